Background: an optimization exercise with open tools, aiming at small area. Do not read the settings as production practice.
RTL that was checked went through simulation tests only; none was proved equivalent to the original.
The runs stand in the order in which they began. Some may have run side by side, so a run need not build on the results above it, and the first need not be the original design.
Some runs may be left out. An edit can pass the tests and still lose a function that they never use.
For runs 1, 3 and 4, only the layout was checked, not whether the RTL still works.
In runs 5 to 15 the design's own scripts or RTL, not TritonCTS, make the clock network.
No driver is modelled on the clock port, so clock power and skew are understated where the tree is cut down; a real chip needs a root buffer or a tree.
Power and IR drop assume default switching activity.

**design/flow/config.mk**
```make
export PLATFORM = sky130hd
export DESIGN_NAME = top
export DESIGN_NICKNAME = top
export VERILOG_FILES = /design/flow/design.v
export SDC_FILE = /design/flow/constraint.sdc
export NUM_CORES = 4
export LEC_CHECK = 0
export CAP_MARGIN = 20
export CORE_MARGIN = 2
export CORE_UTILIZATION = 40
export SLEW_MARGIN = 20
```
**design/flow/run.sh**
```bash
#!/bin/bash
# synth_recipe.tcl (not shown) runs the flow's synth.tcl, then flattens the netlist and writes it again
# the make line also repeats each setting of config.mk as NAME=value (left out here)
make -C /OpenROAD-flow-scripts/flow DESIGN_CONFIG=/design/flow/config.mk WORK_HOME=/design/flow/orfs CLKGATE_MAP_FILE= SYNTH_SCRIPT=/design/flow/synth_recipe.tcl finish
```
**design/flow/design.v**
```verilog
`timescale 1ns / 1ps
module top(
    input wire clk,
    input wire rstn,
    input wire uart_rx,
    output wire uart_tx,
    input wire [3:0] switches,
    output wire spi_cs,
    output wire spi_dq0,  
    input wire spi_dq1,  
    output wire spi_dq2,  
    output wire spi_dq3,  
    output wire spi_sck,
    output wire speaker_mute,
    output wire mclk,
    (* X_INTERFACE_INFO = "xilinx.com:interface:iic:1.0 IIC SCL_I" *)
    input wire i2c_scl_i,
    (* X_INTERFACE_INFO = "xilinx.com:interface:iic:1.0 IIC SCL_O" *)
    output wire i2c_scl_o,
    (* X_INTERFACE_INFO = "xilinx.com:interface:iic:1.0 IIC SCL_T" *)
    output wire i2c_scl_t,
    (* X_INTERFACE_INFO = "xilinx.com:interface:iic:1.0 IIC SDA_I" *)
    input wire i2c_sda_i,
    (* X_INTERFACE_INFO = "xilinx.com:interface:iic:1.0 IIC SDA_O" *)
    output wire i2c_sda_o,
    (* X_INTERFACE_INFO = "xilinx.com:interface:iic:1.0 IIC SDA_T" *)
    output wire i2c_sda_t,
    output wire i2s_lrclk,
    output wire i2s_dacdat,
    input wire i2s_adcdat,
    output wire i2s_bclk,
    (* X_INTERFACE_INFO = "xilinx.com:interface:bram:1.0 BRAM ADDR" *)
    output wire [31:0] bram_addra,
    (* X_INTERFACE_INFO = "xilinx.com:interface:bram:1.0 BRAM DOUT" *)
    input wire [31:0] bram_douta,
    (* X_INTERFACE_INFO = "xilinx.com:interface:bram:1.0 BRAM EN" *)
    output wire bram_ena,
    (* X_INTERFACE_INFO = "xilinx.com:interface:bram:1.0 BRAM RST" *)
    output wire bram_rsta
    );
    wire rst;
    assign rst = ~rstn;
    assign speaker_mute = 1'b0;
    reg [7:0] mclk_counter;
    reg mclk_reg;
    always @(posedge clk) begin
        if (rst) begin
            mclk_counter <= 8'b0;
            mclk_reg <= 1'b0;
        end else begin
            if (mclk_counter == 8'd2) begin
                mclk_reg <= ~mclk_reg;
                mclk_counter <= 8'b0;
            end else begin
                mclk_counter <= mclk_counter + 8'b1;
            end
        end
    end
    assign mclk = mclk_reg;
    assign uart_tx = uart_rx;
    localparam NUM_I2C_ASSIGNMENTS = 9;
    localparam I2C_ADDRESS = 8'b00110100;
    reg [7:0] i2c_assignment_index;
    reg [8+16-1:0] i2c_assignment;
    always @(*) begin
        case (i2c_assignment_index)
            8'd0: i2c_assignment = {I2C_ADDRESS, 7'b0001111, 9'b0_0000_0000};
            8'd1: i2c_assignment = {I2C_ADDRESS, 7'b0000110, 9'b0_0111_0000};
            8'd2: i2c_assignment = {I2C_ADDRESS, 7'b0000100, 9'b0_0001_0101};
            8'd3: i2c_assignment = {I2C_ADDRESS, 7'b0000001, 9'b1_0001_0111};
            8'd4: i2c_assignment = {I2C_ADDRESS, 7'b0000101, 9'b0_0000_0000};
            8'd5: i2c_assignment = {I2C_ADDRESS, 7'b0000111, 9'b0_0000_1001};
            8'd6: i2c_assignment = {I2C_ADDRESS, 7'b0000010, 9'b1_1110_0101};
            8'd7: i2c_assignment = {I2C_ADDRESS, 7'b0001001, 9'b0_0000_0001};
            8'd8: i2c_assignment = {I2C_ADDRESS, 7'b0000110, 9'b0_0110_0000};
            default: i2c_assignment = 24'b0;
        endcase
    end
    reg [7:0] i2c_bit_index;
    reg [7:0] i2c_scl_counter;
    reg i2c_scl_reg;
    reg i2c_sda_reg;
    reg i2c_sda_reg_delay;
    reg i2c_sda_t_reg;
    localparam I2C_STATE_RESET = 4'd0;
    localparam I2C_STATE_START1 = 4'd1;
    localparam I2C_STATE_WRITE = 4'd2;
    localparam I2C_STATE_READ_ACK = 4'd3;
    localparam I2C_STATE_STOP1 = 4'd4;
    localparam I2C_STATE_STOP2 = 4'd5;
    reg [3:0] i2c_state;
    reg [3:0] i2c_prev_state;
    reg [3:0] i2c_stop_counter;
    always @(posedge clk) begin
        i2c_sda_reg_delay <= i2c_sda_reg;
        if (rst) begin
            i2c_scl_counter <= 8'b0;
            i2c_scl_reg <= 1'b1;
            i2c_sda_reg <= 1'b1;
            i2c_sda_t_reg <= 1'b0;
            i2c_state <= I2C_STATE_RESET;
            i2c_prev_state <= I2C_STATE_RESET;
            i2c_assignment_index <= 8'b0;
        end else begin
            if (i2c_scl_counter == 8'd95) begin
                i2c_scl_counter <= 8'b0;
                case (i2c_state)
                    I2C_STATE_RESET: begin
                        i2c_sda_reg <= 1'b0;
                        i2c_state <= I2C_STATE_START1;
                        i2c_bit_index <= 8'd23;
                    end
                    I2C_STATE_START1: begin
                        i2c_scl_reg <= 1'b0;
                        i2c_state <= I2C_STATE_WRITE;
                        i2c_sda_reg <= i2c_assignment[i2c_bit_index];
                        i2c_bit_index <= i2c_bit_index - 8'b1;
                    end
                    I2C_STATE_WRITE: begin
                        if (i2c_scl_reg == 1'b1) begin
                            if (i2c_prev_state == I2C_STATE_WRITE && (i2c_bit_index == 8'd15 || i2c_bit_index == 8'd7 || i2c_bit_index == 8'hff)) begin
                                i2c_state <= I2C_STATE_READ_ACK;
                                i2c_sda_t_reg <= 1'b1;
                                i2c_sda_reg <= 1'b0;
                            end else begin
                                i2c_sda_t_reg <= 1'b0;
                                i2c_sda_reg <= i2c_assignment[i2c_bit_index];
                                i2c_bit_index <= i2c_bit_index - 8'b1;
                            end
                        end
                        i2c_scl_reg <= ~i2c_scl_reg;
                    end
                    I2C_STATE_READ_ACK: begin
                        if (i2c_scl_reg == 1'b1) begin
                            if (i2c_bit_index == 8'hff) begin
                                i2c_state <= I2C_STATE_STOP1;
                                i2c_sda_t_reg <= 1'b0;
                            end else begin
                                i2c_state <= I2C_STATE_WRITE;
                                i2c_sda_t_reg <= 1'b0;
                                i2c_sda_reg <= i2c_assignment[i2c_bit_index];
                                i2c_bit_index <= i2c_bit_index - 8'b1;
                            end
                        end
                        i2c_scl_reg <= ~i2c_scl_reg;
                    end
                    I2C_STATE_STOP1: begin
                        i2c_scl_reg <= 1'b1;
                        i2c_state <= I2C_STATE_STOP2;
                        i2c_stop_counter <= 4'b0;
                    end
                    I2C_STATE_STOP2: begin
                        i2c_sda_reg <= 1'b1;
                        if (i2c_stop_counter == 4'hf) begin
                            if (i2c_assignment_index != NUM_I2C_ASSIGNMENTS - 1) begin
                                i2c_assignment_index <= i2c_assignment_index + 8'b1;
                                i2c_state <= I2C_STATE_RESET;
                            end
                        end else begin
                            i2c_stop_counter <= i2c_stop_counter + 4'b1;
                        end
                    end
                    default: begin
                    end
                endcase
                if (i2c_scl_reg == 1'b0) begin
                    i2c_prev_state <= i2c_state;
                end
            end else begin
                i2c_scl_counter <= i2c_scl_counter + 8'b1;
            end
        end
    end
    assign i2c_scl_o = i2c_scl_reg;
    assign i2c_scl_t = 1'b0;
    assign i2c_sda_o = i2c_sda_reg_delay;
    assign i2c_sda_t = i2c_sda_t_reg;
    reg [15:0] i2s_lrclk_counter;
    reg i2s_lrclk_reg;
    always @(posedge clk) begin
        if (rst) begin
            i2s_lrclk_counter <= 16'b0;
            i2s_lrclk_reg <= 1'b0;
        end else begin
            if (i2s_lrclk_counter == 16'd767) begin
                i2s_lrclk_reg <= ~i2s_lrclk_reg;
                i2s_lrclk_counter <= 16'b0;
            end else begin
                i2s_lrclk_counter <= i2s_lrclk_counter + 16'b1;
            end
        end
    end
    assign i2s_lrclk = i2s_lrclk_reg;
    assign bram_rsta = 1'b0;
    assign bram_ena = 1'b1;
    reg [7:0] i2s_bclk_counter;
    reg i2s_bclk_reg;
    reg [31:0] bram_addr;
    wire [31:0] bram_addr_shift;
    reg [31:0] bram_data;
    assign spi_cs = 1'b1;
    assign spi_dq0 = 1'b0;
    assign spi_dq2 = 1'b0;
    assign spi_dq3 = 1'b0;
    assign spi_sck = 1'b0;
    assign i2s_dacdat = switches[0] ? i2s_adcdat : bram_data[31];
    assign bram_addr_shift = {bram_addr[31:2], 2'b0};
    assign bram_addra = bram_addr_shift;
    always @(posedge clk) begin
        if (rst) begin
            i2s_bclk_counter <= 16'b0;
            i2s_bclk_reg <= 1'b0;
            bram_addr <= 32'b0;
            bram_data <= 32'b0;
        end else begin
            if (i2s_bclk_counter == 8'd15) begin
                if (i2s_bclk_reg == 1'b1) begin
                    bram_data <= {bram_data[30:0], 1'b0};
                end
                if (i2s_lrclk_counter == 16'd767 && i2s_lrclk_reg == 1'b0) begin
                    bram_data <= bram_douta;
                    if (bram_addr[31:2] < 32'd1000 - 32'd1) begin
                        bram_addr <= bram_addr + 32'b1;
                    end else begin
                        bram_addr <= 32'b0;
                    end
                end else if (i2s_lrclk_counter == 16'd767 && i2s_lrclk_reg == 1'b1) begin
                    bram_data <= bram_douta;
                end
                i2s_bclk_reg <= ~i2s_bclk_reg;
                i2s_bclk_counter <= 8'b0;
            end else begin
                i2s_bclk_counter <= i2s_bclk_counter + 8'b1;
            end
        end
    end
    assign i2s_bclk = i2s_bclk_reg;
endmodule
```
**design/flow/constraint.sdc**
```tcl
create_clock -name core_clock -period 13.5 [get_ports {clk}]
set_input_delay 2.7000 -clock core_clock [delete_from_list [all_inputs] [get_ports {clk}]]
set_output_delay 2.7000 -clock core_clock [all_outputs]
set_load 0.01 [all_outputs]
```
==> results.txt, run 1 <==
Post-CTS Setup Bufs 0; Hold Crit Depth 0; Starting Density 41.2%; top cell type's share of synthesized area 38.7%; Post-Synthesis Cell Area 7140 sq um; final core utilization 47.7%; Hold Worst Slack 381 ps; Fin. Hold Viols 0; hold_sp i2c_sda_reg; worst-margin pin slew 895 ps; commonest non-fill, non-tap cells in the layout 138 x dfxtp_1, 132 x nor2_1, 72 x clkdlybuf4s50_1; most common cell after layout, fill and taps aside dfxtp_1; Avg Vias per Cell 5.15; core footprint 17,400 sq um; largest cells by area after synthesis dfxtp_1 39%, nor2_1 6.9%, mux2i_1 6.0%, edfxtp_1 5.0%, buf_4 4.8%; share of flip-flops with an asynchronous set or reset 0%; residual DRC count 0; wire per inst 13.7 microns; share of cells above drive strength 1 6.23%; Layout area overhead 16.0%; CTS buffer count 17; Buffers on Ports 72; Most used DFF post-synth dfxtp_1; Yosys reg bits 150; EDFF count, synth 12; outcome no timing/DRC/antenna violations; combinational power share 3.4%; post-route cell area 8290 sq um; register area 3120 sq um; RR Startpoint i2c_state[0]; Post-CTS Resized 0; DP HPWL 10.0 mm; Root Driver clkbuf_16; Multi-input gate area 3500 sq um; Pins Over Slew Limit 0; Mapped Avg Cell Area 9.18 sq um; r2r setup slk 10,220 ps; Clk Latency, worst-skew pair 420 ps; Hold Path Class flop to flop; vias post-DR 5,374; area of placed instances 7740 sq um; largest net degree at the start of global routing 64; Seq pwr share 49.4%; final wirelength 14.3 mm; drt pass-1 iters 5; Clock Skew 8.90 ps; Slew HR 39.7%; P_sw 0.193 mW; I/O Pins 92; fmax 150 MHz; Yosys top cell by area dfxtp_1; pwr/cell area 111 nW/um^2; global-route wire length before repair 24.0 mm; 1st-iter DRT viols 369; CTS Hold Bufs 0; WP data arrival 3970 ps; yosys warns 1; Clk network pwr share 47.1%; initial antenna violation count 0; number of library cell types mapped by synthesis 59; Sw Share 20.9%; TNS Setup 0 ps; Antenna Cells 0; Die Height 138 microns; Worst setup EP type output pin; num rows 48; CP Launch Type input port; clock buffer depth 2; Final period util 49.4%; number of global-route vias before repair 5,309; critical-path maximum fanout 1; GP Congestion 0.813; CTS tree yes; CP startpoint switches[0]; Critical Setup Path Class input port to output pin; Leak 3.17 nW; Post-Synthesis Cells 778; Die Wd 138 microns; Antenna Nets Post-Route 0; RSZ-0062 raised after global routing false; internal power 0.730 mW; Reg2Reg Depth 8; Total GRT Usage 15.8%; Die ar. 18,900 sq um; Max-cap violations 0; Final Critical Period 6670 ps; final setup fails 0; clock slew seen by the registers of the worst setup and hold paths 60 ps; Top Registers bram_addr: 32 flops, bram_data: 32 flops, i2s_lrclk_counter: 16 flops; # nets final 867; register area share after synthesis 43.7%; worst endpoint required time 10,800 ps; WHS Endpoint i2c_sda_reg_delay; CTS sink cnt 150; final-layout fill cell count 1,631; peak supply drop 94.2 uV; GR Overflow Total 0; H-Tree Level Count 4
## worst max-delay path, cell delays in order
cell,delay (ps)
clkdlybuf4s50_1,460
mux2_2,320
clkdlybuf4s50_1,480
## worst max-delay path by stage
| stage | depth (start not counted) | endpoint | slack [ps] |
|---|---|---|---|
| CTS | 3 | i2s_dacdat | 6830 |
| global route | 3 | i2s_dacdat | 6820 |
| global placement | 3 | i2s_dacdat | 6830 |
| floorplan | 1 | i2s_dacdat | 7760 |
| detailed placement | 3 | i2s_dacdat | 6840 |
| finish | 3 | i2s_dacdat | 6830 |
## layer usage
layer	track usage (%)	part of all wire [%]
met3	3.94	4.9
met5	0	0
met4	6.76	1.3
met2	25.8	47
met1	19.7	47
## power groups by stage
stage / clock network (mW) / logic [mW] / registers, mW
after floorplan: 0 / 0.0182 / 0.466
after global placement: 0 / 0.0311 / 0.466
after detailed placement: 0 / 0.0316 / 0.466
after CTS: 0.448 / 0.0319 / 0.457
after global routing: 0.467 / 0.0349 / 0.457
final: 0.435 / 0.0315 / 0.457
## stage by stage
step | std cells | worst slack (ps) | power, mW
after floorplan | 787 | 7760 | 0.484
after global placement | 1012 | 6830 | 0.497
after detailed placement | 1012 | 6840 | 0.498
after CTS | 1044 | 6830 | 0.936
after global routing | 1044 | 6820 | 0.959
final | 1044 | 6830 | 0.924
## cell usage after synthesis, types with 2 or more instances
cell type / number
ha_1: 18
clkbuf_1: 17
nor3b_1: 4
and4_1: 5
or3_1: 3
nand2_1: 38
dfxtp_1: 138
buf_1: 3
nand3b_1: 5
mux2i_1: 43
and4b_1: 2
o211ai_1: 5
a21oi_1: 24
mux2_2: 2
xnor2_1: 32
nand2b_1: 6
a211oi_1: 33
buf_2: 9
conb_1: 2
o21ai_0: 7
a31oi_1: 6
nor3_2: 2
o21ba_2: 2
nand4_1: 9
o31ai_1: 4
xor2_1: 26
and2_1: 3
and3_1: 20
nor3_1: 20
edfxtp_1: 12
nand4bb_1: 2
nand3_1: 30
or2_2: 3
o41a_1: 2
nor2_1: 132
inv_1: 21
buf_4: 46
nor4_1: 14
nand4b_1: 2
or4_1: 4
nor4_2: 4
## cell type report
class | count | area share (%)
multi-input combinational | 539 | 42.3
tap | 225 | 3.40
timing repair buffer | 76 | 9.06
inverter | 22 | 0.997
sequential | 150 | 37.7
clock buffer | 23 | 5.65
clock inverter | 9 | 0.936
## cells by family (layout without fill, tap and decap cells)
group / count (synthesis) / count (layout) / synth area share, %
AND/OR/NAND/NOR: 313 / 313 / 22.1
flip-flops: 150 / 150 / 43.7
buffers and inverters: 98 / 130 / 7.83
AO/OA/AOI/OAI: 93 / 93 / 9.33
XOR/XNOR: 58 / 58 / 7.11
multiplexers: 46 / 46 / 6.65
adder cells (fa/ha/maj): 18 / 18 / 3.15
other: 2 / 11 / 0.105
==> inputs of run 2 (changes only) <==
==> design/flow/design.v (replaced) <==
`timescale 1ns / 1ps
module top(
    input wire clk,
    input wire rstn,
    input wire uart_rx,
    output wire uart_tx,
    input wire [3:0] switches,
    output wire spi_cs,
    output wire spi_dq0,
    input wire spi_dq1,
    output wire spi_dq2,
    output wire spi_dq3,
    output wire spi_sck,
    output wire speaker_mute,
    output wire mclk,
    input wire i2c_scl_i,
    output wire i2c_scl_o,
    output wire i2c_scl_t,
    input wire i2c_sda_i,
    output wire i2c_sda_o,
    output wire i2c_sda_t,
    output wire i2s_lrclk,
    output wire i2s_dacdat,
    input wire i2s_adcdat,
    output wire i2s_bclk,
    output wire [31:0] bram_addra,
    input wire [31:0] bram_douta,
    output wire bram_ena,
    output wire bram_rsta
    );
    wire rst = ~rstn;
    assign speaker_mute = 1'b0;
    assign spi_cs = 1'b1;
    assign spi_dq0 = 1'b0;
    assign spi_dq2 = 1'b0;
    assign spi_dq3 = 1'b0;
    assign spi_sck = 1'b0;
    assign bram_rsta = 1'b0;
    assign bram_ena = 1'b1;
    assign i2c_scl_t = 1'b0;
    assign uart_tx = uart_rx;
    reg [2:0] mj;
    always @(posedge clk) begin
        if (rst) mj <= 3'b000;
        else mj <= {mj[1:0], ~mj[2]};
    end
    assign mclk = mj[2];
    reg [4:0] b;
    reg [1:0] v;
    reg [3:0] u;
    wire b_end = &b;
    wire step = b_end & v[1];            
    wire load = step & (&u[2:0]);        
    wire rise = load & ~u[3];
    always @(posedge clk) begin
        if (rst) begin
            b <= 5'd0;
            v <= 2'd0;
            u <= 4'd0;
        end else begin
            b <= b ^ {&b[3:0], &b[2:0], &b[1:0], b[0], 1'b1};
            if (b_end) v <= {v[0], ~v[1] & ~v[0]};
            if (step) u <= u ^ {&u[2:0], &u[1:0], u[0], 1'b1};
        end
    end
    assign i2s_bclk = b[4];
    assign i2s_lrclk = u[3];
    reg [11:0] k;
    wire [11:0] kinc;
    genvar gi;
    assign kinc[0] = 1'b1;
    generate for (gi = 1; gi < 12; gi = gi + 1) begin : kc
        assign kinc[gi] = &k[gi-1:0];
    end endgenerate
    always @(posedge clk) begin
        if (rst) k <= 12'd0;
        else if (rise) k <= (&k[11:7] & (&k[4:2])) ? 12'd0 : k ^ kinc;
    end
    assign bram_addra = {20'b0, k[11:2], 2'b0};
    reg [23:0] d;
    always @(posedge clk) begin
        if (load) d <= bram_douta[31:8];
    end
    reg [2:0] grp;
    always @(*) begin
        case (u[2:0])
            3'd0: grp = d[23:21];
            3'd1: grp = d[20:18];
            3'd2: grp = d[17:15];
            3'd3: grp = d[14:12];
            3'd4: grp = d[11:9];
            3'd5: grp = d[8:6];
            3'd6: grp = d[5:3];
            default: grp = d[2:0];
        endcase
    end
    wire dbit = v[1] ? grp[0] : (v[0] ? grp[1] : grp[2]);
    reg [3:0] t;
    reg [1:0] s;
    reg [3:0] n;
    reg h;
    wire i2c_done = t[3] & t[0];
    wire tail = &s;
    wire hold = i2c_done & n[3] & h;
    always @(posedge clk) begin
        if (rst) begin
            t <= 4'd0;
            s <= 2'd3;
            n <= 4'd8;
            h <= 1'b1;
        end else if (step & ~hold) begin
            if (tail & n[3] & n[0]) begin
                h <= 1'b0;
                n <= 4'd0;
                s <= 2'd0;
            end else if (h) begin
                h <= 1'b0;
                if (n[3] & ~tail) begin
                    n <= 4'd0;
                    s <= {s[1] ^ s[0], ~s[0]};
                    if (s[1]) t <= t ^ {&t[2:0], &t[1:0], t[0], 1'b1};
                end else begin
                    n <= n ^ {&n[2:0], &n[1:0], n[0], 1'b1};
                end
            end else begin
                h <= 1'b1;
            end
        end
    end
    reg [7:0] byte1, byte2;
    always @(*) begin
        case (t)
            4'd0: begin byte1 = 8'b0001111_0; byte2 = 8'b0000_0000; end
            4'd1: begin byte1 = 8'b0000110_0; byte2 = 8'b0111_0000; end
            4'd2: begin byte1 = 8'b0000100_0; byte2 = 8'b0001_0101; end
            4'd3: begin byte1 = 8'b0000001_1; byte2 = 8'b0001_0111; end
            4'd4: begin byte1 = 8'b0000101_0; byte2 = 8'b0000_0000; end
            4'd5: begin byte1 = 8'b0000111_0; byte2 = 8'b0000_1001; end
            4'd6: begin byte1 = 8'b0000010_1; byte2 = 8'b1110_0101; end
            4'd7: begin byte1 = 8'b0001001_0; byte2 = 8'b0000_0001; end
            default: begin byte1 = 8'b0000110_0; byte2 = 8'b0110_0000; end
        endcase
    end
    reg [7:0] cur;
    always @(*) begin
        case (s)
            2'd0: cur = 8'b00110100;
            2'd1: cur = byte1;
            default: cur = byte2;
        endcase
    end
    wire tbit = cur[~n[2:0]];
    wire n_zero = ~|n;
    wire scl_w = h | (tail & ~n_zero);
    wire sdat_w = ~tail & n[3];
    wire sda_w = tail ? (~n_zero & ~(n[3] & n[0])) : (~n[3] & tbit);
    reg sda_dly;
    always @(posedge clk) sda_dly <= sda_w;
    assign i2c_scl_o = scl_w;
    assign i2c_sda_t = sdat_w;
    assign i2c_sda_o = sda_dly;
    wire valid = (|k) | i2c_done;
    assign i2s_dacdat = switches[0] ? i2s_adcdat : (valid & dbit);
endmodule
==> design/flow/flow/run.sh (new file) <==
#!/bin/bash
set -euo pipefail
export SKIP_REPAIR_TIE_FANOUT=1
export BUFFER_PORTS_ARGS="-buffer_cell sky130_fd_sc_hd__buf_1"
export CTS_ARGS="-sink_clustering_enable -repair_clock_nets -dont_use_dummy_load -buf_list {sky130_fd_sc_hd__clkbuf_4 sky130_fd_sc_hd__clkbuf_8}"
bash standard.sh > standard.log 2>&1
==> design/flow/standard.sh (new file) <==
#!/bin/bash
# synth_recipe.tcl (not shown) runs the flow's synth.tcl, then flattens the netlist and writes it again
# the make line also repeats each setting of config.mk as NAME=value (left out here)
make -C /OpenROAD-flow-scripts/flow DESIGN_CONFIG=/design/flow/config.mk WORK_HOME=/design/flow/orfs CLKGATE_MAP_FILE= SYNTH_SCRIPT=/design/flow/synth_recipe.tcl "${@:-finish}"
removed: design/flow/run.sh
==> results.txt, run 2 <==
outcome no timing/DRC/antenna violations (unchanged); CTS sink cnt 74 (was 150); CTS buffer count 9 (was 17); top cell type's share of synthesized area 27.3% (was 38.7%); r2r setup slk 10,660 ps (was 10,220 ps); Antenna Nets Post-Route 0 (unchanged); Starting Density 41.6% (was 41.2%); worst-margin pin slew 911 ps (was 895 ps); CTS Hold Bufs 0 (unchanged); core footprint 8810 sq um (was 17,400 sq um); Post-CTS Setup Bufs 0 (unchanged); Die ar. 9940 sq um (was 18,900 sq um); Leak 1.44 nW (was 3.17 nW); peak supply drop 61.9 uV (was 94.2 uV); worst endpoint required time 10,800 ps (about the same); Seq pwr share 62.4% (was 49.4%); critical-path maximum fanout 2 (was 1); Root Driver clkbuf_8 (was clkbuf_16); global-route wire length before repair 10.9 mm (was 24.0 mm); synth cell count leaders 50 x dfxtp_1, 42 x buf_4, 35 x nor2_1 (was 138 x dfxtp_1, 132 x nor2_1, 46 x buf_4); DP HPWL 4.45 mm (was 10.0 mm); fmax 167 MHz (was 150 MHz); GP Congestion 0.798 (was 0.813); Slew HR 39.1% (was 39.7%); pwr/cell area 99.4 nW/um^2 (was 111 nW/um^2); Critical Setup Path Class input port to output pin (unchanged); most numerous cell in the Yosys netlist dfxtp_1 (unchanged); clock slew seen by the registers of the worst setup and hold paths 50 ps (was 60 ps); CTS tree yes (unchanged); wire per inst 13.4 microns (was 13.7 microns); Final period util 44.4% (was 49.4%); Worst setup EP type output pin (unchanged); Layout area overhead 1.78% (was 16.0%); yosys warns 1 (unchanged); WP data arrival 3290 ps (was 3970 ps); Total GRT Usage 13.6% (was 15.8%); share of cells above drive strength 1 6.15% (was 6.23%); commonest non-fill, non-tap cells in the layout 50 x dfxtp_1, 44 x buf_1, 35 x nor2_1 (was 138 x dfxtp_1, 132 x nor2_1, 72 x clkdlybuf4s50_1); EDFF count, synth 24 (was 12); Yosys reg bits 74 (was 150); residual DRC count 0 (unchanged); Die Height 99.7 microns (was 138 microns); largest net degree at the start of global routing 30 (was 64); drt pass-1 iters 4 (was 5); vias post-DR 2,348 (was 5,374); final wirelength 6.23 mm (was 14.3 mm); Hold Path Class flop to flop (unchanged); Antenna Cells 0 (unchanged); Die Wd 99.7 microns (was 138 microns); Reg2Reg Depth 9 (was 8); Pins Over Slew Limit 0 (unchanged); internal power 0.293 mW (was 0.730 mW); Avg Vias per Cell 5.04 (was 5.15); Most used DFF post-synth dfxtp_1 (unchanged); final setup fails 0 (unchanged); H-Tree Level Count 3 (was 4); Post-Synthesis Cell Area 3660 sq um (was 7140 sq um); most common cell after layout, fill and taps aside dfxtp_1 (unchanged); RSZ-0062 raised after global routing false (unchanged); initial antenna violation count 0 (unchanged); RR Startpoint b[0] (was i2c_state[0]); Post-Synthesis Cells 356 (was 778); Final Critical Period 5990 ps (was 6670 ps); WHS Endpoint b[0] (was i2c_sda_reg_delay); Max-cap violations 0 (unchanged); Buffers on Ports 44 (was 72); Clk network pwr share 34.7% (was 47.1%); num rows 34 (was 48); Sw Share 20.8% (was 20.9%); Mapped Avg Cell Area 10.3 sq um (was 9.18 sq um); hold_sp b[0] (was i2c_sda_reg); number of global-route vias before repair 2,325 (was 5,309); final core utilization 42.3% (was 47.7%); share of flip-flops with an asynchronous set or reset 0% (unchanged); TNS Setup 0 ps (unchanged); Clock Skew 39.0 ps (was 8.90 ps); Clk Latency, worst-skew pair 350 ps (was 420 ps); CP Launch Type input port (unchanged); largest cells by area after synthesis dfxtp_1 27%, edfxtp_1 20%, ha_1 9.6%, buf_4 8.6%, nor2_1 3.6% (was dfxtp_1 39%, nor2_1 6.9%, mux2i_1 6.0%, edfxtp_1 5.0%, buf_4 4.8%); combinational power share 2.9% (was 3.4%); total power 0.370 mW (was 0.924 mW); 1st-iter DRT viols 60 (was 369); P_sw 0.0772 mW (was 0.193 mW); Fin. Hold Viols 0 (unchanged); final-layout fill cell count 840 (was 1,631); Post-CTS Resized 0 (unchanged); clock buffer depth 2 (unchanged); number of library cell types mapped by synthesis 57 (was 59); GR Overflow Total 0 (unchanged); Crit Reg-Reg Endpoint k[3]; register area share after synthesis 47.0% (was 43.7%); # nets final 431 (was 867); Hold Crit Depth 1 (was 0); I/O Pins 92 (unchanged); Yosys top cell by area dfxtp_1 (unchanged)
## run 2: how the worst max path moves through the flow
stage,start,endpoint,depth (start not counted)
final,switches[0],i2s_dacdat,4
after global routing,switches[0],i2s_dacdat,4
after floorplan,switches[0],i2s_dacdat,2
after CTS,switches[0],i2s_dacdat,4
after global placement,switches[0],i2s_dacdat,4
after detailed placement,switches[0],i2s_dacdat,4
## run 2: cell type report
class | count | area [sq um] | share of cell area [%]
sequential | 74 | 1720 | 46.2
multi-input combinational | 212 | 1500 | 40.3
timing repair buffer | 46 | 180 | 4.83
tap | 108 | 135 | 3.63
clock buffer | 9 | 124 | 3.32
inverter | 17 | 63.8 | 1.71
## run 2: cells by family (layout without fill, tap and decap cells)
family                   Yosys count  after routing  synth area share [%]
AND/OR/NAND/NOR                  103            103                  14.1
flip-flops                        74             74                  47.0
buffers and inverters             70             72                  12.0
AO/OA/AOI/OAI                     52             52                  9.70
adder cells (fa/ha/maj)           28             28                  9.57
multiplexers                      14             14                  4.30
XOR/XNOR                          13             13                  3.11
other                              2              2                 0.205
## run 2: through the flow
stage	instances	setup slack (ps)	hold slack, ps	cell area [sq um]
after floorplan	356	7730	390	3660
after global placement	457	7510	393	3600
after detailed placement	457	7500	409	3600
after CTS	466	7500	417	3730
after global routing	466	7440	440	3730
final	466	7510	414	3730
## run 2: metal layers
metal,GRT usage (%),part of all wire (%),up-vias
met4,6.74,1.9,0
met3,2.46,4.0,11
met2,21.5,45,45
met1,18.1,49,1098
met5,0,0,-
li1,-,-,1194
## run 2: power by group through the flow
stage | clock, mW | sequential, mW | combinational (mW)
CTS | 0.134 | 0.231 | 0.0109
global route | 0.142 | 0.231 | 0.0126
finish | 0.129 | 0.231 | 0.0108
detailed placement | 0 | 0.236 | 0.0109
floorplan | 0 | 0.236 | 0.0134
global placement | 0 | 0.236 | 0.0107
## run 2: critical path, cell delays in order
cell and delay [ps]:
buf_1 90, a41oi_1 170, a32o_1 190, buf_1 150
==> inputs of run 3 (changes only) <==
--- a/design/flow/design.v
+++ b/design/flow/design.v
@@ -127,28 +127,17 @@
             end
         end
     end
-    reg [7:0] byte1, byte2;
-    always @(*) begin
-        case (t)
-            4'd0: begin byte1 = 8'b0001111_0; byte2 = 8'b0000_0000; end
-            4'd1: begin byte1 = 8'b0000110_0; byte2 = 8'b0111_0000; end
-            4'd2: begin byte1 = 8'b0000100_0; byte2 = 8'b0001_0101; end
-            4'd3: begin byte1 = 8'b0000001_1; byte2 = 8'b0001_0111; end
-            4'd4: begin byte1 = 8'b0000101_0; byte2 = 8'b0000_0000; end
-            4'd5: begin byte1 = 8'b0000111_0; byte2 = 8'b0000_1001; end
-            4'd6: begin byte1 = 8'b0000010_1; byte2 = 8'b1110_0101; end
-            4'd7: begin byte1 = 8'b0001001_0; byte2 = 8'b0000_0001; end
-            default: begin byte1 = 8'b0000110_0; byte2 = 8'b0110_0000; end
-        endcase
-    end
-    reg [7:0] cur;
-    always @(*) begin
-        case (s)
-            2'd0: cur = 8'b00110100;
-            2'd1: cur = byte1;
-            default: cur = byte2;
-        endcase
-    end
+    wire [15:0] w =
+        (t == 4'd0) ? {7'b0001111, 9'b0_0000_0000} :
+        (t == 4'd1) ? {7'b0000110, 9'b0_0111_0000} :
+        (t == 4'd2) ? {7'b0000100, 9'b0_0001_0101} :
+        (t == 4'd3) ? {7'b0000001, 9'b1_0001_0111} :
+        (t == 4'd4) ? {7'b0000101, 9'b0_0000_0000} :
+        (t == 4'd5) ? {7'b0000111, 9'b0_0000_1001} :
+        (t == 4'd6) ? {7'b0000010, 9'b1_1110_0101} :
+        (t == 4'd7) ? {7'b0001001, 9'b0_0000_0001} :
+                      {7'b0000110, 9'b0_0110_0000};
+    wire [7:0] cur = s[1] ? w[7:0] : (s[0] ? w[15:8] : 8'b00110100);
     wire tbit = cur[~n[2:0]];
     wire n_zero = ~|n;
     wire scl_w = h | (tail & ~n_zero);
==> results.txt, run 3 <==
Post-Synthesis Cell Area 3420 sq um (was 3660 sq um); post-synthesis simple-gate area fraction 16.3% (was 14.1%); fmax 168 MHz (was 167 MHz); critical-path maximum fanout 2 (unchanged); Avg Vias per Cell 5.09 (was 5.04); GR Overflow Total 0 (unchanged); Pins Over Slew Limit 0 (unchanged); number of global-route vias before repair 2,109 (was 2,325); Post-Synth Adder-Cell Area 8.77% (was 9.57%); Leak 1.27 nW (was 1.44 nW); Clk Latency, worst-skew pair 340 ps (was 350 ps); yosys warns 1 (unchanged); Max-cap violations 0 (unchanged); core footprint 8260 sq um (was 8810 sq um); CP peak stage delay 160 ps (was 190 ps); Mapped Avg Cell Area 10.0 sq um (was 10.3 sq um); register area share after synthesis 43.3% (was 47.0%); final-layout fill cell count 815 (was 840); post-place setup slack 7560 ps (was 7500 ps); CP cell instances buf_1, a41oi_1, a22o_1, buf_1 (was buf_1, a41oi_1, a32o_1, buf_1); Fin. Hold Viols 0 (unchanged); WP data arrival 3250 ps (was 3290 ps); H-Tree Level Count 3 (unchanged); top cell type's share of synthesized area 22.2% (was 27.3%); Hold Path Class flop to flop (unchanged); share of flip-flops with an asynchronous set or reset 0% (unchanged); wire per inst 13.4 microns (about the same); DP HPWL 4.15 mm (was 4.45 mm); most common cell after layout, fill and taps aside buf_1 (was dfxtp_1); # nets final 409 (was 431); drt pass-1 iters 4 (unchanged); outcome no timing/DRC/antenna violations (unchanged); main combinational cell family by area after synthesis simple AND/OR/NAND/NOR gates (unchanged); I/O Pins 92 (unchanged); delay-heaviest family, CP compound AO/OA/AOI/OAI gates (unchanged); initial antenna violation count 0 (unchanged); Root Driver clkbuf_8 (unchanged); Post-CTS Setup Bufs 0 (unchanged); post-synthesis compound-gate area fraction 11.7% (was 9.70%); Starting Density 41.5% (was 41.6%); Final period util 44.1% (was 44.4%); share of cells above drive strength 1 5.29% (was 6.15%); Die ar. 9310 sq um (was 9940 sq um); worst endpoint required time 10,800 ps (about the same); Post-CTS Resized 0 (unchanged); crit-path most repeated cell buf_1 (unchanged); GP Congestion 0.766 (was 0.798); global-route wire length before repair 9.66 mm (was 10.9 mm); max FFs per register 24; number of library cell types mapped by synthesis 58 (was 57); CTS Hold Bufs 0 (unchanged); pwr/cell area 94.5 nW/um^2 (was 99.4 nW/um^2); met2 Use GR 21.6% (was 21.5%); CP bufs+invs 2 (unchanged); Total GRT Usage 13.7% (was 13.6%); Layout area overhead 1.10% (was 1.78%); final setup fails 0 (unchanged); vias post-DR 2,264 (was 2,348); Post-Layout Cell Count 445 (was 466); clock slew seen by the registers of the worst setup and hold paths 60 ps (was 50 ps); met3 usage 4.42% (was 2.46%); fin worst setup slack 7550 ps (was 7510 ps); Die Wd 96.5 microns (was 99.7 microns); commonest non-fill, non-tap cells in the layout 44 x buf_1, 38 x dfxtp_1, 24 x nor2_1, 24 x ha_1, 24 x edfxtp_1 (was 50 x dfxtp_1, 44 x buf_1, 35 x nor2_1); XOR/XNOR share of the synthesized area 2.81% (was 3.11%); Die Height 96.5 microns (was 99.7 microns); synth cell count leaders 45 x buf_4, 38 x dfxtp_1, 24 x edfxtp_1, 24 x ha_1, 24 x nor2_1 (was 50 x dfxtp_1, 42 x buf_4, 35 x nor2_1); CTS tree yes (unchanged); GRT Max-Usage Layer met2 (unchanged); Yosys top cell by area dfxtp_1 (unchanged); Antenna Nets Post-Route 0 (unchanged); EDFF count, synth 24 (unchanged); Final Critical Period 5950 ps (was 5990 ps); proportion of synthesized area in mux cells 3.95% (was 4.30%); clock buffer depth 2 (unchanged); Post-Synthesis Cells 342 (was 356); 1st-iter DRT viols 86 (was 60); Yosys reg bits 62 (was 74); worst-margin pin slew 927 ps (was 911 ps); most numerous cell in the Yosys netlist buf_4 (was dfxtp_1); TNS Setup 0 ps (unchanged); residual DRC count 0 (unchanged); Slew HR 38.2% (was 39.1%); Buffers on Ports 44 (unchanged); num rows 33 (was 34); CTS buffer count 9 (unchanged); Worst setup EP type output pin (unchanged); Clock Skew 14.6 ps (was 39.0 ps); CTS sink cnt 62 (was 74); Top Registers d: 24 flops, k: 12 flops, b: 5 flops; RSZ-0062 raised after global routing false (unchanged); Antenna Cells 0 (unchanged); met1 Use GR 17.2% (was 18.1%); final wirelength 5.98 mm (was 6.23 mm); CP max-delay cell a41oi_1 (was a32o_1); peak supply drop 68.3 uV (was 61.9 uV); Most used DFF post-synth dfxtp_1 (unchanged); Critical Setup Path Class input port to output pin (unchanged); Biggest register d; largest cells by area after synthesis dfxtp_1 22%, edfxtp_1 21%, buf_4 9.9%, ha_1 8.8%, mux2i_1 2.6% (was dfxtp_1 27%, edfxtp_1 20%, ha_1 9.6%, buf_4 8.6%, nor2_1 3.6%); largest net degree at the start of global routing 30 (unchanged); Inst Count DP 436 (was 457); CP Launch Type input port (unchanged)
-- run 3: cell families after synthesis --
logic type,Yosys count
multiplexers,13
flip-flops,62
adder cells (fa/ha/maj),24
other,2
XOR/XNOR,11
AND/OR/NAND/NOR,105
AO/OA/AOI/OAI,56
buffers and inverters,69
-- run 3: layout make-up --
cell class / count / area (sq um) / area share (%)
clock buffers: 9 / 124 / 3.58
flip-flops and latches: 62 / 1480 / 42.8
repair buffers: 46 / 180 / 5.21
inverters: 12 / 45.0 / 1.30
multi-input cells: 211 / 1500 / 43.3
well taps: 105 / 131 / 3.80
-- run 3: per-layer routing --
| metal | share of wire, % | routed length [microns] |
|---|---|---|
| met4 | 1.5 | 88 |
| met1 | 47 | 2790 |
| met3 | 6.3 | 374 |
| met2 | 46 | 2730 |
| met5 | 0 | 0 |
-- run 3: per-stage QoR --
step / hold WS [ps] / power [mW] / utilization, % / cell area, sq um
2_1_floorplan: 398 / 0.213 / - / 3420
3_3_place_gp: 409 / 0.210 / 40.4 / 3340
3_5_place_dp: 414 / 0.210 / 40.4 / 3340
4_1_cts: 425 / 0.332 / 41.9 / 3460
5_1_grt: 433 / 0.340 / 41.9 / 3460
6_report: 419 / 0.327 / 41.9 / 3460
-- run 3: path summary, 6_finish.rpt --
check | from | cells after the start | slack [ps] | endpoint
setup / recovery | switches[0] | 4 | 7550 | i2s_dacdat
hold / removal | mj[2] | 1 | 420 | mj[0]
hold reg to reg | mj[2] | 1 | 420 | mj[0]
setup reg to reg | b[0] | 9 | 10580 | k[8]
-- run 3: power by group --
part | leakage, nW | switching [mW] | internal (mW)
clock | 0.0647 | 0.0620 | 0.0593
combinational | 0.685 | 0.00700 | 0.00310
sequential | 0.523 | 0.000430 | 0.195
total | 1.27 | 0.0694 | 0.258
==> inputs of run 4 (changes only) <==
==> design/flow/flow/run.sh (replaced) <==
#!/bin/bash
set -euo pipefail
export SKIP_REPAIR_TIE_FANOUT=1
export BUFFER_PORTS_ARGS="-buffer_cell sky130_fd_sc_hd__buf_1"
export CTS_ARGS="-sink_clustering_enable -repair_clock_nets -dont_use_dummy_load -buf_list {sky130_fd_sc_hd__clkbuf_16} -sink_clustering_size 100 -sink_clustering_max_diameter 500"
bash standard.sh > standard.log 2>&1
==> results.txt, run 4 <==
outcome no timing/DRC/antenna violations (unchanged); Yosys top cell by area dfxtp_1 (unchanged); largest net degree at the start of global routing 30 (unchanged); synth cell count leaders 45 x buf_4, 38 x dfxtp_1, 24 x edfxtp_1, 24 x ha_1, 24 x nor2_1 (unchanged); Root Driver clkbuf_16 (was clkbuf_8); Post-CTS Resized 0 (unchanged); Most used DFF post-synth dfxtp_1 (unchanged); yosys warns 1 (unchanged); CP Depth 4 (unchanged); CTS sink cnt 62 (unchanged); Critical Setup Path Class input port to output pin (unchanged); num rows 33 (unchanged); vias post-DR 2,265 (was 2,264); most numerous cell in the Yosys netlist buf_4 (unchanged); peak supply drop 56.3 uV (was 68.3 uV); post-route cell area 3560 sq um (was 3460 sq um); number of global-route vias before repair 2,115 (was 2,109); max FFs per register 24 (unchanged); share of cells above drive strength 1 5.29% (unchanged); Antenna Cells 0 (unchanged); delay-heaviest family, CP compound AO/OA/AOI/OAI gates (unchanged); Post-Synthesis Cell Area 3420 sq um (unchanged); clock slew seen by the registers of the worst setup and hold paths 50 ps (was 60 ps); CP Launch Type input port (unchanged); global-route wire length before repair 9.66 mm (unchanged); H-Tree Level Count 3 (unchanged); crit-path most repeated cell buf_1 (unchanged); wire per inst 13.3 microns (was 13.4 microns); Fin. Hold Viols 0 (unchanged); critical path endpoint i2s_dacdat (unchanged); largest cells by area after synthesis dfxtp_1 22%, edfxtp_1 21%, buf_4 9.9%, ha_1 8.8%, mux2i_1 2.6% (unchanged); Biggest register d (unchanged); GP Congestion 0.766 (unchanged); final core utilization 43.1% (was 41.9%); Clk Latency, worst-skew pair 320 ps (was 340 ps); final-layout fill cell count 803 (was 815); Final period util 44.1% (about the same); CP max-delay cell a41oi_1 (unchanged); core footprint 8260 sq um (unchanged); Total GRT Usage 13.6% (was 13.7%); worst-margin pin slew 931 ps (was 927 ps); area of placed instances 3340 sq um (unchanged); CP peak stage delay 160 ps (about the same); commonest non-fill, non-tap cells in the layout 44 x buf_1, 38 x dfxtp_1, 24 x nor2_1, 24 x ha_1, 24 x edfxtp_1 (unchanged); clock buffer depth 2 (unchanged); critical-path maximum fanout 2 (unchanged); Starting Density 41.5% (unchanged); Post-CTS Setup Bufs 0 (unchanged); Die ar. 9310 sq um (unchanged); Buffers on Ports 44 (unchanged); Worst setup EP type output pin (unchanged); Avg Vias per Cell 5.09 (about the same); EDFF count, synth 24 (unchanged); CP cell instances buf_1, a41oi_1, a22o_1, buf_1 (unchanged); Mapped Avg Cell Area 10.0 sq um (unchanged); GR Overflow Total 0 (unchanged); Clock Skew 16.1 ps (was 14.6 ps); Top Registers d: 24 flops, k: 12 flops, b: 5 flops (unchanged); number of library cell types mapped by synthesis 58 (unchanged); Leak 1.32 nW (was 1.27 nW); share of flip-flops with an asynchronous set or reset 0% (unchanged); RR Startpoint b[0] (unchanged); Final Critical Period 5950 ps (about the same); Yosys reg bits 62 (unchanged); Reg2Reg Depth 9 (unchanged); # nets final 409 (unchanged); CTS tree yes (unchanged); register area 1480 sq um (unchanged); CP startpoint switches[0] (unchanged); Crit Reg-Reg Endpoint k[8] (unchanged); final setup fails 0 (unchanged); WP data arrival 3250 ps (about the same); Pins Over Slew Limit 0 (unchanged); DP HPWL 4.15 mm (unchanged); CTS buffer count 9 (unchanged); 1st-iter DRT viols 67 (was 86); register area share after synthesis 43.3% (unchanged); drt pass-1 iters 9 (was 4); Die Wd 96.5 microns (unchanged); top cell type's share of synthesized area 22.2% (unchanged); Inst Count DP 436 (unchanged); Post-Layout Cell Count 445 (unchanged); CP bufs+invs 2 (unchanged); initial antenna violation count 0 (unchanged); residual DRC count 0 (unchanged); I/O Pins 92 (unchanged); Slew HR 37.9% (was 38.2%); Die Height 96.5 microns (unchanged); Post-Synthesis Cells 342 (unchanged); r2r setup slk 10,580 ps (about the same); Hold Path Class flop to flop (unchanged); final wirelength 5.94 mm (was 5.98 mm); Multi-input gate area 1500 sq um (unchanged); Max-cap violations 0 (unchanged); Antenna Nets Post-Route 0 (unchanged); RSZ-0062 raised after global routing false (unchanged); worst endpoint required time 10,800 ps (about the same); CTS Hold Bufs 0 (unchanged); most common cell after layout, fill and taps aside buf_1 (unchanged); TNS Setup 0 ps (unchanged); fmax 168 MHz (about the same); Layout area overhead 4.06% (was 1.10%); pwr/cell area 109 nW/um^2 (was 94.5 nW/um^2)
-- run 4: cell counts after synthesis --
No cell type changed its count.
-- run 4: how the worst min path moves through the flow --
stage | cells past startpoint | start | slack [ps] | to
final | 1 | mj[2] | 420 | mj[0]
after global routing | 1 | mj[2] | 430 | mj[0]
after CTS | 1 | mj[2] | 420 | mj[0]
after detailed placement | 1 | mj[2] | 410 | mj[0]
after global placement | 1 | b[0] | 410 | b[0]
after floorplan | 1 | b[0] | 400 | b[0]
-- run 4: final cells by class --
cell class | count | share of cell area, %
clock buffers | 9 | 6.32
well taps | 105 | 3.69
repair buffers | 46 | 5.06
flip-flops and latches | 62 | 41.6
inverters | 12 | 1.26
multi-input cells | 211 | 42.1
-- run 4: cell families (layout without fill, tap and decap cells) --
family,Yosys count,in the layout,share of synthesized area [%]
multiplexers,13,13,3.95
AO/OA/AOI/OAI,56,56,11.7
buffers and inverters,69,67,12.9
other,2,2,0.219
XOR/XNOR,11,11,2.81
AND/OR/NAND/NOR,105,105,16.3
flip-flops,62,62,43.3
adder cells (fa/ha/maj),24,24,8.77
-- run 4: routing by layer --
| metal | vias to the layer above | track usage, % | wire (microns) |
|---|---|---|---|
| met4 | 0 | 6.34 | 45 |
| li1 | 1164 | - | - |
| met1 | 1056 | 17.1 | 2860 |
| met3 | 2 | 3.96 | 238 |
| met2 | 43 | 21.8 | 2800 |
| met5 | - | 0 | 0 |
-- run 4: through the flow --
step / hold WS, ps / power [mW] / setup WS [ps]
floorplan: 398 / 0.213 / 7770
global placement: 409 / 0.210 / 7540
detailed placement: 414 / 0.210 / 7560
CTS: 422 / 0.397 / 7540
global route: 430 / 0.405 / 7490
finish: 417 / 0.390 / 7550
-- run 4: power by group --
part / internal [mW] / switching [mW]
clock network: 0.116 / 0.0672
registers: 0.196 / 0.000428
logic: 0.00310 / 0.00701
total: 0.315 / 0.0746
==> inputs of run 5 (changes only) <==
--- a/design/flow/design.v
+++ b/design/flow/design.v
@@ -98,23 +98,20 @@
     reg [3:0] t;
     reg [1:0] s;
     reg [3:0] n;
-    reg h;
+    wire tail = &s;
+    wire h = u[0] ^ t[0] ^ tail;
     wire i2c_done = t[3] & t[0];
-    wire tail = &s;
-    wire hold = i2c_done & n[3] & h;
+    wire hold = i2c_done & n[3];
     always @(posedge clk) begin
         if (rst) begin
             t <= 4'd0;
             s <= 2'd3;
             n <= 4'd8;
-            h <= 1'b1;
         end else if (step & ~hold) begin
             if (tail & n[3] & n[0]) begin
-                h <= 1'b0;
                 n <= 4'd0;
                 s <= 2'd0;
             end else if (h) begin
-                h <= 1'b0;
                 if (n[3] & ~tail) begin
                     n <= 4'd0;
                     s <= {s[1] ^ s[0], ~s[0]};
@@ -122,21 +119,26 @@
                 end else begin
                     n <= n ^ {&n[2:0], &n[1:0], n[0], 1'b1};
                 end
-            end else begin
-                h <= 1'b1;
             end
         end
     end
-    wire [15:0] w =
-        (t == 4'd0) ? {7'b0001111, 9'b0_0000_0000} :
-        (t == 4'd1) ? {7'b0000110, 9'b0_0111_0000} :
-        (t == 4'd2) ? {7'b0000100, 9'b0_0001_0101} :
-        (t == 4'd3) ? {7'b0000001, 9'b1_0001_0111} :
-        (t == 4'd4) ? {7'b0000101, 9'b0_0000_0000} :
-        (t == 4'd5) ? {7'b0000111, 9'b0_0000_1001} :
-        (t == 4'd6) ? {7'b0000010, 9'b1_1110_0101} :
-        (t == 4'd7) ? {7'b0001001, 9'b0_0000_0001} :
-                      {7'b0000110, 9'b0_0110_0000};
+    wire [15:0] w;
+    assign w[0] = (t[0] & t[2]) | (t[1]);
+    assign w[1] = (t[0] & t[1] & ~t[2]);
+    assign w[2] = (~t[0] & t[1]) | (t[1] & ~t[2]);
+    assign w[3] = (t[0] & ~t[1] & t[2]);
+    assign w[4] = (t[0] & ~t[2]) | (t[1] & ~t[2]);
+    assign w[5] = (~t[0] & t[1] & t[2]) | (t[0] & ~t[1] & ~t[2]) | (t[3]);
+    assign w[6] = (~t[0] & t[1] & t[2]) | (t[0] & ~t[1] & ~t[2]) | (t[3]);
+    assign w[7] = (~t[0] & t[1] & t[2]);
+    assign w[8] = (~t[0] & t[1] & t[2]) | (t[0] & t[1] & ~t[2]);
+    assign w[9] = (~t[0] & ~t[1] & ~t[3]) | (t[0] & t[1]) | (t[0] & t[2]);
+    assign w[10] = (~t[0] & t[1] & t[2]) | (t[0] & ~t[1]) | (~t[1] & ~t[2]);
+    assign w[11] = (~t[0] & ~t[2]) | (~t[1]);
+    assign w[12] = (~t[0] & ~t[1] & ~t[2] & ~t[3]) | (t[0] & t[1] & t[2]);
+    assign w[13] = 1'b0;
+    assign w[14] = 1'b0;
+    assign w[15] = 1'b0;
     wire [7:0] cur = s[1] ? w[7:0] : (s[0] ? w[15:8] : 8'b00110100);
     wire tbit = cur[~n[2:0]];
     wire n_zero = ~|n;
==> design/flow/flow/run.sh (replaced) <==
#!/bin/bash
set -euo pipefail
export SKIP_REPAIR_TIE_FANOUT=1
export BUFFER_PORTS_ARGS="-buffer_cell sky130_fd_sc_hd__buf_1"
export CLOCK_LEAF_CELL=sky130_fd_sc_hd__clkbuf_8
export CLOCK_LEAVES=3
export PRE_CTS_TCL=$PWD/flow/cts_pre.tcl
bash standard.sh > standard.log 2>&1
==> design/flow/flow/cts_pre.tcl (new file) <==
set block [ord::get_db_block]
set db [ord::get_db]
set master [$db findMaster $::env(CLOCK_LEAF_CELL)]
set k $::env(CLOCK_LEAVES)
set clknet [$block findNet clk]
set sinks {}
set xs {}
set ys {}
foreach it [$clknet getITerms] {
  set loc [[$it getInst] getLocation]
  lappend sinks $it
  lappend xs [lindex $loc 0]
  lappend ys [lindex $loc 1]
}
set n [llength $sinks]
# start from sinks spread along the sorted x+y order
set order [lsort -integer -indices [lmap x $xs y $ys {expr {$x + $y}}]]
set cx {}
set cy {}
for {set c 0} {$c < $k} {incr c} {
  set i [lindex $order [expr {int(($c + 0.5) * $n / $k)}]]
  lappend cx [lindex $xs $i]
  lappend cy [lindex $ys $i]
}
set cap [expr {int(ceil(double($n) / $k)) + 1}]
for {set iter 0} {$iter < 30} {incr iter} {
  # balanced assignment: nearest centre with room left, sinks farthest from
  # their best centre first
  set cnt [lrepeat $k 0]
  set asg [lrepeat $n -1]
  set pref {}
  for {set i 0} {$i < $n} {incr i} {
    set best 1e18
    for {set c 0} {$c < $k} {incr c} {
      set d [expr {abs([lindex $xs $i] - [lindex $cx $c]) + abs([lindex $ys $i] - [lindex $cy $c])}]
      if {$d < $best} { set best $d }
    }
    lappend pref [list $i $best]
  }
  foreach p [lsort -real -decreasing -index 1 $pref] {
    set i [lindex $p 0]
    set best 1e18
    set bc -1
    for {set c 0} {$c < $k} {incr c} {
      if {[lindex $cnt $c] >= $cap} continue
      set d [expr {abs([lindex $xs $i] - [lindex $cx $c]) + abs([lindex $ys $i] - [lindex $cy $c])}]
      if {$d < $best} { set best $d; set bc $c }
    }
    lset asg $i $bc
    lset cnt $bc [expr {[lindex $cnt $bc] + 1}]
  }
  set sx [lrepeat $k 0]
  set sy [lrepeat $k 0]
  for {set i 0} {$i < $n} {incr i} {
    set c [lindex $asg $i]
    lset sx $c [expr {[lindex $sx $c] + [lindex $xs $i]}]
    lset sy $c [expr {[lindex $sy $c] + [lindex $ys $i]}]
  }
  for {set c 0} {$c < $k} {incr c} {
    if {[lindex $cnt $c] > 0} {
      lset cx $c [expr {[lindex $sx $c] / [lindex $cnt $c]}]
      lset cy $c [expr {[lindex $sy $c] / [lindex $cnt $c]}]
    }
  }
}
for {set c 0} {$c < $k} {incr c} {
  set buf [odb::dbInst_create $block $master clkbuf_leaf_$c]
  set net [odb::dbNet_create $block clknet_leaf_$c]
  $net setSigType CLOCK
  [$buf findITerm A] connect $clknet
  [$buf findITerm X] connect $net
  $buf setLocation [expr {int([lindex $cx $c])}] [expr {int([lindex $cy $c])}]
  $buf setPlacementStatus PLACED
  set nets($c) $net
}
for {set i 0} {$i < $n} {incr i} {
  set it [lindex $sinks $i]
  $it disconnect
  $it connect $nets([lindex $asg $i])
}
puts "clock: $k x [$master getName] drive $n clock pins, groups of [lsort -integer $cnt]"
proc clock_tree_synthesis {args} {
  puts "clock_tree_synthesis skipped: clock buffered by cts_pre.tcl"
}
==> results.txt, run 5 <==
global-route wire length before repair 9.31 mm (was 9.66 mm); GR Overflow Total 0 (unchanged); critical-path maximum fanout 2 (unchanged); share of flip-flops with an asynchronous set or reset 0% (unchanged); GP Congestion 0.800 (was 0.766); Post-Synth Adder-Cell Area 9.11% (was 8.77%); CP max-delay cell o41ai_1 (was a41oi_1); TNS Setup 0 ps (unchanged); CTS Hold Bufs 0 (unchanged); number of library cell types mapped by synthesis 53 (was 58); post-synthesis compound-gate area fraction 12.5% (was 11.7%); Clk Latency, worst-skew pair 170 ps (was 320 ps); largest cells by area after synthesis dfxtp_1 22%, edfxtp_1 22%, buf_4 9.6%, ha_1 9.1%, nand2_1 4.2% (was dfxtp_1 22%, edfxtp_1 21%, buf_4 9.9%, ha_1 8.8%, mux2i_1 2.6%); Antenna Nets Post-Route 0 (unchanged); main combinational cell family by area after synthesis simple AND/OR/NAND/NOR gates (unchanged); Starting Density 40.7% (was 41.5%); Final period util 44.6% (was 44.1%); outcome no timing/DRC/antenna violations (unchanged); Final Critical Period 6020 ps (was 5950 ps); yosys warns 1 (unchanged); Die Wd 94.8 microns (was 96.5 microns); clock slew seen by the registers of the worst setup and hold paths 110 ps (was 50 ps); final wirelength 5.57 mm (was 5.94 mm); CP Launch Type input port (unchanged); Pins Over Slew Limit 0 (unchanged); Slew HR 41.0% (was 37.9%); number of global-route vias before repair 2,055 (was 2,115); CP cell instances buf_1, o41ai_1, buf_1 (was buf_1, a41oi_1, a22o_1, buf_1); Die Height 94.8 microns (was 96.5 microns); Biggest register d (unchanged); Total GRT Usage 12.3% (was 13.6%); largest net degree at the start of global routing 30 (unchanged); core footprint 8090 sq um (was 8260 sq um); synth cell count leaders 42 x buf_4, 37 x dfxtp_1, 37 x nand2_1 (was 45 x buf_4, 38 x dfxtp_1, 24 x edfxtp_1, 24 x ha_1, 24 x nor2_1); Fin. Hold Viols 0 (unchanged); Clock Skew 10.8 ps (was 16.1 ps); WP data arrival 3320 ps (was 3250 ps); Critical Setup Path Class input port to output pin (unchanged); most numerous cell in the Yosys netlist buf_4 (unchanged); CP bufs+invs 2 (unchanged); post-synthesis simple-gate area fraction 15.7% (was 16.3%); XOR/XNOR share of the synthesized area 3.42% (was 2.81%); Top Registers d: 24 flops, k: 12 flops, b: 5 flops (unchanged); fmax 166 MHz (was 168 MHz); pwr/cell area 82.2 nW/um^2 (was 109 nW/um^2); Inst Count DP 432 (was 436); wire per inst 12.8 microns (was 13.3 microns); CP Depth 3 (was 4); proportion of synthesized area in mux cells 1.56% (was 3.95%); RSZ-0062 raised after global routing false (unchanged); Reg2Reg Depth 8 (was 9); CP peak stage delay 350 ps (was 160 ps); Hold Crit Depth 1 (unchanged); initial antenna violation count 0 (unchanged); commonest non-fill, non-tap cells in the layout 44 x buf_1, 37 x nand2_1, 37 x dfxtp_1 (was 44 x buf_1, 38 x dfxtp_1, 24 x nor2_1, 24 x ha_1, 24 x edfxtp_1); Post-Synthesis Cells 336 (was 342); Antenna Cells 0 (unchanged); Buffers on Ports 44 (unchanged); register area share after synthesis 44.3% (was 43.3%); Yosys top cell by area dfxtp_1 (unchanged); most common cell after layout, fill and taps aside buf_1 (unchanged); Post-CTS Resized 0 (unchanged); EDFF count, synth 24 (unchanged); I/O Pins 92 (unchanged); Worst setup EP type output pin (unchanged); # nets final 399 (was 409); drt pass-1 iters 4 (was 9); share of cells above drive strength 1 3.03% (was 5.29%); worst endpoint required time 10,800 ps (about the same); Die ar. 8980 sq um (was 9310 sq um); worst-margin pin slew 884 ps (was 931 ps); Layout area overhead -0.987% (was 4.06%); peak supply drop 82.1 uV (was 56.3 uV); Max-cap violations 0 (unchanged); num rows 33 (unchanged); Post-Layout Cell Count 435 (was 445); crit-path most repeated cell buf_1 (unchanged); Mapped Avg Cell Area 9.81 sq um (was 10.0 sq um); max FFs per register 24 (unchanged); Hold Path Class flop to flop (unchanged); Leak 1.23 nW (was 1.32 nW); Post-CTS Setup Bufs 0 (unchanged); Avg Vias per Cell 4.93 (was 5.09); Most used DFF post-synth dfxtp_1 (unchanged); Yosys reg bits 61 (was 62); Post-Synthesis Cell Area 3300 sq um (was 3420 sq um); residual DRC count 0 (unchanged); 1st-iter DRT viols 109 (was 67); vias post-DR 2,146 (was 2,265); top cell type's share of synthesized area 22.5% (was 22.2%); DP HPWL 4.07 mm (was 4.15 mm); delay-heaviest family, CP compound AO/OA/AOI/OAI gates (unchanged); final setup fails 0 (unchanged)
[run 5: worst paths after layout]
check	endpoint	slack, ps	startpoint
setup / recovery	i2s_dacdat	7480	switches[0]
hold / removal	mj[0]	420	mj[2]
setup reg to reg	k[9]	10770	b[0]
hold reg to reg	mj[0]	420	mj[2]
[run 5: logic make-up (layout without fill, tap and decap cells)]
kind of cell	after synthesis	count (layout)
XOR/XNOR	12	12
buffers and inverters	70	64
AO/OA/AOI/OAI	59	59
other	2	2
AND/OR/NAND/NOR	103	103
flip-flops	61	61
multiplexers	5	5
adder cells (fa/ha/maj)	24	24
[run 5: layout make-up]
class	count	area [sq um]
inverter	17	63.8
fill	875	4830
sequential	61	1460
tap	105	131
buffer	3	41.3
timing repair buffer	44	165
multi-input combinational	205	1400
[run 5: metal layers]
layer / part of all wire (%) / track usage, % / vias to the layer above
li1: - / - / 1112
met4: 0.84 / 0.966 / 0
met5: 0 / 0 / -
met3: 4.2 / 1.44 / 4
met2: 47 / 21.7 / 30
met1: 48 / 16.8 / 1000
[run 5: worst reg2reg max path, cell delays in order (launching register included)]
cell and delay (ps):
dfxtp_1 350, ha_1 170, and3_1 160, ha_1 370, nand3_1 180, nor2_1 440
nand3_1 130, o21ai_1 680, nor2_1 120
[run 5: per-stage QoR]
stage                     utilization [%]  instance area [sq um]  power, mW  setup slack (ps)  hold slack [ps]
after floorplan                         -                   3300      0.210              7560              398
after global routing                 40.3                   3260      0.279              7460              454
after global placement               39.8                   3220      0.207              7500              408
after CTS                            40.3                   3260      0.255              7480              412
final                                40.3                   3260      0.268              7480              422
after detailed placement             39.8                   3220      0.207              7490              411
[run 5: report_power, final]
group / switching (mW) / total (mW) / internal (mW)
Sequential: 0.000403 / 0.193 / 0.192
Combinational: 0.00702 / 0.0101 / 0.00309
Clock: 0.0446 / 0.0655 / 0.0209
==> inputs of run 6 (changes only) <==
==> design/flow/flow/run.sh (replaced) <==
#!/bin/bash
set -euo pipefail
export SKIP_REPAIR_TIE_FANOUT=1
export BUFFER_PORTS_ARGS="-buffer_cell sky130_fd_sc_hd__buf_1"
export CLOCK_LEAF_CELL=sky130_fd_sc_hd__clkbuf_8
export CLOCK_LEAVES=4
export PRE_CTS_TCL=$PWD/flow/cts_pre.tcl
bash standard.sh > standard.log 2>&1
==> results.txt, run 6 <==
outcome no timing/DRC/antenna violations (unchanged); Buffers on Ports 44 (unchanged); Antenna Cells 0 (unchanged); drt pass-1 iters 4 (unchanged); Die ar. 8980 sq um (unchanged); initial antenna violation count 0 (unchanged); Sw Share 19.1% (was 19.4%); Total GRT Usage 12.5% (was 12.3%); number of library cell types mapped by synthesis 53 (unchanged); Post-CTS Setup Bufs 0 (unchanged); share of flip-flops with an asynchronous set or reset 0% (unchanged); fin worst setup slack 7480 ps (about the same); Post-Layout Cell Count 436 (was 435); top cell type's share of synthesized area 22.5% (unchanged); final wirelength 5.59 mm (was 5.57 mm); Yosys top cell by area dfxtp_1 (unchanged); Leak 1.24 nW (was 1.23 nW); Final period util 44.6% (about the same); Slew HR 40.7% (was 41.0%); main combinational cell family by area after synthesis simple AND/OR/NAND/NOR gates (unchanged); clock slew seen by the registers of the worst setup and hold paths 70 ps (was 110 ps); Inst Count DP 432 (unchanged); total power 0.275 mW (was 0.268 mW); combinational power share 3.7% (was 3.8%); P_sw 0.0524 mW (was 0.0521 mW); final setup fails 0 (unchanged); WP data arrival 3320 ps (about the same); Clk network pwr share 26.3% (was 24.4%); Post-Synth Adder-Cell Area 9.11% (unchanged); largest net degree at the start of global routing 30 (unchanged); largest cells by area after synthesis dfxtp_1 22%, edfxtp_1 22%, buf_4 9.6%, ha_1 9.1%, nand2_1 4.2% (unchanged); critical-path maximum fanout 2 (unchanged); register area share after synthesis 44.3% (unchanged); max FFs per register 24 (unchanged); Most used DFF post-synth dfxtp_1 (unchanged); Clock Skew 29.2 ps (was 10.8 ps); r2r setup slk 10,770 ps (about the same); share of cells above drive strength 1 3.32% (was 3.03%); most numerous cell in the Yosys netlist buf_4 (unchanged); Hold Worst Slack 416 ps (was 422 ps); # nets final 400 (was 399); global-route wire length before repair 9.42 mm (was 9.31 mm); Worst setup EP type output pin (unchanged); most common cell after layout, fill and taps aside buf_1 (unchanged); Post-Synthesis Cells 336 (unchanged); post-synthesis compound-gate area fraction 12.5% (unchanged); XOR/XNOR share of the synthesized area 3.42% (unchanged); Antenna Nets Post-Route 0 (unchanged); worst endpoint required time 10,800 ps (about the same); Die Height 94.8 microns (unchanged); peak supply drop 78.2 uV (was 82.1 uV); worst-margin pin slew 889 ps (was 884 ps); final-layout fill cell count 876 (was 875); Critical Setup Path Class input port to output pin (unchanged); Top Registers d: 24 flops, k: 12 flops, b: 5 flops (unchanged); EDFF count, synth 24 (unchanged); num rows 33 (unchanged); core footprint 8090 sq um (unchanged); synth cell count leaders 42 x buf_4, 37 x dfxtp_1, 37 x nand2_1 (unchanged); Biggest register d (unchanged); Layout area overhead -0.570% (was -0.987%); CP Launch Type input port (unchanged); Starting Density 40.7% (unchanged); number of global-route vias before repair 2,051 (was 2,055); Pins Over Slew Limit 0 (unchanged); Avg Vias per Cell 4.93 (about the same); TNS Setup 0 ps (unchanged); final core utilization 40.5% (was 40.3%); fmax 166 MHz (about the same); Max-cap violations 0 (unchanged); area of placed instances 3220 sq um (unchanged); Yosys reg bits 61 (unchanged); Clk Latency, worst-skew pair 160 ps (was 170 ps); residual DRC count 0 (unchanged); post-place setup slack 7490 ps (unchanged); GP Congestion 0.800 (unchanged); pwr/cell area 83.9 nW/um^2 (was 82.2 nW/um^2); Seq pwr share 70.0% (was 71.8%); Die Wd 94.8 microns (unchanged); Mapped Avg Cell Area 9.81 sq um (unchanged); post-synthesis simple-gate area fraction 15.7% (unchanged); yosys warns 1 (unchanged); vias post-DR 2,151 (was 2,146); Post-CTS Resized 0 (unchanged); RSZ-0062 raised after global routing false (unchanged); Hold Path Class flop to flop (unchanged); post-route cell area 3280 sq um (was 3260 sq um); DP HPWL 4.07 mm (unchanged); CTS Hold Bufs 0 (unchanged); proportion of synthesized area in mux cells 1.56% (unchanged); Final Critical Period 6020 ps (about the same); GR Overflow Total 0 (unchanged); wire per inst 12.8 microns (about the same); internal power 0.223 mW (was 0.216 mW); Post-Synthesis Cell Area 3300 sq um (unchanged); 1st-iter DRT viols 100 (was 109); Fin. Hold Viols 0 (unchanged); commonest non-fill, non-tap cells in the layout 44 x buf_1, 37 x nand2_1, 37 x dfxtp_1 (unchanged); I/O Pins 92 (unchanged)
run 6: cell counts after synthesis:
Identical to the previous run, type by type.
run 6: layout make-up:
type	instances	area [sq um]	area share, %
buffer	4	55.1	1.68
inverter	17	63.8	1.95
sequential	61	1460	44.6
multi-input combinational	205	1400	42.7
timing repair buffer	44	165	5.04
tap	105	131	4.01
run 6: kinds of logic (layout without fill, tap and decap cells):
kind of cell	Yosys count	count (layout)
simple gates	103	103
flops	61	61
other cells	2	2
xor+xnor	12	12
buf+inv	70	65
fa+ha+maj	24	24
mux	5	5
compound gates	59	59
run 6: critical path, cell delays in order:
cell and delay, ps:
buf_1 90, o41ai_1 340, buf_1 190
run 6: worst paths after layout:
kind         cells after the start        start    endpoint
max                              3  switches[0]  i2s_dacdat
max reg2reg                      8         b[0]        k[9]
min                              1        mj[2]       mj[0]
min reg2reg                      1        mj[2]       mj[0]
run 6: routing by layer:
layer	share of wire, %	GRT usage, %	vias up	routed length, microns
met5	0	0	-	0
met4	1.2	1.21	0	67
met3	4.7	1.60	4	263
met2	48	22.2	32	2700
met1	46	16.8	1000	2560
li1	-	-	1115	-
run 6: power by group through the flow:
stage / clock, mW / combinational, mW / sequential, mW
final: 0.0724 / 0.0101 / 0.193
after floorplan: 0 / 0.0134 / 0.197
after global placement: 0 / 0.00994 / 0.197
after CTS: 0.0541 / 0.0102 / 0.197
after detailed placement: 0 / 0.0102 / 0.197
after global routing: 0.0841 / 0.0116 / 0.193
==> inputs of run 7 (changes only) <==
--- a/design/flow/design.v
+++ b/design/flow/design.v
@@ -59,8 +59,8 @@
             u <= 4'd0;
         end else begin
             b <= b ^ {&b[3:0], &b[2:0], &b[1:0], b[0], 1'b1};
-            if (b_end) v <= {v[0], ~v[1] & ~v[0]};
-            if (step) u <= u ^ {&u[2:0], &u[1:0], u[0], 1'b1};
+            v <= v ^ {b_end & (v[1] | v[0]), b_end & ~v[1]};
+            u <= u ^ {load, step & u[1] & u[0], step & u[0], step};
         end
     end
     assign i2s_bclk = b[4];
@@ -68,33 +68,24 @@
     reg [11:0] k;
     wire [11:0] kinc;
     genvar gi;
-    assign kinc[0] = 1'b1;
+    assign kinc[0] = rise;
     generate for (gi = 1; gi < 12; gi = gi + 1) begin : kc
-        assign kinc[gi] = &k[gi-1:0];
+        assign kinc[gi] = kinc[gi-1] & k[gi-1];
     end endgenerate
     always @(posedge clk) begin
-        if (rst) k <= 12'd0;
-        else if (rise) k <= (&k[11:7] & (&k[4:2])) ? 12'd0 : k ^ kinc;
+        if (rst | (rise & (&k[11:7]) & (&k[4:2]))) k <= 12'd0;
+        else k <= k ^ kinc;
     end
     assign bram_addra = {20'b0, k[11:2], 2'b0};
     reg [23:0] d;
     always @(posedge clk) begin
         if (load) d <= bram_douta[31:8];
     end
-    reg [2:0] grp;
-    always @(*) begin
-        case (u[2:0])
-            3'd0: grp = d[23:21];
-            3'd1: grp = d[20:18];
-            3'd2: grp = d[17:15];
-            3'd3: grp = d[14:12];
-            3'd4: grp = d[11:9];
-            3'd5: grp = d[8:6];
-            3'd6: grp = d[5:3];
-            default: grp = d[2:0];
-        endcase
-    end
-    wire dbit = v[1] ? grp[0] : (v[0] ? grp[1] : grp[2]);
+    wire [7:0] col0 = {d[2], d[5], d[8], d[11], d[14], d[17], d[20], d[23]};
+    wire [7:0] col1 = {d[1], d[4], d[7], d[10], d[13], d[16], d[19], d[22]};
+    wire [7:0] col2 = {d[0], d[3], d[6], d[9], d[12], d[15], d[18], d[21]};
+    wire [7:0] col = v[1] ? col2 : (v[0] ? col1 : col0);
+    wire dbit = col[u[2:0]];
     reg [3:0] t;
     reg [1:0] s;
     reg [3:0] n;
@@ -102,24 +93,21 @@
     wire h = u[0] ^ t[0] ^ tail;
     wire i2c_done = t[3] & t[0];
     wire hold = i2c_done & n[3];
+    wire adv = step & ~hold;
+    wire wrap_t = adv & tail & n[3] & n[0];          
+    wire end_byte = adv & h & n[3] & ~tail;          
+    wire inc_n = adv & h & ~(n[3] & ~tail);
+    wire inc_t = end_byte & s[1];
     always @(posedge clk) begin
         if (rst) begin
             t <= 4'd0;
             s <= 2'd3;
             n <= 4'd8;
-        end else if (step & ~hold) begin
-            if (tail & n[3] & n[0]) begin
-                n <= 4'd0;
-                s <= 2'd0;
-            end else if (h) begin
-                if (n[3] & ~tail) begin
-                    n <= 4'd0;
-                    s <= {s[1] ^ s[0], ~s[0]};
-                    if (s[1]) t <= t ^ {&t[2:0], &t[1:0], t[0], 1'b1};
-                end else begin
-                    n <= n ^ {&n[2:0], &n[1:0], n[0], 1'b1};
-                end
-            end
+        end else begin
+            n <= n ^ {(inc_n & n[2] & n[1] & n[0]) | end_byte | wrap_t,
+                      inc_n & n[1] & n[0], inc_n & n[0], inc_n | wrap_t};
+            s <= s ^ {(end_byte & s[0]) | wrap_t, end_byte | wrap_t};
+            t <= t ^ {inc_t & t[2] & t[1] & t[0], inc_t & t[1] & t[0], inc_t & t[0], inc_t};
         end
     end
     wire [15:0] w;
==> results.txt, run 7 <==
largest cells by area after synthesis dfxtp_1 23%, edfxtp_1 22%, buf_4 10%, ha_1 6.6%, and2_1 5.8% (was dfxtp_1 22%, edfxtp_1 22%, buf_4 9.6%, ha_1 9.1%, nand2_1 4.2%); Most used DFF post-synth dfxtp_1 (unchanged); commonest non-fill, non-tap cells in the layout 44 x buf_1, 37 x dfxtp_1, 30 x and2_1 (was 44 x buf_1, 37 x nand2_1, 37 x dfxtp_1); num rows 32 (was 33); Layout area overhead -1.71% (was -0.570%); # nets final 359 (was 400); share of flip-flops with an asynchronous set or reset 0% (unchanged); Sw Share 18.9% (was 19.1%); Avg Vias per Cell 4.91 (was 4.93); Post-Synthesis Cell Area 3220 sq um (was 3300 sq um); Die Height 93.7 microns (was 94.8 microns); Reg2Reg Depth 20 (was 8); WP data arrival 3320 ps (about the same); pwr/cell area 86.8 nW/um^2 (was 83.9 nW/um^2); most common cell after layout, fill and taps aside buf_1 (unchanged); P_sw 0.0517 mW (was 0.0524 mW); yosys warns 1 (unchanged); largest net degree at the start of global routing 30 (unchanged); Clk Latency, worst-skew pair 160 ps (about the same); Hold Path Class flop to flop (unchanged); Post-Synthesis Cells 309 (was 336); Antenna Cells 0 (unchanged); final wirelength 4.92 mm (was 5.59 mm); max FFs per register 24 (unchanged); Post-Layout Cell Count 399 (was 436); CP cell instances buf_1, a41oi_1, a32o_1, buf_1 (was buf_1, o41ai_1, buf_1); RSZ-0062 raised after global routing false (unchanged); Total GRT Usage 11.2% (was 12.5%); Starting Density 41.4% (was 40.7%); Seq pwr share 70.2% (was 70.0%); peak supply drop 64.8 uV (was 78.2 uV); combinational power share 3.6% (was 3.7%); Critical Setup Path Class input port to output pin (unchanged); Max-cap violations 0 (unchanged); Inst Count DP 395 (was 432); 1st-iter DRT viols 79 (was 100); core footprint 7770 sq um (was 8090 sq um); fin worst setup slack 7480 ps (about the same); top cell type's share of synthesized area 23.0% (was 22.5%); Crit Reg-Reg Endpoint k[11] (was k[9]); Buffers on Ports 44 (unchanged); residual DRC count 0 (unchanged); Yosys reg bits 61 (unchanged); number of global-route vias before repair 1,813 (was 2,051); r2r setup slk 9370 ps (was 10,770 ps); Leak 1.17 nW (was 1.24 nW); synth cell count leaders 44 x buf_4, 37 x dfxtp_1, 30 x and2_1 (was 42 x buf_4, 37 x dfxtp_1, 37 x nand2_1); Post-CTS Resized 0 (unchanged); Slew HR 40.5% (was 40.7%); Hold Worst Slack 427 ps (was 416 ps); worst-margin pin slew 892 ps (was 889 ps); final core utilization 40.7% (was 40.5%); Worst setup EP type output pin (unchanged); Biggest register d (unchanged); register area share after synthesis 45.4% (was 44.3%); clock slew seen by the registers of the worst setup and hold paths 90 ps (was 70 ps); global-route wire length before repair 8.34 mm (was 9.42 mm); GP Congestion 0.775 (was 0.800); Fin. Hold Viols 0 (unchanged); outcome no timing/DRC/antenna violations (unchanged); post-place setup slack 7470 ps (was 7490 ps); RR Startpoint b[0] (unchanged); I/O Pins 92 (unchanged); Clock Skew 10.4 ps (was 29.2 ps); crit-path most repeated cell buf_1 (unchanged); internal power 0.222 mW (was 0.223 mW); TNS Setup 0 ps (unchanged); number of library cell types mapped by synthesis 50 (was 53); critical-path maximum fanout 2 (unchanged); final setup fails 0 (unchanged); Die ar. 8770 sq um (was 8980 sq um); vias post-DR 1,959 (was 2,151); CP peak stage delay 210 ps (was 340 ps); CP Launch Type input port (unchanged); DP HPWL 3.53 mm (was 4.07 mm); Die Wd 93.7 microns (was 94.8 microns); fmax 166 MHz (about the same); Final Critical Period 6020 ps (about the same); CP startpoint switches[0] (unchanged); CTS Hold Bufs 0 (unchanged); Final period util 44.6% (about the same); Yosys top cell by area dfxtp_1 (unchanged); Clk network pwr share 26.2% (was 26.3%); EDFF count, synth 24 (unchanged); Pins Over Slew Limit 0 (unchanged); drt pass-1 iters 4 (unchanged); most numerous cell in the Yosys netlist buf_4 (unchanged); Post-CTS Setup Bufs 0 (unchanged); worst endpoint required time 10,800 ps (about the same); initial antenna violation count 0 (unchanged); Antenna Nets Post-Route 0 (unchanged); Mapped Avg Cell Area 10.4 sq um (was 9.81 sq um); wire per inst 12.3 microns (was 12.8 microns); GR Overflow Total 0 (unchanged); CP max-delay cell a32o_1 (was o41ai_1); critical path endpoint i2s_dacdat (unchanged); share of cells above drive strength 1 4.38% (was 3.32%); Top Registers d: 24 flops, k: 12 flops, b: 5 flops (unchanged)
-- run 7: cell type report --
class / count / area (sq um)
fill: 788 / 4610
sequential: 61 / 1460
multi-input combinational: 182 / 1330
timing repair buffer: 44 / 165
tap: 102 / 128
buffer: 4 / 55.1
inverter: 6 / 22.5
-- run 7: cell families (layout without fill, tap and decap cells) --
| kind of cell | Yosys count | count (layout) | share of synthesized area [%] |
|---|---|---|---|
| buffers and inverters | 66 | 54 | 13.5 |
| multiplexers | 14 | 14 | 4.98 |
| AND/OR/NAND/NOR | 97 | 97 | 16.9 |
| XOR/XNOR | 12 | 12 | 3.50 |
| flip-flops | 61 | 61 | 45.4 |
| AO/OA/AOI/OAI | 40 | 40 | 8.83 |
| other | 2 | 2 | 0.234 |
| adder cells (fa/ha/maj) | 17 | 17 | 6.61 |
-- run 7: metal layers --
layer / track usage (%) / part of all wire, % / vias up
met5: 0 / 0 / -
li1: - / - / 1015
met4: 2.05 / 2.2 / 0
met1: 16.0 / 48 / 898
met2: 18.8 / 45 / 40
met3: 0.883 / 4.5 / 6
-- run 7: how the worst min path moves through the flow --
stage               start    end  slack (ps)  cells past startpoint
floorplan            b[0]   b[0]         400                      1
global placement     b[0]   b[0]         410                      1
detailed placement  mj[2]  mj[0]         400                      1
CTS                 mj[2]  mj[0]         420                      1
global route         b[0]   b[0]         440                      1
finish              mj[2]  mj[0]         430                      1
-- run 7: power by group through the flow --
stage	Sequential, mW	Clock, mW	Combinational, mW
global placement	0.197	0	0.00975
CTS	0.197	0.0542	0.00989
global route	0.193	0.0813	0.0117
finish	0.193	0.0718	0.00985
detailed placement	0.197	0	0.00990
floorplan	0.197	0	0.0131
-- run 7: critical path, delay by kind of cell --
family,cells,cell delay [ps]
buffers and inverters,2,250
AOI/OAI and AO/OA,2,370
-- run 7: per-stage QoR --
step	total power, mW	cell area [sq um]
after floorplan	0.210	3220
after global placement	0.207	3100
after detailed placement	0.207	3110
after CTS	0.261	3160
after global routing	0.286	3160
final	0.274	3160
==> inputs of run 8 (changes only) <==
--- a/design/flow/config.mk
+++ b/design/flow/config.mk
@@ -5,6 +5,7 @@
 export SDC_FILE = /design/flow/constraint.sdc
 export NUM_CORES = 4
 export LEC_CHECK = 0
+export ABC_AREA = 1
 export CAP_MARGIN = 20
 export CORE_MARGIN = 2
 export CORE_UTILIZATION = 40
==> results.txt, run 8 <==
wire per inst 12.0 microns (was 12.3 microns); CTS Hold Bufs 0 (unchanged); WP data arrival 3210 ps (was 3320 ps); Slew HR 51.1% (was 40.5%); main combinational cell family by area after synthesis simple AND/OR/NAND/NOR gates (unchanged); peak supply drop 40.0 uV (was 64.8 uV); Clock Skew 20.5 ps (was 10.4 ps); XOR/XNOR share of the synthesized area 1.12% (was 3.50%); Antenna Cells 0 (unchanged); number of library cell types mapped by synthesis 34 (was 50); fin worst setup slack 7590 ps (was 7480 ps); fmax 169 MHz (was 166 MHz); core footprint 7650 sq um (was 7770 sq um); commonest non-fill, non-tap cells in the layout 65 x nand2_1, 44 x buf_1, 37 x dfxtp_1 (was 44 x buf_1, 37 x dfxtp_1, 30 x and2_1); Leak 1.32 nW (was 1.17 nW); Avg Vias per Cell 4.69 (was 4.91); Mapped Avg Cell Area 8.84 sq um (was 10.4 sq um); Post-Synth Adder-Cell Area 6.80% (was 6.61%); Pins Over Slew Limit 0 (unchanged); pwr/cell area 88.3 nW/um^2 (was 86.8 nW/um^2); Hold Worst Slack 421 ps (was 427 ps); yosys warns 1 (unchanged); critical-path maximum fanout 2 (unchanged); max FFs per register 24 (unchanged); synth cell count leaders 65 x nand2_1, 44 x buf_4, 37 x dfxtp_1 (was 44 x buf_4, 37 x dfxtp_1, 30 x and2_1); vias post-DR 2,134 (was 1,959); Post-CTS Setup Bufs 0 (unchanged); proportion of synthesized area in mux cells 0% (was 4.98%); worst endpoint required time 10,800 ps (about the same); GP Congestion 0.846 (was 0.775); Buffers on Ports 44 (unchanged); post-place setup slack 7580 ps (was 7470 ps); Die ar. 8550 sq um (was 8770 sq um); Fin. Hold Viols 0 (unchanged); Layout area overhead -0.200% (was -1.71%); Final Critical Period 5910 ps (was 6020 ps); outcome no timing/DRC/antenna violations (unchanged); EDFF count, synth 24 (unchanged); share of cells above drive strength 1 6.52% (was 4.38%); residual DRC count 0 (unchanged); final core utilization 40.8% (was 40.7%); num rows 32 (unchanged); post-synthesis compound-gate area fraction 6.28% (was 8.83%); Top Registers d: 24 flops, k: 12 flops, b: 5 flops (unchanged); worst-margin pin slew 734 ps (was 892 ps); TNS Setup 0 ps (unchanged); drt pass-1 iters 4 (unchanged); Post-CTS Resized 0 (unchanged); Critical Setup Path Class input port to output pin (unchanged); I/O Pins 92 (unchanged); top cell type's share of synthesized area 23.7% (was 23.0%); share of flip-flops with an asynchronous set or reset 0% (unchanged); # nets final 415 (was 359); Post-Synthesis Cell Area 3130 sq um (was 3220 sq um); Hold Path Class flop to flop (unchanged); Die Height 92.5 microns (was 93.7 microns); DP HPWL 4.06 mm (was 3.53 mm); Yosys top cell by area dfxtp_1 (unchanged); Clk Latency, worst-skew pair 160 ps (about the same); global-route wire length before repair 9.29 mm (was 8.34 mm); register area share after synthesis 46.7% (was 45.4%); final setup fails 0 (unchanged); Die Wd 92.5 microns (was 93.7 microns); largest cells by area after synthesis dfxtp_1 24%, edfxtp_1 23%, buf_4 11%, nand2_1 7.8%, ha_1 6.8% (was dfxtp_1 23%, edfxtp_1 22%, buf_4 10%, ha_1 6.6%, and2_1 5.8%); 1st-iter DRT viols 73 (was 79); most numerous cell in the Yosys netlist nand2_1 (was buf_4); RSZ-0062 raised after global routing false (unchanged); Max-cap violations 0 (unchanged); Biggest register d (unchanged); Final period util 43.8% (was 44.6%); largest net degree at the start of global routing 30 (unchanged); most common cell after layout, fill and taps aside nand2_1 (was buf_1); Post-Synthesis Cells 354 (was 309); GR Overflow Total 0 (unchanged); Reg2Reg Depth 19 (was 20); CP Launch Type input port (unchanged); number of global-route vias before repair 2,065 (was 1,813); initial antenna violation count 0 (unchanged); Yosys reg bits 61 (unchanged); Most used DFF post-synth dfxtp_1 (unchanged); Hold Crit Depth 2 (was 1); Antenna Nets Post-Route 0 (unchanged); Starting Density 40.9% (was 41.4%); clock slew seen by the registers of the worst setup and hold paths 100 ps (was 90 ps); post-synthesis simple-gate area fraction 21.6% (was 16.9%); Total GRT Usage 12.7% (was 11.2%); Worst setup EP type output pin (unchanged); final wirelength 5.44 mm (was 4.92 mm)
[run 8: changes by cell type after synthesis, sizes merged, moves of 4 or more]
cell,change
and2,-31
nand3,+28
nor4,-4
nor2,+21
mux2i,-10
xor2,-6
o211ai,+8
inv,+34
nand2,+56
buf,-6
nor2b,-8
[run 8: path summary, 6_finish.rpt]
| kind | from | to | slack (ps) |
|---|---|---|---|
| setup / recovery | switches[0] | i2s_dacdat | 7590 |
| hold / removal | mj[0] | mj[1] | 420 |
| setup reg to reg | b[0] | k[11] | 9820 |
| hold reg to reg | mj[0] | mj[1] | 420 |
[run 8: cell type report]
| type | instances | area (sq um) |
|---|---|---|
| Fill cell | 780 | 4520 |
| Sequential cell | 61 | 1460 |
| Tap cell | 102 | 128 |
| Multi-Input combinational cell | 200 | 1130 |
| Inverter | 42 | 165 |
| Buffer | 4 | 55.1 |
| Timing Repair Buffer | 46 | 180 |
[run 8: layer usage]
layer  part of all wire (%)  vias to the layer above  global-route usage [%]
li1                       -                     1118                       -
met1                     47                      964                    17.4
met2                     46                       43                    22.3
met3                    4.4                        9                    1.22
met4                    1.9                        0                    1.99
met5                      0                        -                       0
[run 8: stage by stage]
stage	cells	area, sq um	power (mW)
floorplan	354	3130	0.210
global placement	451	3070	0.207
detailed placement	451	3070	0.208
CTS	455	3120	0.262
global route	455	3120	0.288
finish	455	3120	0.276
[run 8: logic make-up (layout without fill, tap and decap cells)]
logic type                 Yosys count  in the layout
xor gates and xnor gates             4              4
and+or+nand+nor                    146            146
AOI/OAI and AO/OA                   31             31
adders and majority gates           17             17
buffers and inverters               93             92
other                                2              2
DFF                                 61             61
[run 8: worst max-delay path, cell delays in order]
cell     delay, ps
buf_1           80
a41oi_1        160
nand2_1         70
nand2_1         60
buf_1          150
[run 8: where the power goes]
| group | internal (mW) | total, mW | switching (mW) |
|---|---|---|---|
| clock | 0.0274 | 0.0722 | 0.0448 |
| combinational | 0.00298 | 0.0109 | 0.00790 |
| sequential | 0.192 | 0.193 | 0.000475 |
| total | 0.223 | 0.276 | 0.0532 |
==> inputs of run 9 (changes only) <==
--- a/design/flow/design.v
+++ b/design/flow/design.v
@@ -92,20 +92,20 @@
     wire tail = &s;
     wire h = u[0] ^ t[0] ^ tail;
     wire i2c_done = t[3] & t[0];
-    wire hold = i2c_done & n[3];
+    wire hold = i2c_done & n[2];
     wire adv = step & ~hold;
-    wire wrap_t = adv & tail & n[3] & n[0];          
-    wire end_byte = adv & h & n[3] & ~tail;          
-    wire inc_n = adv & h & ~(n[3] & ~tail);
+    wire wrap_t = adv & tail & n[3];                         
+    wire end_byte = adv & h & ~tail & n[3] & (~s[1] | n[0]);  
+    wire inc_n = adv & h & ~(~tail & n[3] & (~s[1] | n[0]));
     wire inc_t = end_byte & s[1];
     always @(posedge clk) begin
         if (rst) begin
             t <= 4'd0;
             s <= 2'd3;
-            n <= 4'd8;
+            n <= 4'd7;
         end else begin
             n <= n ^ {(inc_n & n[2] & n[1] & n[0]) | end_byte | wrap_t,
-                      inc_n & n[1] & n[0], inc_n & n[0], inc_n | wrap_t};
+                      inc_n & n[1] & n[0], inc_n & n[0], inc_n | (end_byte & n[0])};
             s <= s ^ {(end_byte & s[0]) | wrap_t, end_byte | wrap_t};
             t <= t ^ {inc_t & t[2] & t[1] & t[0], inc_t & t[1] & t[0], inc_t & t[0], inc_t};
         end
@@ -129,10 +129,9 @@
     assign w[15] = 1'b0;
     wire [7:0] cur = s[1] ? w[7:0] : (s[0] ? w[15:8] : 8'b00110100);
     wire tbit = cur[~n[2:0]];
-    wire n_zero = ~|n;
-    wire scl_w = h | (tail & ~n_zero);
-    wire sdat_w = ~tail & n[3];
-    wire sda_w = tail ? (~n_zero & ~(n[3] & n[0])) : (~n[3] & tbit);
+    wire scl_w = h | tail;
+    wire sdat_w = ~tail & n[3] & ~n[0];
+    wire sda_w = ~n[3] & (tail | tbit);
     reg sda_dly;
     always @(posedge clk) sda_dly <= sda_w;
     assign i2c_scl_o = scl_w;
--- a/design/flow/config.mk
+++ b/design/flow/config.mk
@@ -5,7 +5,6 @@
 export SDC_FILE = /design/flow/constraint.sdc
 export NUM_CORES = 4
 export LEC_CHECK = 0
-export ABC_AREA = 1
 export CAP_MARGIN = 20
 export CORE_MARGIN = 2
 export CORE_UTILIZATION = 40
==> results.txt, run 9 <==
outcome no timing/DRC/antenna violations (unchanged); pwr/cell area 90.0 nW/um^2 (was 88.3 nW/um^2); drt pass-1 iters 4 (unchanged); Max-cap violations 0 (unchanged); combinational power share 3.6% (was 3.9%); number of library cell types mapped by synthesis 48 (was 34); Seq pwr share 69.7% (was 69.9%); Inst Count DP 369 (was 451); GP Congestion 0.791 (was 0.846); Post-Synthesis Cells 281 (was 354); clock slew seen by the registers of the worst setup and hold paths 100 ps (about the same); Post-CTS Setup Bufs 0 (unchanged); Most used DFF post-synth dfxtp_1 (unchanged); Worst setup EP type output pin (unchanged); EDFF count, synth 24 (unchanged); most numerous cell in the Yosys netlist buf_4 (was nand2_1); Yosys top cell by area dfxtp_1 (unchanged); Layout area overhead -1.41% (was -0.200%); worst endpoint required time 10,800 ps (about the same); share of cells above drive strength 1 5.54% (was 6.52%); Slew HR 39.9% (was 51.1%); Final period util 44.4% (was 43.8%); Avg Vias per Cell 4.88 (was 4.69); post-place setup slack 7490 ps (was 7580 ps); critical-path maximum fanout 2 (unchanged); TNS Setup 0 ps (unchanged); internal power 0.223 mW (about the same); Yosys reg bits 61 (unchanged); top cell type's share of synthesized area 23.8% (was 23.7%); CP startpoint switches[0] (unchanged); Clk network pwr share 26.7% (was 26.2%); CP Launch Type input port (unchanged); synth cell count leaders 43 x buf_4, 37 x dfxtp_1, 29 x and2_1 (was 65 x nand2_1, 44 x buf_4, 37 x dfxtp_1); global-route wire length before repair 8.26 mm (was 9.29 mm); share of flip-flops with an asynchronous set or reset 0% (unchanged); RR Startpoint b[0] (unchanged); 1st-iter DRT viols 45 (was 73); num rows 32 (unchanged); GR Overflow Total 0 (unchanged); max FFs per register 24 (unchanged); Critical Setup Path Class input port to output pin (unchanged); Sw Share 19.5% (was 19.3%); Post-Layout Cell Count 373 (was 455); RSZ-0062 raised after global routing false (unchanged); peak supply drop 87.8 uV (was 40.0 uV); Die Wd 92.2 microns (was 92.5 microns); wire per inst 13.0 microns (was 12.0 microns); most common cell after layout, fill and taps aside buf_1 (was nand2_1); yosys warns 1 (unchanged); fmax 167 MHz (was 169 MHz); Total GRT Usage 11.4% (was 12.7%); initial antenna violation count 0 (unchanged); Clk Latency, worst-skew pair 160 ps (about the same); largest net degree at the start of global routing 30 (unchanged); Fin. Hold Viols 0 (unchanged); Final Critical Period 6000 ps (was 5910 ps); core footprint 7650 sq um (unchanged); final wirelength 4.86 mm (was 5.44 mm); WP data arrival 3300 ps (was 3210 ps); Pins Over Slew Limit 0 (unchanged); Starting Density 40.7% (was 40.9%); vias post-DR 1,819 (was 2,134); Antenna Nets Post-Route 0 (unchanged); residual DRC count 0 (unchanged); commonest non-fill, non-tap cells in the layout 44 x buf_1, 37 x dfxtp_1, 29 x and2_1 (was 65 x nand2_1, 44 x buf_1, 37 x dfxtp_1); Post-Synthesis Cell Area 3110 sq um (was 3130 sq um); P_sw 0.0538 mW (was 0.0532 mW); register area share after synthesis 46.9% (was 46.7%); Clock Skew 6.12 ps (was 20.5 ps); Top Registers d: 24 flops, k: 12 flops, b: 5 flops (unchanged); fin worst setup slack 7500 ps (was 7590 ps); Die Height 92.2 microns (was 92.5 microns); Hold Worst Slack 429 ps (was 421 ps); worst-margin pin slew 902 ps (was 734 ps); Antenna Cells 0 (unchanged); final setup fails 0 (unchanged); number of global-route vias before repair 1,706 (was 2,065); Biggest register d (unchanged); Mapped Avg Cell Area 11.1 sq um (was 8.84 sq um); Post-CTS Resized 0 (unchanged); Buffers on Ports 44 (unchanged); hold_sp mj[2] (was mj[0]); largest cells by area after synthesis dfxtp_1 24%, edfxtp_1 23%, buf_4 10%, ha_1 7.2%, and2_1 5.8% (was dfxtp_1 24%, edfxtp_1 23%, buf_4 11%, nand2_1 7.8%, ha_1 6.8%); Leak 1.15 nW (was 1.32 nW); CTS Hold Bufs 0 (unchanged); Die ar. 8500 sq um (was 8550 sq um); # nets final 334 (was 415); Hold Path Class flop to flop (unchanged); I/O Pins 92 (unchanged); DP HPWL 3.48 mm (was 4.06 mm)
-- run 9: changes by cell type after synthesis, sizes merged, moves of 4 or more --
cell,change
inv,-34
nor2,-27
a2111oi,+4
o211ai,-9
xor2,+5
nand2,-53
nand3,-30
nand2b,+5
and2,+29
mux4,+6
clkbuf,+6
-- run 9: final cells by class --
type	instances	area (sq um)
multi-input combinational	156	1240
inverter	6	22.5
tap	102	128
buffer	4	55.1
timing repair buffer	44	165
fill	770	4580
sequential	61	1460
-- run 9: path summary, 6_finish.rpt --
kind | slack (ps) | cells after the start | endpoint
setup reg to reg | 9350 | 20 | k[11]
hold reg to reg | 430 | 1 | mj[0]
setup / recovery | 7500 | 4 | i2s_dacdat
hold / removal | 430 | 1 | mj[0]
-- run 9: critical path: stages --
cell	delay (ps)
buf_1	90
a41oi_1	180
a32o_1	180
buf_1	150
-- run 9: metal layers --
| metal | global-route usage, % | vias up | share of wire, % |
|---|---|---|---|
| met5 | 0 | - | 0 |
| met4 | 1.24 | 0 | 1.6 |
| met3 | 1.48 | 7 | 4.1 |
| met2 | 18.3 | 45 | 44 |
| met1 | 17.1 | 846 | 50 |
| li1 | - | 921 | - |
-- run 9: cell families (layout without fill, tap and decap cells) --
kind of cell,Yosys count,in the layout,synth area share (%)
other cells,2,2,0.241
compound gates,35,35,8.48
fa+ha+maj,18,18,7.23
mux,10,10,5.67
buf+inv,64,54,13.5
simple gates,80,80,14.8
xor+xnor,11,11,3.09
flops,61,61,46.9
-- run 9: through the flow --
stage / power (mW) / utilization [%] / area (sq um)
4_1_cts: 0.261 / 40.1 / 3070
3_3_place_gp: 0.207 / 39.3 / 3010
6_report: 0.276 / 40.1 / 3070
3_5_place_dp: 0.207 / 39.4 / 3010
5_1_grt: 0.285 / 40.1 / 3070
2_1_floorplan: 0.210 / - / 3110
-- run 9: power groups by stage --
stage	Combinational (mW)	Clock, mW	Sequential [mW]
finish	0.00988	0.0739	0.193
global route	0.0115	0.0810	0.193
detailed placement	0.00993	0	0.197
CTS	0.00991	0.0542	0.197
floorplan	0.0131	0	0.197
global placement	0.00987	0	0.197
==> inputs of run 10 (changes only) <==
==> design/flow/flow/run.sh (replaced) <==
#!/bin/bash
set -euo pipefail
export SKIP_REPAIR_TIE_FANOUT=1
export BUFFER_PORTS_ARGS="-buffer_cell sky130_fd_sc_hd__buf_1"
export CLOCK_LEAF_CELL=sky130_fd_sc_hd__clkbuf_8
export CLOCK_LEAVES=3
export PRE_CTS_TCL=$PWD/flow/cts_pre.tcl
bash standard.sh > standard.log 2>&1
--- a/design/flow/config.mk
+++ b/design/flow/config.mk
@@ -7,5 +7,6 @@
 export LEC_CHECK = 0
 export CAP_MARGIN = 20
 export CORE_MARGIN = 2
-export CORE_UTILIZATION = 40
+export CORE_UTILIZATION = 65
+export PLACE_DENSITY = 0.75
 export SLEW_MARGIN = 20
==> results.txt, run 10 <==
GR Overflow Total 0 (unchanged); number of global-route vias before repair 1,683 (was 1,706); outcome no timing/DRC/antenna violations (unchanged); # nets final 334 (unchanged); Post-CTS Setup Bufs 0 (unchanged); Seq pwr share 72.8% (was 69.7%); TNS Setup 0 ps (unchanged); internal power 0.216 mW (was 0.223 mW); Leak 1.15 nW (about the same); WP data arrival 3330 ps (was 3300 ps); Clk Latency, worst-skew pair 170 ps (was 160 ps); share of cells above drive strength 1 5.54% (unchanged); core footprint 4660 sq um (was 7650 sq um); met2 wire len 2.08 mm (was 2.13 mm); most numerous cell in the Yosys netlist buf_4 (unchanged); Yosys reg bits 61 (unchanged); Biggest register d (unchanged); Most used DFF post-synth dfxtp_1 (unchanged); Hold Path Class flop to flop (unchanged); Max-cap violations 0 (unchanged); commonest non-fill, non-tap cells in the layout 44 x buf_1, 37 x dfxtp_1, 29 x and2_1 (unchanged); Post-Synthesis Cell Area 3110 sq um (unchanged); fin worst setup slack 7470 ps (was 7500 ps); worst endpoint required time 10,800 ps (about the same); num rows 25 (was 32); GP Congestion 0.900 (was 0.791); Top Registers d: 24 flops, k: 12 flops, b: 5 flops (unchanged); Slew HR 41.8% (was 39.9%); Yosys top cell by area dfxtp_1 (unchanged); top cell type's share of synthesized area 23.8% (unchanged); global-route wire length before repair 7.56 mm (was 8.26 mm); yosys warns 1 (unchanged); Worst setup EP type output pin (unchanged); met1 WL 2.14 mm (was 2.45 mm); DP HPWL 3.28 mm (was 3.48 mm); Post-Synthesis Cells 281 (unchanged); CP Launch Type input port (unchanged); vias post-DR 1,833 (was 1,819); metal3 WL 211 microns (was 201 microns); pwr/cell area 88.3 nW/um^2 (was 90.0 nW/um^2); Sw Share 18.4% (was 19.5%); wire per inst 13.8 microns (was 13.0 microns); Fin. Hold Viols 0 (unchanged); Critical Setup Path Class input port to output pin (unchanged); Antenna Cells 0 (unchanged); critical-path maximum fanout 2 (unchanged); register area share after synthesis 46.9% (unchanged); largest net degree at the start of global routing 30 (unchanged); Clock Skew 12.5 ps (was 6.12 ps); number of library cell types mapped by synthesis 48 (unchanged); peak supply drop 94.0 uV (was 87.8 uV); final wirelength 4.47 mm (was 4.86 mm); P_sw 0.0487 mW (was 0.0538 mW); Mapped Avg Cell Area 11.1 sq um (unchanged); residual DRC count 0 (unchanged); Starting Density 66.8% (was 40.7%); Die Wd 73.2 microns (was 92.2 microns); Final Critical Period 6030 ps (was 6000 ps); largest cells by area after synthesis dfxtp_1 24%, edfxtp_1 23%, buf_4 10%, ha_1 7.2%, and2_1 5.8% (unchanged); max FFs per register 24 (unchanged); total power 0.265 mW (was 0.276 mW); Pins Over Slew Limit 0 (unchanged); fmax 166 MHz (was 167 MHz); Layout area overhead -3.70% (was -1.41%); post-place setup slack 7470 ps (was 7490 ps); combinational power share 3.7% (was 3.6%); Buffers on Ports 44 (unchanged); final setup fails 0 (unchanged); clock slew seen by the registers of the worst setup and hold paths 110 ps (was 100 ps); Clk network pwr share 23.5% (was 26.7%); CTS Hold Bufs 0 (unchanged); I/O Pins 92 (unchanged); EDFF count, synth 24 (unchanged); Final period util 44.7% (was 44.4%); initial antenna violation count 0 (unchanged); most common cell after layout, fill and taps aside buf_1 (unchanged); drt pass-1 iters 4 (unchanged); Avg Vias per Cell 5.64 (was 4.88); share of flip-flops with an asynchronous set or reset 0% (unchanged); Antenna Nets Post-Route 0 (unchanged); 1st-iter DRT viols 142 (was 45); Die ar. 5360 sq um (was 8500 sq um); max layer used met4 (unchanged); RSZ-0062 raised after global routing false (unchanged); Post-CTS Resized 0 (unchanged); worst-margin pin slew 873 ps (was 902 ps); synth cell count leaders 43 x buf_4, 37 x dfxtp_1, 29 x and2_1 (unchanged); Total GRT Usage 17.3% (was 11.4%); Die Height 73.2 microns (was 92.2 microns)
run 10: cell counts after synthesis:
No cell type changed its count.
run 10: layout make-up:
| type | instances | area [sq um] |
|---|---|---|
| well taps | 54 | 67.6 |
| fillers | 380 | 1660 |
| repair buffers | 45 | 173 |
| plain buffers | 3 | 41.3 |
| flip-flops and latches | 61 | 1460 |
| inverters | 6 | 22.5 |
| multi-input cells | 156 | 1230 |
run 10: logic make-up after synthesis:
| logic type | Yosys count | share of synthesized area (%) |
|---|---|---|
| adders and majority gates | 18 | 7.23 |
| and+or+nand+nor | 80 | 14.8 |
| AOI/OAI and AO/OA | 35 | 8.48 |
| xor gates and xnor gates | 11 | 3.09 |
| muxes | 10 | 5.67 |
| DFF | 61 | 46.9 |
| buffers and inverters | 64 | 13.5 |
| other | 2 | 0.241 |
run 10: critical path, cell delays in order:
cell	delay, ps
buf_1	100
a41oi_1	200
a32o_1	180
buf_1	150
run 10: metal layers:
layer	GRT usage, %	vias up
met5	0	-
met4	2.06	0
met3	0.829	4
met2	27.6	43
met1	27.0	859
li1	-	927
run 10: per-stage QoR:
stage	cell area (sq um)	hold slack, ps	instances	util (%)
global route	3000	462	325	64.3
CTS	3000	416	325	64.3
detailed placement	2960	403	322	63.4
finish	3000	430	325	64.3
floorplan	3110	398	281	-
global placement	2960	412	322	63.4
run 10: worst paths after layout:
path	from	endpoint	slack, ps	cells past startpoint
hold / removal	mj[2]	mj[0]	430	1
hold reg to reg	mj[2]	mj[0]	430	1
setup / recovery	switches[0]	i2s_dacdat	7470	4
setup reg to reg	b[0]	k[11]	9550	20
run 10: power by group through the flow:
stage | clock [mW] | sequential [mW] | combinational, mW
2_1_floorplan | 0 | 0.197 | 0.0131
3_3_place_gp | 0 | 0.197 | 0.00960
3_5_place_dp | 0 | 0.197 | 0.00993
4_1_cts | 0.0477 | 0.197 | 0.00995
5_1_grt | 0.0703 | 0.193 | 0.0115
6_report | 0.0622 | 0.193 | 0.00992
==> inputs of run 11 (changes only) <==
==> design/flow/flow/run.sh (replaced) <==
#!/bin/bash
set -euo pipefail
export SKIP_REPAIR_TIE_FANOUT=1
export BUFFER_PORTS_ARGS="-buffer_cell sky130_fd_sc_hd__buf_1"
export CLOCK_LEAF_CELL=sky130_fd_sc_hd__clkbuf_16
export CLOCK_LEAVES=2
export PRE_CTS_TCL=$PWD/flow/cts_pre.tcl
bash standard.sh > standard.log 2>&1
==> results.txt, run 11 <==
worst-margin pin slew 882 ps (was 873 ps); # nets final 333 (was 334); number of global-route vias before repair 1,679 (was 1,683); Pins Over Slew Limit 0 (unchanged); 1st-iter DRT viols 141 (was 142); Post-Synthesis Cell Area 3110 sq um (unchanged); Clk Latency, worst-skew pair 170 ps (about the same); peak supply drop 65.4 uV (was 94.0 uV); Die Height 73.2 microns (unchanged); initial antenna violation count 0 (unchanged); outcome no timing/DRC/antenna violations (unchanged); most common cell after layout, fill and taps aside buf_1 (unchanged); Hold Worst Slack 430 ps (about the same); largest net degree at the start of global routing 33 (was 30); Total GRT Usage 17.4% (was 17.3%); synth cell count leaders 43 x buf_4, 37 x dfxtp_1, 29 x and2_1 (unchanged); EDFF count, synth 24 (unchanged); TNS Setup 0 ps (unchanged); worst endpoint required time 10,800 ps (about the same); WP data arrival 3330 ps (about the same); drt pass-1 iters 4 (unchanged); core footprint 4660 sq um (unchanged); fmax 166 MHz (about the same); Biggest register d (unchanged); DP HPWL 3.28 mm (unchanged); register area share after synthesis 46.9% (unchanged); critical-path maximum fanout 2 (unchanged); most numerous cell in the Yosys netlist buf_4 (unchanged); wire per inst 13.9 microns (was 13.8 microns); CTS Hold Bufs 0 (unchanged); Reg2Reg Depth 20 (unchanged); residual DRC count 0 (unchanged); CP Launch Type input port (unchanged); Die Wd 73.2 microns (unchanged); Leak 1.16 nW (was 1.15 nW); I/O Pins 92 (unchanged); top cell type's share of synthesized area 23.8% (unchanged); Max-cap violations 0 (unchanged); total power 0.274 mW (was 0.265 mW); Yosys top cell by area dfxtp_1 (unchanged); pwr/cell area 91.1 nW/um^2 (was 88.3 nW/um^2); Antenna Cells 0 (unchanged); Post-CTS Resized 0 (unchanged); Die ar. 5360 sq um (unchanged); Hold Crit Depth 1 (unchanged); yosys warns 1 (unchanged); Worst setup EP type output pin (unchanged); Layout area overhead -3.42% (was -3.70%); clock slew seen by the registers of the worst setup and hold paths 110 ps (about the same); Buffers on Ports 44 (unchanged); num rows 25 (unchanged); RSZ-0062 raised after global routing false (unchanged); Most used DFF post-synth dfxtp_1 (unchanged); share of flip-flops with an asynchronous set or reset 0% (unchanged); Critical Setup Path Class input port to output pin (unchanged); Yosys reg bits 61 (unchanged); Final Critical Period 6030 ps (about the same); Avg Vias per Cell 5.71 (was 5.64); Post-CTS Setup Bufs 0 (unchanged); number of library cell types mapped by synthesis 48 (unchanged); global-route wire length before repair 7.60 mm (was 7.56 mm); commonest non-fill, non-tap cells in the layout 44 x buf_1, 37 x dfxtp_1, 29 x and2_1 (unchanged); Top Registers d: 24 flops, k: 12 flops, b: 5 flops (unchanged); Starting Density 66.8% (unchanged); Hold Path Class flop to flop (unchanged); Mapped Avg Cell Area 11.1 sq um (unchanged); register area 1460 sq um (unchanged); Multi-input gate area 1230 sq um (unchanged); Clock Skew 2.81 ps (was 12.5 ps); Fin. Hold Viols 0 (unchanged); Post-Synthesis Cells 281 (unchanged); Final period util 44.6% (was 44.7%); GP Congestion 0.900 (unchanged); final wirelength 4.50 mm (was 4.47 mm); vias post-DR 1,850 (was 1,833); Antenna Nets Post-Route 0 (unchanged); share of cells above drive strength 1 5.19% (was 5.54%); largest cells by area after synthesis dfxtp_1 24%, edfxtp_1 23%, buf_4 10%, ha_1 7.2%, and2_1 5.8% (unchanged); final-layout fill cell count 382 (was 380); max FFs per register 24 (unchanged); GR Overflow Total 0 (unchanged); Slew HR 41.2% (was 41.8%); final setup fails 0 (unchanged)
## run 11: cell counts after synthesis
No cell type changed its count.
## run 11: cell families after synthesis
kind of cell	share of synthesized area (%)
AOI/OAI and AO/OA	8.48
xor gates and xnor gates	3.09
adders and majority gates	7.23
buffers and inverters	13.5
DFF	46.9
muxes	5.67
other	0.241
and+or+nand+nor	14.8
## run 11: path summary, 6_finish.rpt
check	startpoint	to	slack, ps
hold reg to reg	mj[2]	mj[0]	430
setup / recovery	switches[0]	i2s_dacdat	7470
setup reg to reg	b[0]	k[11]	9560
hold / removal	mj[2]	mj[0]	430
## run 11: critical path, stage by stage
cell and delay (ps):
buf_1 100, a41oi_1 200, a32o_1 180, buf_1 150
## run 11: routing by layer
metal / vias to the layer above / global-route usage [%] / routed length (microns)
li1: 929 / - / -
met3: 4 / 0.552 / 241
met2: 52 / 27.8 / 2110
met5: - / 0 / 0
met4: 0 / 2.47 / 53
met1: 865 / 27.3 / 2100
## run 11: report_power, final
part	switching (mW)	total, mW	internal, mW
registers	0.000436	0.193	0.192
clock network	0.0439	0.0714	0.0276
logic	0.00691	0.00994	0.00303
## run 11: cell type report
| class | count | share of cell area, % |
|---|---|---|
| flip-flops and latches | 61 | 48.6 |
| multi-input cells | 156 | 41.0 |
| repair buffers | 45 | 5.74 |
| well taps | 54 | 2.25 |
| plain buffers | 2 | 1.66 |
| inverters | 6 | 0.749 |
## run 11: metrics by stage
stage                     setup WS [ps]  utilization, %  instance area, sq um  std cells
after floorplan                    7730               -                  3110        281
after global placement             7520            63.4                  2960        322
after detailed placement           7470            63.4                  2960        322
after CTS                          7470            64.5                  3010        324
after global routing               7430            64.5                  3010        324
final                              7470            64.5                  3010        324
==> inputs of run 12 (changes only) <==
--- a/design/flow/design.v
+++ b/design/flow/design.v
@@ -39,12 +39,11 @@
     assign bram_ena = 1'b1;
     assign i2c_scl_t = 1'b0;
     assign uart_tx = uart_rx;
-    reg [2:0] mj;
+    reg [1:0] m3;
     always @(posedge clk) begin
-        if (rst) mj <= 3'b000;
-        else mj <= {mj[1:0], ~mj[2]};
+        if (rst) m3 <= 2'd0;
+        else m3 <= {m3[0], ~m3[1] & ~m3[0]};
     end
-    assign mclk = mj[2];
     reg [4:0] b;
     reg [1:0] v;
     reg [3:0] u;
@@ -64,6 +63,7 @@
         end
     end
     assign i2s_bclk = b[4];
+    assign mclk = b[0] ^ m3[0];
     assign i2s_lrclk = u[3];
     reg [11:0] k;
     wire [11:0] kinc;
==> results.txt, run 12 <==
outcome no timing/DRC/antenna violations (unchanged); Pins Over Slew Limit 0 (unchanged); peak supply drop 110 uV (was 65.4 uV); Total GRT Usage 18.0% (was 17.4%); Avg Vias per Cell 5.70 (was 5.71); Post-Synthesis Cell Area 3050 sq um (was 3110 sq um); WP data arrival 3260 ps (was 3330 ps); fmax 168 MHz (was 166 MHz); Mapped Avg Cell Area 10.9 sq um (was 11.1 sq um); Max-cap violations 0 (unchanged); Fin. Hold Viols 0 (unchanged); GP Congestion 0.829 (was 0.900); Yosys reg bits 60 (was 61); Critical Setup Path Class input port to output pin (unchanged); Post-Synthesis Cells 280 (was 281); total power 0.270 mW (was 0.274 mW); global-route wire length before repair 7.76 mm (was 7.60 mm); share of flip-flops with an asynchronous set or reset 0% (unchanged); pwr/cell area 91.3 nW/um^2 (was 91.1 nW/um^2); most common cell after layout, fill and taps aside buf_1 (unchanged); core footprint 4440 sq um (was 4660 sq um); number of library cell types mapped by synthesis 49 (was 48); Hold Path Class flop to flop (unchanged); CTS Hold Bufs 0 (unchanged); Top Registers d: 24 flops, k: 12 flops, b: 5 flops (unchanged); residual DRC count 0 (unchanged); Buffers on Ports 44 (unchanged); Leak 1.18 nW (was 1.16 nW); final wirelength 4.64 mm (was 4.50 mm); I/O Pins 92 (unchanged); num rows 24 (was 25); Die ar. 5260 sq um (was 5360 sq um); Biggest register d (unchanged); Layout area overhead -3.03% (was -3.42%); clock slew seen by the registers of the worst setup and hold paths 110 ps (about the same); Slew HR 44.1% (was 41.2%); 1st-iter DRT viols 109 (was 141); Starting Density 68.7% (was 66.8%); synth cell count leaders 43 x buf_4, 36 x dfxtp_1, 28 x and2_1 (was 43 x buf_4, 37 x dfxtp_1, 29 x and2_1); Final period util 44.2% (was 44.6%); critical-path maximum fanout 2 (unchanged); initial antenna violation count 0 (unchanged); Worst setup EP type output pin (unchanged); max FFs per register 24 (unchanged); Clk Latency, worst-skew pair 170 ps (about the same); Yosys top cell by area dfxtp_1 (unchanged); vias post-DR 1,836 (was 1,850); register area share after synthesis 47.2% (was 46.9%); TNS Setup 0 ps (unchanged); commonest non-fill, non-tap cells in the layout 44 x buf_1, 36 x dfxtp_1, 28 x and2_1 (was 44 x buf_1, 37 x dfxtp_1, 29 x and2_1); Die Height 72.5 microns (was 73.2 microns); top cell type's share of synthesized area 23.6% (was 23.8%); worst endpoint required time 10,800 ps (about the same); final setup fails 0 (unchanged); Antenna Cells 0 (unchanged); share of cells above drive strength 1 4.07% (was 5.19%); CP Launch Type input port (unchanged); Antenna Nets Post-Route 0 (unchanged); most numerous cell in the Yosys netlist buf_4 (unchanged); worst-margin pin slew 839 ps (was 882 ps); Post-CTS Resized 0 (unchanged); largest net degree at the start of global routing 31 (was 33); EDFF count, synth 24 (unchanged); wire per inst 14.4 microns (was 13.9 microns); yosys warns 1 (unchanged); Post-CTS Setup Bufs 0 (unchanged); GR Overflow Total 0 (unchanged); number of global-route vias before repair 1,773 (was 1,679); Final Critical Period 5960 ps (was 6030 ps); largest cells by area after synthesis dfxtp_1 24%, edfxtp_1 24%, buf_4 11%, ha_1 7.4%, and2_1 5.7% (was dfxtp_1 24%, edfxtp_1 23%, buf_4 10%, ha_1 7.2%, and2_1 5.8%); # nets final 333 (unchanged); Most used DFF post-synth dfxtp_1 (unchanged); Clock Skew 5.91 ps (was 2.81 ps); drt pass-1 iters 4 (unchanged); RSZ-0062 raised after global routing false (unchanged); DP HPWL 3.41 mm (was 3.28 mm); Die Wd 72.5 microns (was 73.2 microns)
[run 12: logic make-up after synthesis]
| logic type | Yosys count | synth area share [%] |
|---|---|---|
| muxes | 7 | 4.76 |
| other | 2 | 0.246 |
| buffers and inverters | 64 | 13.4 |
| xor gates and xnor gates | 12 | 3.44 |
| adders and majority gates | 18 | 7.38 |
| DFF | 60 | 47.2 |
| AOI/OAI and AO/OA | 33 | 7.26 |
| and+or+nand+nor | 84 | 16.2 |
[run 12: power by group]
part | switching [mW] | internal (mW) | leakage, nW
combinational | 0.00749 | 0.00331 | 0.649
clock | 0.0419 | 0.0275 | 0.0246
sequential | 0.000690 | 0.189 | 0.507
total | 0.0501 | 0.220 | 1.18
[run 12: stage by stage]
step	instance area (sq um)	hold WS (ps)	utilization (%)	std cells	setup slack [ps]
after floorplan	3050	372	-	280	7770
after global placement	2900	375	65.3	320	7540
after detailed placement	2900	386	65.3	320	7570
after CTS	2950	386	66.5	322	7550
after global routing	2960	429	66.6	322	7510
final	2960	396	66.6	322	7540
[run 12: per-layer routing]
| layer | vias up | wire length, microns | global-route usage [%] |
|---|---|---|---|
| li1 | 918 | - | - |
| met1 | 858 | 2080 | 24.1 |
| met2 | 52 | 2230 | 32.1 |
| met3 | 8 | 246 | 1.39 |
| met4 | 0 | 87 | 3.50 |
| met5 | - | 0 | 0 |
[run 12: area by class of cell]
class | instances | area (sq um)
Sequential cell | 60 | 1440
Tap cell | 52 | 65.1
Fill cell | 360 | 1490
Buffer | 2 | 50.0
Timing Repair Buffer | 44 | 165
Inverter | 8 | 30.0
Multi-Input combinational cell | 156 | 1210
[run 12: path summary, 6_finish.rpt]
check        cells past startpoint         end   startpoint  slack (ps)
max reg2reg                     20       k[11]         b[0]        9330
max                              4  i2s_dacdat  switches[0]        7540
min                              1       m3[0]        m3[1]         400
min reg2reg                      1       m3[0]        m3[1]         400
[run 12: critical path, stage by stage]
cell and delay (ps):
buf_1 90, a41oi_1 170, a22o_1 150, buf_1 150
==> inputs of run 13 (changes only) <==
==> design/flow/flow/run.sh (replaced) <==
#!/bin/bash
set -euo pipefail
export SKIP_REPAIR_TIE_FANOUT=1
export BUFFER_PORTS_ARGS="-buffer_cell sky130_fd_sc_hd__buf_1"
export CLOCK_LEAF_CELL=sky130_fd_sc_hd__clkbuf_8
export CLOCK_LEAVES=3
export PRE_CTS_TCL=$PWD/flow/cts_pre.tcl
export POST_FLOORPLAN_TCL=$PWD/flow/tie_merge.tcl
bash standard.sh > standard.log 2>&1
==> design/flow/flow/tie_merge.tcl (new file) <==
# One conb cell has both a HI and a LO output: drive the constant-1 and the
# constant-0 nets from the same cell and remove the other tie cell.
set block [ord::get_db_block]
set ties {}
foreach inst [$block getInsts] {
  if {[[$inst getMaster] getName] eq "sky130_fd_sc_hd__conb_1"} { lappend ties $inst }
}
if {[llength $ties] == 2} {
  set keep [lindex $ties 0]
  set drop [lindex $ties 1]
  foreach pin {HI LO} {
    set dnet [[$drop findITerm $pin] getNet]
    if {$dnet eq "NULL" || $dnet eq ""} continue
    set knet [[$keep findITerm $pin] getNet]
    if {$knet ne "NULL" && $knet ne ""} {
      puts "tie_merge: both cells drive $pin, left as is"
      return
    }
    [$drop findITerm $pin] disconnect
    [$keep findITerm $pin] connect $dnet
  }
  odb::dbInst_destroy $drop
  puts "tie_merge: [$keep getName] drives both constants"
}
--- a/design/flow/config.mk
+++ b/design/flow/config.mk
@@ -7,6 +7,6 @@
 export LEC_CHECK = 0
 export CAP_MARGIN = 20
 export CORE_MARGIN = 2
-export CORE_UTILIZATION = 65
-export PLACE_DENSITY = 0.75
+export CORE_UTILIZATION = 80
+export PLACE_DENSITY = 0.9
 export SLEW_MARGIN = 20
==> results.txt, run 13 <==
Die Wd 65.8 microns (was 72.5 microns); wire per inst 16.4 microns (was 14.4 microns); core footprint 3660 sq um (was 4440 sq um); Yosys reg bits 60 (unchanged); Pins Over Slew Limit 0 (unchanged); number of global-route vias before repair 1,799 (was 1,773); commonest non-fill, non-tap cells in the layout 44 x buf_1, 36 x dfxtp_1, 28 x and2_1 (unchanged); most common cell after layout, fill and taps aside buf_1 (unchanged); Total GRT Usage 24.2% (was 18.0%); final setup fails 0 (unchanged); worst-margin pin slew 854 ps (was 839 ps); post-synthesis compound-gate area fraction 7.26% (unchanged); fmax 167 MHz (was 168 MHz); Clk Latency, worst-skew pair 170 ps (about the same); EDFF count, synth 24 (unchanged); Post-Synthesis Cell Area 3050 sq um (unchanged); Hold Path Class flop to flop (unchanged); residual DRC count 0 (unchanged); 1st-iter DRT viols 200 (was 109); Die Height 65.8 microns (was 72.5 microns); Post-CTS Resized 0 (unchanged); Multi-input gate area 1200 sq um (was 1210 sq um); Biggest register d (unchanged); Slew HR 43.1% (was 44.1%); # nets final 334 (was 333); initial antenna violation count 0 (unchanged); Post-CTS Setup Bufs 0 (unchanged); Starting Density 83.4% (was 68.7%); worst endpoint required time 10,800 ps (about the same); Inst Count DP 315 (was 320); Mapped Avg Cell Area 10.9 sq um (unchanged); outcome no timing/DRC/antenna violations (unchanged); Clock Skew 11.0 ps (was 5.91 ps); Leak 1.17 nW (was 1.18 nW); RSZ-0062 raised after global routing false (unchanged); largest cells by area after synthesis dfxtp_1 24%, edfxtp_1 24%, buf_4 11%, ha_1 7.4%, and2_1 5.7% (unchanged); TNS Setup 0 ps (unchanged); Post-Synthesis Cells 280 (unchanged); Top Registers d: 24 flops, k: 12 flops, b: 5 flops (unchanged); Critical Setup Path Class input port to output pin (unchanged); clock slew seen by the registers of the worst setup and hold paths 120 ps (was 110 ps); final-layout fill cell count 220 (was 360); global-route wire length before repair 8.10 mm (was 7.76 mm); Worst setup EP type output pin (unchanged); max FFs per register 24 (unchanged); Post-Synth Adder-Cell Area 7.38% (unchanged); post-synthesis simple-gate area fraction 16.2% (unchanged); Post-Layout Cell Count 318 (was 322); Final Critical Period 6000 ps (was 5960 ps); vias post-DR 1,910 (was 1,836); Antenna Cells 0 (unchanged); register area 1440 sq um (unchanged); CTS Hold Bufs 0 (unchanged); Max-cap violations 0 (unchanged); proportion of synthesized area in mux cells 4.76% (unchanged); share of cells above drive strength 1 4.44% (was 4.07%); num rows 22 (was 24); WP data arrival 3300 ps (was 3260 ps); Antenna Nets Post-Route 0 (unchanged); Hold Crit Depth 1 (unchanged); Most used DFF post-synth dfxtp_1 (unchanged); I/O Pins 92 (unchanged); XOR/XNOR share of the synthesized area 3.44% (unchanged); synth cell count leaders 43 x buf_4, 36 x dfxtp_1, 28 x and2_1 (unchanged); largest net degree at the start of global routing 30 (was 31); yosys warns 1 (unchanged); Reg2Reg Depth 20 (unchanged); register area share after synthesis 47.2% (unchanged); main combinational cell family by area after synthesis simple AND/OR/NAND/NOR gates (unchanged); Final period util 44.4% (was 44.2%); drt pass-1 iters 4 (unchanged); critical-path maximum fanout 2 (unchanged); GR Overflow Total 0 (unchanged); Die ar. 4320 sq um (was 5260 sq um); DP HPWL 3.80 mm (was 3.41 mm); share of flip-flops with an asynchronous set or reset 0% (unchanged); Avg Vias per Cell 6.01 (was 5.70); Layout area overhead -3.61% (was -3.03%); Buffers on Ports 44 (unchanged); Yosys top cell by area dfxtp_1 (unchanged); top cell type's share of synthesized area 23.6% (unchanged); CP Launch Type input port (unchanged); number of library cell types mapped by synthesis 49 (unchanged); final wirelength 5.22 mm (was 4.64 mm); peak supply drop 134 uV (was 110 uV); most numerous cell in the Yosys netlist buf_4 (unchanged); pwr/cell area 90.0 nW/um^2 (was 91.3 nW/um^2); GP Congestion 0.820 (was 0.829); Fin. Hold Viols 0 (unchanged)
-- run 13: cell counts after synthesis --
Identical to the previous run, type by type.
-- run 13: power by group --
group	total [mW]	internal [mW]	switching [mW]
combinational	0.0107	0.00330	0.00742
clock	0.0640	0.0208	0.0432
sequential	0.190	0.189	0.000698
total	0.265	0.213	0.0513
-- run 13: worst paths after layout --
kind | to | slack, ps | from
worst max-delay path | i2s_dacdat | 7500 | switches[0]
worst min-delay path | m3[0] | 400 | m3[1]
worst max register to register | k[11] | 9300 | b[0]
worst min register to register | m3[0] | 400 | m3[1]
-- run 13: final cells by class --
| type | instances | share of cell area [%] |
|---|---|---|
| sequential | 60 | 49.0 |
| multi-input combinational | 155 | 40.9 |
| buffer | 3 | 1.40 |
| tap | 48 | 2.04 |
| inverter | 8 | 1.02 |
| timing repair buffer | 44 | 5.61 |
-- run 13: cells by family after synthesis --
kind of cell    Yosys count
simple gates             84
other cells               2
flops                    60
fa+ha+maj                18
mux                       7
xor+xnor                 12
compound gates           33
buf+inv                  64
-- run 13: through the flow --
step	hold slack [ps]	total power [mW]	cell area (sq um)	setup WS (ps)	utilization [%]
2_1_floorplan	372	0.208	3050	7770	-
3_3_place_gp	376	0.204	2900	7540	79.1
3_5_place_dp	382	0.205	2900	7530	79.1
4_1_cts	382	0.252	2940	7520	80.2
5_1_grt	426	0.271	2940	7430	80.3
6_report	396	0.265	2940	7500	80.3
-- run 13: routing by layer --
metal	track usage, %	vias up	wire (microns)
li1	-	923	-
met1	29.7	889	2040
met2	44.4	84	2680
met3	2.91	14	346
met4	7.03	0	154
met5	0	-	0
-- run 13: worst max-delay path, cell delays in order --
cell and delay [ps]:
buf_1 90, a41oi_1 170, a22o_1 180, buf_1 160
==> inputs of run 14 (changes only) <==
==> design/flow/flow/run.sh (replaced) <==
#!/bin/bash
set -euo pipefail
export SKIP_REPAIR_TIE_FANOUT=1
export BUFFER_PORTS_ARGS="-buffer_cell sky130_fd_sc_hd__buf_1"
export CLOCK_LEAF_CELL=sky130_fd_sc_hd__clkbuf_16
export CLOCK_LEAVES=2
export PRE_CTS_TCL=$PWD/flow/cts_pre.tcl
export POST_FLOORPLAN_TCL=$PWD/flow/tie_merge.tcl
bash standard.sh > standard.log 2>&1
--- a/design/flow/config.mk
+++ b/design/flow/config.mk
@@ -7,6 +7,6 @@
 export LEC_CHECK = 0
 export CAP_MARGIN = 20
 export CORE_MARGIN = 2
-export CORE_UTILIZATION = 80
-export PLACE_DENSITY = 0.9
+export CORE_UTILIZATION = 65
+export PLACE_DENSITY = 0.75
 export SLEW_MARGIN = 20
==> results.txt, run 14 <==
WP data arrival 3250 ps (was 3300 ps); Clk Latency, worst-skew pair 170 ps (about the same); Starting Density 68.7% (was 83.4%); yosys warns 1 (unchanged); global-route wire length before repair 7.60 mm (was 8.10 mm); final wirelength 4.42 mm (was 5.22 mm); internal power 0.220 mW (was 0.213 mW); Final period util 44.1% (was 44.4%); Sw Share 18.4% (was 19.4%); Die Height 72.5 microns (was 65.8 microns); Reg2Reg Depth 20 (unchanged); CTS Hold Bufs 0 (unchanged); Total GRT Usage 17.5% (was 24.2%); most common cell after layout, fill and taps aside buf_1 (unchanged); Hold Path Class flop to flop (unchanged); Critical Setup Path Class input port to output pin (unchanged); CP startpoint switches[0] (unchanged); fmax 168 MHz (was 167 MHz); GR Overflow Total 0 (unchanged); Yosys reg bits 60 (unchanged); largest cells by area after synthesis dfxtp_1 24%, edfxtp_1 24%, buf_4 11%, ha_1 7.4%, and2_1 5.7% (unchanged); residual DRC count 0 (unchanged); TNS Setup 0 ps (unchanged); P_sw 0.0497 mW (was 0.0513 mW); combinational power share 3.9% (was 4.1%); Die ar. 5260 sq um (was 4320 sq um); Worst setup EP type output pin (unchanged); Inst Count DP 319 (was 315); Post-Synthesis Cells 280 (unchanged); max FFs per register 24 (unchanged); top cell type's share of synthesized area 23.6% (unchanged); num rows 24 (was 22); number of global-route vias before repair 1,720 (was 1,799); vias post-DR 1,820 (was 1,910); Leak 1.18 nW (was 1.17 nW); peak supply drop 118 uV (was 134 uV); Hold Worst Slack 393 ps (was 396 ps); synth cell count leaders 43 x buf_4, 36 x dfxtp_1, 28 x and2_1 (unchanged); RR Startpoint b[0] (unchanged); total power 0.270 mW (was 0.265 mW); Post-CTS Resized 0 (unchanged); worst endpoint required time 10,800 ps (about the same); core footprint 4440 sq um (was 3660 sq um); Biggest register d (unchanged); number of library cell types mapped by synthesis 49 (unchanged); commonest non-fill, non-tap cells in the layout 44 x buf_1, 36 x dfxtp_1, 28 x and2_1 (unchanged); Final Critical Period 5950 ps (was 6000 ps); EDFF count, synth 24 (unchanged); share of flip-flops with an asynchronous set or reset 0% (unchanged); RSZ-0062 raised after global routing false (unchanged); CP Launch Type input port (unchanged); wire per inst 13.8 microns (was 16.4 microns); outcome no timing/DRC/antenna violations (unchanged); worst-margin pin slew 854 ps (about the same); Clock Skew 4.94 ps (was 11.0 ps); drt pass-1 iters 4 (unchanged); Buffers on Ports 44 (unchanged); Max-cap violations 0 (unchanged); most numerous cell in the Yosys netlist buf_4 (unchanged); r2r setup slk 9360 ps (was 9300 ps); clock slew seen by the registers of the worst setup and hold paths 100 ps (was 120 ps); Clk network pwr share 25.7% (was 24.2%); GP Congestion 0.851 (was 0.820); Antenna Cells 0 (unchanged); largest net degree at the start of global routing 32 (was 30); Top Registers d: 24 flops, k: 12 flops, b: 5 flops (unchanged); critical-path maximum fanout 2 (unchanged); initial antenna violation count 0 (unchanged); Crit Reg-Reg Endpoint k[11] (unchanged); Layout area overhead -3.16% (was -3.61%); Post-CTS Setup Bufs 0 (unchanged); Seq pwr share 70.4% (was 71.8%); I/O Pins 92 (unchanged); Slew HR 43.1% (about the same); Fin. Hold Viols 0 (unchanged); DP HPWL 3.22 mm (was 3.80 mm); pwr/cell area 91.3 nW/um^2 (was 90.0 nW/um^2); # nets final 333 (was 334); share of cells above drive strength 1 4.09% (was 4.44%); Hold Crit Depth 1 (unchanged); Post-Synthesis Cell Area 3050 sq um (unchanged); Yosys top cell by area dfxtp_1 (unchanged); 1st-iter DRT viols 92 (was 200); Pins Over Slew Limit 0 (unchanged); Most used DFF post-synth dfxtp_1 (unchanged); Mapped Avg Cell Area 10.9 sq um (unchanged); Avg Vias per Cell 5.67 (was 6.01); critical path endpoint i2s_dacdat (unchanged); register area share after synthesis 47.2% (unchanged); Antenna Nets Post-Route 0 (unchanged); final setup fails 0 (unchanged); Die Wd 72.5 microns (was 65.8 microns); Post-Layout Cell Count 321 (was 318)
==> run 14: cells by family after synthesis <==
logic type	share of synthesized area (%)
buffers and inverters	13.4
flip-flops	47.2
other	0.246
AO/OA/AOI/OAI	7.26
AND/OR/NAND/NOR	16.2
adder cells (fa/ha/maj)	7.38
XOR/XNOR	3.44
multiplexers	4.76
==> run 14: cell type report <==
type,instances,area [sq um]
Fill cell,365,1490
Buffer,2,50.0
Sequential cell,60,1440
Multi-Input combinational cell,155,1200
Inverter,8,30.0
Timing Repair Buffer,44,165
Tap cell,52,65.1
==> run 14: stage by stage <==
| step | setup WS [ps] | util [%] | cell area [sq um] |
|---|---|---|---|
| floorplan | 7770 | - | 3050 |
| global placement | 7530 | 65.3 | 2900 |
| detailed placement | 7560 | 65.3 | 2900 |
| CTS | 7540 | 66.4 | 2950 |
| global route | 7480 | 66.5 | 2960 |
| finish | 7550 | 66.5 | 2960 |
==> run 14: per-layer routing <==
| layer | global-route usage [%] | wire length [microns] |
|---|---|---|
| met5 | 0 | 0 |
| met4 | 1.44 | 44 |
| met3 | 1.11 | 204 |
| met2 | 31.1 | 2090 |
| met1 | 24.8 | 2080 |
==> run 14: how the worst min path moves through the flow <==
stage / from / to / slack [ps]
3_3_place_gp: m3[1] / m3[0] / 370
4_1_cts: m3[1] / m3[0] / 380
2_1_floorplan: m3[1] / m3[0] / 370
3_5_place_dp: m3[1] / m3[0] / 380
5_1_grt: m3[1] / m3[0] / 420
6_report: m3[1] / m3[0] / 390
==> run 14: worst max-delay path: stages <==
cell,delay [ps]
buf_1,90
a41oi_1,170
a22o_1,150
buf_1,150
==> run 14: power groups by stage <==
stage,Clock (mW),Sequential (mW),Combinational [mW]
2_1_floorplan,0,0.194,0.0137
3_3_place_gp,0,0.194,0.0103
3_5_place_dp,0,0.194,0.0106
4_1_cts,0.0536,0.194,0.0107
5_1_grt,0.0770,0.190,0.0124
6_report,0.0693,0.190,0.0105
==> inputs of run 15 (changes only) <==
==> design/flow/config.mk (replaced) <==
export PLATFORM = sky130hd
export DESIGN_NAME = top
export DESIGN_NICKNAME = top
export VERILOG_FILES = /design/flow/design.v
export SDC_FILE = /design/flow/constraint.sdc
export NUM_CORES = 4
export LEC_CHECK = 0
export CAP_MARGIN = 0
export CORE_MARGIN = 2
export CORE_UTILIZATION = 65
export PLACE_DENSITY = 0.75
export SLEW_MARGIN = 0
==> results.txt, run 15 <==
Post-CTS Setup Bufs 0 (unchanged); Biggest register d (unchanged); Post-Layout Cell Count 321 (unchanged); most numerous cell in the Yosys netlist buf_4 (unchanged); max FFs per register 24 (unchanged); vias post-DR 1,837 (was 1,820); Yosys top cell by area dfxtp_1 (unchanged); Critical Setup Path Class input port to output pin (unchanged); EDFF count, synth 24 (unchanged); outcome no timing/DRC/antenna violations (unchanged); global-route wire length before repair 7.60 mm (unchanged); critical path endpoint i2s_dacdat (unchanged); CTS Hold Bufs 0 (unchanged); Post-CTS Resized 0 (unchanged); Mapped Avg Cell Area 10.9 sq um (unchanged); CP startpoint switches[0] (unchanged); Starting Density 68.7% (unchanged); peak supply drop 118 uV (about the same); Clk Latency, worst-skew pair 160 ps (was 170 ps); Layout area overhead -3.32% (was -3.16%); Leak 1.18 nW (about the same); register area share after synthesis 47.2% (unchanged); post-place setup slack 7560 ps (unchanged); Most used DFF post-synth dfxtp_1 (unchanged); DP HPWL 3.22 mm (unchanged); delay-heaviest family, CP compound AO/OA/AOI/OAI gates (unchanged); Worst setup EP type output pin (unchanged); worst-margin pin slew 1170 ps (was 854 ps); Max-cap violations 0 (unchanged); final-layout fill cell count 363 (was 365); Post-Synthesis Cell Area 3050 sq um (unchanged); core footprint 4440 sq um (unchanged); Post-Synthesis Cells 280 (unchanged); Total GRT Usage 17.5% (unchanged); crit-path most repeated cell buf_1 (unchanged); Inst Count DP 319 (unchanged); fmax 168 MHz (unchanged); Fin. Hold Viols 0 (unchanged); final wirelength 4.42 mm (about the same); CP bufs+invs 2 (unchanged); TNS Setup 0 ps (unchanged); WP data arrival 3250 ps (about the same); synth cell count leaders 43 x buf_4, 36 x dfxtp_1, 28 x and2_1 (unchanged); Pins Over Slew Limit 0 (unchanged); GP Congestion 0.851 (unchanged); Avg Vias per Cell 5.72 (was 5.67); residual DRC count 0 (unchanged); Hold Crit Depth 1 (unchanged); final setup fails 0 (unchanged); drt pass-1 iters 4 (unchanged); yosys warns 1 (unchanged); Antenna Cells 0 (unchanged); pwr/cell area 91.3 nW/um^2 (about the same); commonest non-fill, non-tap cells in the layout 44 x buf_1, 36 x dfxtp_1, 28 x and2_1 (unchanged); Slew HR 21.8% (was 43.1%); number of global-route vias before repair 1,720 (unchanged); Top Registers d: 24 flops, k: 12 flops, b: 5 flops (unchanged); CP Depth 4 (unchanged); Final Critical Period 5950 ps (about the same); largest cells by area after synthesis dfxtp_1 24%, edfxtp_1 24%, buf_4 11%, ha_1 7.4%, and2_1 5.7% (unchanged); Die ar. 5260 sq um (unchanged); 1st-iter DRT viols 105 (was 92); Die Wd 72.5 microns (unchanged); # nets final 333 (unchanged); wire per inst 13.8 microns (about the same); Final period util 44.1% (about the same); Hold Path Class flop to flop (unchanged); CP peak stage delay 170 ps (about the same); fin worst setup slack 7550 ps (about the same); Die Height 72.5 microns (unchanged); most common cell after layout, fill and taps aside buf_1 (unchanged); worst endpoint required time 10,800 ps (about the same); clock slew seen by the registers of the worst setup and hold paths 100 ps (about the same); critical-path maximum fanout 2 (unchanged); top cell type's share of synthesized area 23.6% (unchanged); share of flip-flops with an asynchronous set or reset 0% (unchanged); GR Overflow Total 0 (unchanged); RSZ-0062 raised after global routing false (unchanged); r2r setup slk 9040 ps (was 9360 ps); Antenna Nets Post-Route 0 (unchanged); number of library cell types mapped by synthesis 49 (unchanged); share of cells above drive strength 1 4.09% (unchanged); num rows 24 (unchanged); Reg2Reg Depth 20 (unchanged); largest net degree at the start of global routing 32 (unchanged); Buffers on Ports 44 (unchanged); Clock Skew 5.14 ps (was 4.94 ps); Crit Reg-Reg Endpoint k[11] (unchanged); CP max-delay cell a41oi_1 (unchanged); CP cell instances buf_1, a41oi_1, a22o_1, buf_1 (unchanged); I/O Pins 92 (unchanged); initial antenna violation count 0 (unchanged); RR Startpoint b[0] (unchanged); Yosys reg bits 60 (unchanged); CP Launch Type input port (unchanged)
==> run 15: cell families after synthesis <==
logic type      Yosys count  share of synthesized area, %
compound gates           33                          7.26
other cells               2                         0.246
mux                       7                          4.76
xor+xnor                 12                          3.44
simple gates             84                          16.2
flops                    60                          47.2
buf+inv                  64                          13.4
fa+ha+maj                18                          7.38
==> run 15: where the power goes <==
part	leakage [nW]	switching, mW	total (mW)	internal (mW)
sequential	0.507	0.000677	0.190	0.189
combinational	0.646	0.00727	0.0106	0.00328
clock	0.0246	0.0416	0.0691	0.0275
total	1.18	0.0496	0.270	0.220
==> run 15: worst min-delay path by stage <==
stage          start  endpoint  slack (ps)
6_report       m3[1]     m3[0]         390
5_1_grt        m3[1]     m3[0]         420
2_1_floorplan  m3[1]     m3[0]         370
3_5_place_dp   m3[1]     m3[0]         380
3_3_place_gp   m3[1]     m3[0]         370
4_1_cts        m3[1]     m3[0]         380
==> run 15: cell type report <==
type / count / area (sq um) / area share [%]
tap: 52 / 65.1 / 2.21
timing repair buffer: 44 / 165 / 5.60
multi-input combinational: 155 / 1200 / 40.6
buffer: 2 / 50.0 / 1.70
sequential: 60 / 1440 / 48.9
inverter: 8 / 30.0 / 1.02
==> run 15: stage by stage <==
stage	area [sq um]	hold WS (ps)	total power, mW	util (%)
floorplan	3050	372	0.208	-
global placement	2900	375	0.204	65.3
detailed placement	2900	378	0.205	65.3
CTS	2950	380	0.258	66.4
global route	2950	422	0.279	66.4
finish	2950	393	0.270	66.4
==> run 15: routing by layer <==
layer,share of wire (%),track usage [%],vias up
met5,0,0,-
met4,1.0,1.44,0
li1,-,-,921
met1,46,24.8,865
met2,48,31.1,48
met3,4.8,1.11,3
==> run 15: worst register-to-register path, delay by kind of cell (launching register included) <==
kind	cells	cell delay, ps
adder cells (fa/ha/maj)	14	2360
AND/OR/NAND/NOR	5	1560
flip-flops	1	380
XOR/XNOR	1	130

[separate check: timing with driven ports]
No port has a modelled driver above. Below, the same layouts with a new extraction and two added sets of constraints. Step 1, drivers: a clkbuf_16 drives clk and a buf_2 each remaining input, both assumed. Step 2, shift: input delay + t, output delay - t, t = (earliest + latest rising clock arrival at the registers) / 2. This alone moves slack from input paths to output paths. Slacks: ideal / step 1 / step 2; pairs: ideal / step 1.
run | shift t [ns] | setup WS [ns] | clock arrival spread, ns | cell pins on the clock port's net
run 1 | 0.456 | 6.835 / 6.812 / 6.812 | 0.011 / 0.011 | 1
run 2 | 0.361 | 7.509 / 7.489 / 7.489 | 0.039 / 0.039 | 1
run 3 | 0.361 | 7.547 / 7.524 / 7.524 | 0.020 / 0.020 | 1
run 4 | 0.346 | 7.547 / 7.524 / 7.524 | 0.018 / 0.018 | 1
run 5 | 0.216 | 7.475 / 7.455 / 7.455 | 0.011 / 0.011 | 3
run 6 | 0.208 | 7.479 / 7.459 / 7.459 | 0.029 / 0.029 | 4
run 7 | 0.212 | 7.484 / 7.461 / 7.461 | 0.012 / 0.013 | 4
run 8 | 0.207 | 7.587 / 7.568 / 7.568 | 0.020 / 0.021 | 4
run 9 | 0.208 | 7.500 / 7.479 / 7.479 | 0.007 / 0.006 | 4
run 10 | 0.206 | 7.472 / 7.451 / 7.451 | 0.013 / 0.013 | 3
run 11 | 0.209 | 7.473 / 7.451 / 7.451 | 0.003 / 0.003 | 2
run 12 | 0.207 | 7.539 / 7.519 / 7.519 | 0.006 / 0.006 | 2
run 13 | 0.212 | 7.503 / 7.474 / 7.474 | 0.011 / 0.011 | 3
run 14 | 0.208 | 7.545 / 7.526 / 7.526 | 0.005 / 0.005 | 2
run 15 | 0.208 | 7.545 / 7.526 / 7.526 | 0.005 / 0.005 | 2
After both steps setup and hold are still met in every run listed. For run 13, which loses most, drivers alone change the setup slack by -0.029 ns; drivers and shift together by -0.029 ns.
